What follows belongs to an exercise in optimizing a design on an open flow for small area; a production flow would make more cautious choices.
The RTL was checked by simulation tests, not by an equivalence proof against the original design.
Runs are listed by start time; runs that overlapped did not see each other's results, and the first one shown may already differ from the original design.
The series may have gaps, and a smaller design here may also do less where the tests do not look.

==> design/flow/design.v <==
module num_to_svnseg(
    input [3:0] in,
    output [6:0] out);
    reg [6:0] hex_encoding;
    always @(*) begin
        case (in)
            4'h0: hex_encoding <= 7'h7E;
            4'h1: hex_encoding <= 7'h30;
            4'h2: hex_encoding <= 7'h6D;
            4'h3: hex_encoding <= 7'h79;
            4'h4: hex_encoding <= 7'h33;
            4'h5: hex_encoding <= 7'h5B;
            4'h6: hex_encoding <= 7'h5F;
            4'h7: hex_encoding <= 7'h70;
            4'h8: hex_encoding <= 7'h7F;
            4'h9: hex_encoding <= 7'h7B;
            4'hA: hex_encoding <= 7'h77;
            4'hB: hex_encoding <= 7'h1F;
            4'hC: hex_encoding <= 7'h4E;
            4'hD: hex_encoding <= 7'h3D;
            4'hE: hex_encoding <= 7'h4F;
            default: hex_encoding <= 7'h47;
        endcase
    end
    assign out = ~hex_encoding;
endmodule
module svnseg_controller(
    input clk,
    input rst,
    input [3:0] num3,
    input [3:0] num2,
    input [3:0] num1,
    input [3:0] num0,
    output dig1,
    output dig2,
    output dig3,
    output dig4,
    output seg0,
    output seg1,
    output seg2,
    output seg3,
    output seg4,
    output seg5,
    output seg6,
    output seg7);
    reg [11:0] counter;
    reg edited_clk;
    wire tick = (counter == 0) && !edited_clk;
    always @(posedge clk) begin
        if (rst) begin
            edited_clk <= 1'b0;
            counter <= 0;
        end else begin
            if (counter == 0)
                edited_clk <= !edited_clk;
            counter <= counter + 1;
        end
    end
    reg [1:0] state;
    reg [3:0] digit_select;
    reg [6:0] curr_output;
    wire [6:0] svn3, svn2, svn1, svn0;
    num_to_svnseg decode3(
        .in(num3),
        .out(svn3));
    num_to_svnseg decode2(
        .in(num2),
        .out(svn2));
    num_to_svnseg decode1(
        .in(num1),
        .out(svn1));
    num_to_svnseg decode0(
        .in(num0),
        .out(svn0));
    always @(posedge clk) begin
        if (rst) begin
            state <= 2'b00;
            digit_select <= 4'b1111;
            curr_output <= 7'h7F;
        end else if (tick)
        case (state)
            2'b00: begin
                digit_select <= 4'b1110;
                curr_output <= svn0;
                state <= 2'b01;
            end
            2'b01: begin
                digit_select <= 4'b1101;
                curr_output <= svn1;
                state <= 2'b10;
            end
            2'b10: begin
                digit_select <= 4'b1011;
                curr_output <= svn2;
                state <= 2'b11;
            end
            2'b11: begin
                digit_select <= 4'b0111;
                curr_output <= svn3;
                state <= 2'b00;
            end
        endcase
    end
    assign {dig4, dig3, dig2, dig1} = digit_select;
    assign {seg0, seg1, seg2, seg3, seg4, seg5, seg6, seg7} = {curr_output, 1'b1};
endmodule
module uart_rx(
    input clk,
    input rst,
    input uart_rxd,
    output reg data_valid,
    output reg [7:0] data);
    parameter CLKS_PER_BIT = 433;  
    parameter IDLE = 0, START_BIT = 1, SAMPLING = 2, STOP_BIT = 3;
    reg [1:0] state;
    reg [3:0] bit_index;
    reg [9:0] counter;
    always @(posedge clk) begin
        if (rst) begin
            state <= IDLE;
            bit_index <= 0;
            counter <= 0;
            data_valid <= 1'b0;
            data <= 8'h00;
        end else
        case (state)
            IDLE: begin
                data_valid <= 1'b0;
                if (uart_rxd == 1'b0) begin
                    state <= START_BIT;
                end
            end
            START_BIT: begin
                if (counter < CLKS_PER_BIT/2)
                    counter <= counter + 1;
                else begin
                    counter <= 0;
                    if (uart_rxd == 1'b0) begin
                        state <= SAMPLING;
                    end else
                        state <= IDLE;
                end
            end
            SAMPLING: begin
                if (counter < CLKS_PER_BIT-1)
                    counter <= counter + 1;
                else begin
                    data[bit_index] <= uart_rxd;
                    counter <= 0;
                    if (bit_index < 7) begin
                        bit_index <= bit_index + 1;
                    end else begin
                        bit_index <= 0;
                        state <= STOP_BIT;
                    end
                end
            end
            STOP_BIT: begin
                if (counter < CLKS_PER_BIT + CLKS_PER_BIT/2)
                    counter <= counter + 1;
                else begin
                    counter <= 0;
                    data_valid <= 1'b1;
                    state <= IDLE;
                end
            end
            default:
                state <= IDLE;
        endcase
    end
endmodule
module uart_tx(
    input clk,
    input rst,
    input data_valid,
    input [7:0] data,
    output reg uart_txd);
    parameter CLKS_PER_BIT = 433;  
    parameter IDLE = 0, START_BIT = 1, TRANSMIT = 2, STOP_BIT = 3;
    reg [2:0] state;
    reg [3:0] bit_index;
    reg [8:0] counter;
    reg [7:0] data_byte;
    always @(posedge clk) begin
        if (rst) begin
            state <= IDLE;
            bit_index <= 0;
            counter <= 0;
            uart_txd <= 1'b1;
        end else
        case (state)
            IDLE: begin
                uart_txd <= 1'b1;
                if (data_valid) begin
                    state <= START_BIT;
                    data_byte <= data;
                end
            end
            START_BIT: begin
                uart_txd <= 1'b0;
                if (counter < CLKS_PER_BIT-1) begin
                    counter <= counter + 1;
                end else begin
                    counter <= 0;
                    state <= TRANSMIT;
                end
            end
            TRANSMIT: begin
                if (counter < CLKS_PER_BIT-1) begin
                    counter <= counter + 1;
                    uart_txd <= data_byte[bit_index];
                end else begin
                    counter <= 0;
                    if (bit_index < 7) begin
                        bit_index <= bit_index + 1;
                    end else begin
                        bit_index <= 0;
                        state <= STOP_BIT;
                    end
                end
            end
            STOP_BIT: begin
                uart_txd <= 1'b1;
                if (counter < CLKS_PER_BIT-1) begin
                    counter <= counter + 1;
                end else begin
                    counter <= 0;
                    state <= IDLE;
                end
            end
        endcase
    end
endmodule
module tonegen
(
    input clk,
    input rst,
    input [7:0] data,
    input data_valid,
    output signal
);
    parameter C=191_110, CSHARP=180_388, D=170_265, DSHARP=160_705, E=151_685, F=143_172,
    FSHARP=135_138, G=127_551, GSHARP=120_395, A=113_636, ASHARP=107_259, B=101_239, COCTAVE=95_557;
    reg prev_dv;
    reg [18:0] note_period;
    reg [18:0] counter;
    reg waveform;
    reg mute;
    reg [24:0] mute_counter;
    wire start = !prev_dv && data_valid;
    wire expire = (mute_counter == 25'd12_500_000);
    wire mute_n = start ? 1'b0 : (expire ? 1'b1 : mute);
    wire [24:0] mute_counter_n = (start || expire) ? 25'd0 : mute_counter;
    always @(posedge clk) begin
        if (rst) begin
            prev_dv <= 1'b0;
            note_period <= C;
            counter <= 0;
            waveform <= 1'b0;
            mute <= 1'b1;
            mute_counter <= 0;
        end else begin
            if (start) begin
                case (data)
                    8'h61: note_period <= C;
                    8'h77: note_period <= CSHARP;
                    8'h73: note_period <= D;
                    8'h65: note_period <= DSHARP;
                    8'h64: note_period <= E;
                    8'h66: note_period <= F;
                    8'h74: note_period <= FSHARP;
                    8'h67: note_period <= G;
                    8'h79: note_period <= GSHARP;
                    8'h68: note_period <= A;
                    8'h75: note_period <= ASHARP;
                    8'h6A: note_period <= B;
                    8'h6B: note_period <= COCTAVE;
                    default: note_period <= C;
                endcase
            end
            mute <= mute_n;
            if (!mute_n) begin
                mute_counter <= mute_counter_n + 1;
                if (counter == note_period) begin
                    counter <= 0;
                    waveform <= !waveform;
                end
                else
                    counter <= counter + 1;
            end
            else
                mute_counter <= mute_counter_n;
            prev_dv <= data_valid;
        end
    end
    assign signal = !mute && waveform;
endmodule
module synth
(
    input FPGA_CLK,
    input RESET,
    input UART_RXD,
    output UART_TXD,
    output SVNSEG_DIG1,
    output SVNSEG_DIG2,
    output SVNSEG_DIG3,
    output SVNSEG_DIG4,
    output SVNSEG_SEG0,
    output SVNSEG_SEG1,
    output SVNSEG_SEG2,
    output SVNSEG_SEG3,
    output SVNSEG_SEG4,
    output SVNSEG_SEG5,
    output SVNSEG_SEG6,
    output SVNSEG_SEG7,
    output BEEP
);
    wire rx = !UART_RXD;
    wire tx;
    assign UART_TXD = !tx;
    wire valid;
    wire [7:0] data_byte;
    uart_rx uart_rx_inst
    (
        .clk(FPGA_CLK),
        .rst(RESET),
        .uart_rxd(rx),
        .data(data_byte),
        .data_valid(valid)
    );
    uart_tx uart_tx_inst
    (
        .clk(FPGA_CLK),
        .rst(RESET),
        .data(data_byte),
        .data_valid(valid),
        .uart_txd(tx)
    );
    svnseg_controller controller_inst
    (
        .clk(FPGA_CLK),
        .rst(RESET),
        .num3(4'h0),
        .num2(4'h0),
        .num1(data_byte[7:4]),
        .num0(data_byte[3:0]),
        .dig1(SVNSEG_DIG1),
        .dig2(SVNSEG_DIG2),
        .dig3(SVNSEG_DIG3),
        .dig4(SVNSEG_DIG4),
        .seg0(SVNSEG_SEG0),
        .seg1(SVNSEG_SEG1),
        .seg2(SVNSEG_SEG2),
        .seg3(SVNSEG_SEG3),
        .seg4(SVNSEG_SEG4),
        .seg5(SVNSEG_SEG5),
        .seg6(SVNSEG_SEG6),
        .seg7(SVNSEG_SEG7)
    );
    tonegen tonegen_inst
    (
        .clk(FPGA_CLK),
        .rst(RESET),
        .data(data_byte),
        .data_valid(valid),
        .signal(BEEP)
    );
endmodule
==> design/flow/run.sh <==
#!/bin/bash
# synth_recipe.tcl (not shown) runs the flow's synth.tcl, then flattens the netlist and writes it again
# the make line also repeats each setting of config.mk as NAME=value (left out here)
make -C /OpenROAD-flow-scripts/flow DESIGN_CONFIG=/design/flow/config.mk WORK_HOME=/design/flow/orfs CLKGATE_MAP_FILE= SYNTH_SCRIPT=/design/flow/synth_recipe.tcl finish
==> design/flow/config.mk <==
export PLATFORM = sky130hd
export DESIGN_NAME = synth
export DESIGN_NICKNAME = synth
export VERILOG_FILES = /design/flow/design.v
export SDC_FILE = /design/flow/constraint.sdc
export NUM_CORES = 4
export LEC_CHECK = 0
export CAP_MARGIN = 20
export CORE_MARGIN = 2
export CORE_UTILIZATION = 40
export SLEW_MARGIN = 20
==> design/flow/constraint.sdc <==
create_clock -name core_clock -period 10.0 [get_ports {FPGA_CLK}]
set_input_delay 2.0000 -clock core_clock [delete_from_list [all_inputs] [get_ports {FPGA_CLK}]]
set_output_delay 2.0000 -clock core_clock [all_outputs]
set_load 0.01 [all_outputs]
==> results of run 1 <==
[kinds of logic after synthesis]
kind of cell / after synthesis / synth area share [%]
AO/OA/AOI/OAI: 203 / 16.2
XOR/XNOR: 74 / 8.10
adder cells (fa/ha/maj): 39 / 6.10
buffers and inverters: 77 / 3.82
flip-flops: 154 / 39.5
multiplexers: 17 / 2.49
other: 1 / 0.0469
AND/OR/NAND/NOR: 389 / 23.7
[cell usage after synthesis (all sizes together), types with 5 or more instances]
library cell | instances | area, sq um
dfxtp | 146 | 2920
nor2 | 146 | 548
a21oi | 73 | 365
nand2 | 67 | 254
nand3 | 40 | 205
o21ai | 40 | 204
xor2 | 40 | 350
ha | 39 | 488
clkbuf | 38 | 143
xnor2 | 34 | 298
inv | 33 | 124
nand4 | 21 | 138
nor2b | 18 | 113
and3 | 17 | 106
nor3 | 16 | 80.1
a211o | 15 | 131
nand2b | 15 | 93.8
or3 | 15 | 93.8
mux2i | 12 | 120
a211oi | 11 | 87.6
a22oi | 11 | 82.6
o22ai | 9 | 56.3
edfxtp | 8 | 240
nor4 | 7 | 58.8
and2 | 6 | 37.5
buf | 6 | 38.8
a21o | 5 | 37.5
a2bb2oi | 5 | 43.8
a31oi | 5 | 31.3
or2 | 5 | 31.3
[registers in the layout, indices dropped and copies added (netlist names), 2 cells and up, named ones only]
register	cells
controller_inst.curr_output	7
uart_tx_inst.state	2
uart_rx_inst.bit_index	4
uart_tx_inst.data_byte	8
tonegen_inst.counter	19
uart_rx_inst.counter	10
uart_tx_inst.counter	9
controller_inst.state	2
controller_inst.decode0.hex_encoding	7
uart_tx_inst.bit_index	4
tonegen_inst.mute_counter	25
controller_inst.digit_select	4
tonegen_inst.note_period	18
controller_inst.decode1.hex_encoding	7
uart_rx_inst.data	8
controller_inst.counter	12
[through the flow]
stage / instance area [sq um] / hold WS [ns]
6_report: 8910 / 0.454
5_1_grt: 8910 / 0.479
4_1_cts: 8910 / 0.454
3_5_place_dp: 8320 / 0.445
3_3_place_gp: 8320 / 0.437
2_1_floorplan: 8000 / 0.406
[how the worst max path moves through the flow]
stage	start	end	slack, ns
after floorplan	RESET	controller_inst.decode0.hex_encoding[3]	6.32
after global placement	UART_RXD	controller_inst.decode1.hex_encoding[5]	5.82
after detailed placement	UART_RXD	controller_inst.decode1.hex_encoding[5]	5.79
after CTS	UART_RXD	controller_inst.decode1.hex_encoding[5]	6.24
after global routing	UART_RXD	controller_inst.decode1.hex_encoding[5]	6.01
final	UART_RXD	controller_inst.decode1.hex_encoding[5]	6.21
[worst max-delay path, stage by stage]
cell             delay, ns
clkdlybuf4s50_1       0.46
inv_1                 0.13
and4_1                0.22
a22oi_1               0.08
or2_2                 0.36
ha_1                  0.35
mux2i_1               0.14
a22oi_1               0.08
or2_2                 0.29
[cells in the final DEF, fill, tap and decap left out, types with 16 or more instances in the layout]
master / count
and3_1: 17
clkbuf_16: 17
a21oi_1: 73
nor2_1: 146
nand3_1: 39
dfxtp_1: 146
xor2_1: 40
o21ai_0: 35
ha_1: 39
nor2b_1: 18
inv_1: 32
nand4_1: 20
nand2_1: 66
xnor2_1: 34
nor3_1: 16
[routing by layer]
| layer | up-vias | global-route usage, % | part of all wire (%) |
|---|---|---|---|
| li1 | 3321 | - | - |
| met1 | 2969 | 21.5 | 49 |
| met2 | 103 | 25.9 | 46 |
| met3 | 13 | 3.95 | 3.2 |
| met4 | 0 | 4.17 | 0.98 |
| met5 | - | 0 | 0 |
[area by class of cell]
type / count / area, sq um / share of cell area [%]
repair buffers: 18 / 170 / 1.91
flip-flops and latches: 154 / 3160 / 35.5
well taps: 265 / 332 / 3.72
inverters: 33 / 124 / 1.39
multi-input cells: 723 / 4530 / 50.9
clock buffers: 18 / 429 / 4.82
clock inverters: 13 / 159 / 1.78
==> impl_metrics.toml, run 1 <==
[routing]
via_per_inst = 5.23
wl_per_cell_microns = 13.6
drc = 0
routed_wl_microns = 16600
firstDrtPassIters = 5
drt_iter0_drc = 341
vias = 6406
drtAntennaViolNets = 0

[min_path]
min_from = "controller_inst.edited_clk"
whs_endpoint = "controller_inst.edited_clk"
min_path_cells = 2
hp-class = "reg -> reg"

[critical_path]
rr_endpoint = "controller_inst.decode1.hex_encoding[5]"
worst-setup-path-type = "in -> reg"
r2r_cells = 11
required_ns = 10.31
r2r_setup_slack_ns = 6.51
worstPathArrival_ns = 4.10
crit_fanout = 7
crit_path_end_kind = "flip-flop"
start_kind = "primary input"
r2r_start = "uart_rx_inst.bit_index[0]"

[sta]
period_share_pct = 37.9
slew_headroom_pct = 30.0
worstMarginPinSlew_ns = 1.05
drv_slew = 0
setup_viol = 0
setup_ws_ns = 6.21
hold_viol = 0
rsz0062_at_grt = "no"
fmax_mhz = 264
period_needed_ns = 3.79
finClkSkew_ns = 0.00877
fin_tns_setup_ns = 0

[global_routing]
grt_pass1_wl_microns = 28600
antenna_found_initial = 0
grt_max_degree = 54
grt_pass1_vias = 5918
grt_use_total_pct = 16.0
overflow = 0

[die]
boundaryPins = 17
die_x_microns = 145
core_area_sq_mm = 0.0195
fp.dieH_microns = 145
start_util_pct = 41.0
rows = 51
die_area_sq_mm = 0.0211

[clock_tree]
clock_path_buffers = 2
htree_levels = 4
hold_buffers = 0
cts_tree = "built"
clock_latency_ns = 0.43
cts_made_buffers = 17
clock_sink_count = 154
post-cts-setup-buffers = 0
root_buffer = "clkbuf_16"
post_cts_resized = 0
path_clk_slew_ns = 0.07

[placement]
dp_hpwl_microns = 11100
gp_congestion = 0.858
port_buffers = 15
dp_slack_ns = 5.79
dp_cells = 1193

[layout]
final_nets = 989
diodes = 0
stdcell_count = 1224
final_util_pct = 45.6
n_fill_cell = 1931
syn2layout_area_growth_pct = 11.4
drive_gt1_share_pct = 5.63

[synth]
yosys_most_used_dff = "dfxtp_1"
async_flop_share_pct = 0
synthDistinctLibCells = 73
syn_area_sq_mm = 0.00800
synth_nets = 996
yosysSeqAreaShare_pct = 39.5
syn_inst = 954
synth_warnings = 5
yosys_register_bits = 154
synth.avg_cell_area_sq_um = 8.38
synth_edf_count = 8

[outcome]
outcome = "timing/DRC/antenna clean"

[flow_run]
drv_cap = 0
Power of run 1 is not shown: the default activity estimate is doubtful for this run.
==> run 2, diff against run 1 <==
==> design/flow/design.v (replaced) <==
module num_to_svnseg(
    input [3:0] in,
    output [6:0] out);
    localparam [15:0] SEG6 = 16'b1101_0111_1110_1101;   
    localparam [15:0] SEG5 = 16'b0010_0111_1001_1111;   
    localparam [15:0] SEG4 = 16'b0010_1111_1111_1011;   
    localparam [15:0] SEG3 = 16'b0111_1011_0110_1101;   
    localparam [15:0] SEG2 = 16'b1111_1101_0100_0101;   
    localparam [15:0] SEG1 = 16'b1101_1111_0111_0001;   
    localparam [15:0] SEG0 = 16'b1110_1111_0111_1100;   
    assign out = ~{SEG6[in], SEG5[in], SEG4[in], SEG3[in], SEG2[in], SEG1[in], SEG0[in]};
endmodule
module svnseg_controller(
    input clk,
    input rst,
    input [7:0] num,
    output dig1,
    output dig2,
    output dig3,
    output dig4,
    output seg0,
    output seg1,
    output seg2,
    output seg3,
    output seg4,
    output seg5,
    output seg6,
    output seg7);
    localparam [12:0] POL = 13'b1010101010101;
    reg [12:0] q;
    wire [12:0] s = q ^ POL;
    wire tick = (s == 13'd0);
    always @(posedge clk)
        if (rst)
            q <= POL;
        else
            q <= {s[11:0], s[12] ^ s[3] ^ s[2] ^ s[0] ^ (s[11:0] == 0)} ^ POL;
    reg [1:0] shown;
    reg blank;
    reg [3:0] nib;
    wire [1:0] shown_n = shown + 2'd1;
    always @(posedge clk) begin
        if (rst) begin
            shown <= 2'd3;
            blank <= 1'b1;
            nib <= 4'h0;
        end else if (tick) begin
            shown <= shown_n;
            blank <= 1'b0;
            nib <= (shown_n == 2'd0) ? num[3:0] : (shown_n == 2'd1) ? num[7:4] : 4'h0;
        end
    end
    wire [6:0] svn;
    num_to_svnseg decode(
        .in(nib),
        .out(svn));
    assign dig1 = blank || shown != 2'd0;
    assign dig2 = blank || shown != 2'd1;
    assign dig3 = blank || shown != 2'd2;
    assign dig4 = blank || shown != 2'd3;
    assign {seg0, seg1, seg2, seg3, seg4, seg5, seg6} = blank ? 7'h7F : svn;
    assign seg7 = 1'b1;
endmodule
module uart_rx(
    input clk,
    input rst,
    input uart_rxd,
    output data_valid,
    output reg [7:0] data);
    localparam [8:0] POL = 9'b101010101;
    localparam [8:0] S0 = 9'b000000001;
    localparam [8:0] S216 = 9'b001101011;
    localparam [8:0] T = 9'b011101101;
    localparam [3:0] IDLE = 4'd0, DV = 4'd1, START = 4'd2, STOP1 = 4'd3, STOP2 = 4'd4;
    reg [3:0] state;
    reg [8:0] q;
    wire [8:0] s = q ^ POL;
    wire [8:0] s_step = {s[7:0], s[8] ^ s[4]};
    wire term = (s == T);
    reg [3:0] state_n;
    reg [8:0] s_n;
    always @(*) begin
        state_n = state;
        s_n = s_step;
        if (state[3]) begin
            if (term) begin
                s_n = S0;
                state_n = (state[2:0] == 3'd7) ? STOP1 : state + 4'd1;
            end
        end else
        case (state)
            START: if (term) begin
                s_n = S0;
                state_n = uart_rxd ? IDLE : 4'b1000;
            end
            STOP1: if (term) begin
                s_n = S216;
                state_n = STOP2;
            end
            STOP2: if (term)
                state_n = DV;
            default: begin
                s_n = S216;
                state_n = uart_rxd ? IDLE : START;
            end
        endcase
    end
    always @(posedge clk) begin
        q <= s_n ^ POL;
        if (rst)
            state <= IDLE;
        else
            state <= state_n;
        if (rst)
            data <= 8'h00;
        else if (state[3] && term)
            data[state[2:0]] <= uart_rxd;
    end
    assign data_valid = (state == DV);
endmodule
module uart_tx(
    input clk,
    input rst,
    input data_valid,
    input [7:0] data,
    output reg uart_txd_n);
    localparam [8:0] POL = 9'b101010101;
    localparam [8:0] S0 = 9'b000000001;
    localparam [8:0] T = 9'b011101101;
    localparam [3:0] IDLE = 4'd0, START = 4'd1, STOP = 4'd2;
    reg [3:0] state;
    reg [8:0] q;
    wire [8:0] s = q ^ POL;
    wire [8:0] s_step = {s[7:0], s[8] ^ s[4]};
    wire term = (s == T);
    wire first = (s == S0);
    reg [3:0] state_n;
    reg [8:0] s_n;
    reg tx_n;
    always @(*) begin
        state_n = state;
        s_n = s_step;
        tx_n = 1'b1;
        if (state[3]) begin
            tx_n = first ? data[state[2:0]] : !uart_txd_n;
            if (term) begin
                s_n = S0;
                state_n = (state[2:0] == 3'd7) ? STOP : state + 4'd1;
            end
        end else
        case (state)
            START: begin
                tx_n = 1'b0;
                if (term) begin
                    s_n = S0;
                    state_n = 4'b1000;
                end
            end
            STOP: if (term)
                state_n = IDLE;
            default: begin
                s_n = S0;
                state_n = data_valid ? START : IDLE;
            end
        endcase
    end
    always @(posedge clk) begin
        q <= s_n ^ POL;
        if (rst) begin
            state <= IDLE;
            uart_txd_n <= 1'b0;
        end else begin
            state <= state_n;
            uart_txd_n <= !tx_n;
        end
    end
endmodule
module tonegen
(
    input clk,
    input rst,
    input [7:0] data,
    input data_valid,
    output signal
);
    localparam [18:0] TPOL = 19'b1010101010101010101;
    localparam [18:0] T0 = 19'b0000000000000000000;
    localparam [23:0] MPOL = 24'b010101010101010101010101;
    localparam [23:0] M1 = 24'b000000000000000000000001;
    localparam [23:0] MT = 24'b101011001111010011100010;
    reg [3:0] idx;
    reg [18:0] tq;
    reg waveform;
    reg mute;
    reg [23:0] mq;
    wire [18:0] ts = tq ^ TPOL;
    wire [23:0] ms = mq ^ MPOL;
    reg [3:0] idx_n;
    always @(*)
        case (data)
            8'h77: idx_n = 4'd1;
            8'h73: idx_n = 4'd2;
            8'h65: idx_n = 4'd3;
            8'h64: idx_n = 4'd4;
            8'h66: idx_n = 4'd5;
            8'h74: idx_n = 4'd6;
            8'h67: idx_n = 4'd7;
            8'h79: idx_n = 4'd8;
            8'h68: idx_n = 4'd9;
            8'h75: idx_n = 4'd10;
            8'h6A: idx_n = 4'd11;
            8'h6B: idx_n = 4'd12;
            default: idx_n = 4'd0;
        endcase
    localparam [303:0] TT = 304'h0daef5d10e7002a41bb409940c9c1e7ae43f04c0f0751346f24be5a104bc16a4ed05f9f3eeed;
    wire [18:0] target;
    genvar gi;
    generate for (gi = 0; gi < 19; gi = gi + 1) begin : tgt
        assign target[gi] = TT[gi * 16 + idx];
    end endgenerate
    wire start = data_valid;
    wire expire = (ms == MT);
    wire mute_n = !start && (mute || expire);
    wire match = (ts == target);
    always @(posedge clk) begin
        if (start || mute)
            mq <= M1 ^ MPOL;
        else
            mq <= {ms[22:0], ms[23] ^ ms[22] ^ ms[21] ^ ms[16]} ^ MPOL;
        if (rst) begin
            idx <= 4'd0;
            tq <= T0 ^ TPOL;
            waveform <= 1'b0;
            mute <= 1'b1;
        end else begin
            if (start)
                idx <= idx_n;
            mute <= mute_n;
            if (!mute_n) begin
                if (match) begin
                    tq <= T0 ^ TPOL;
                    waveform <= !waveform;
                end else
                    tq <= {ts[17:0], ts[18] ^ ts[5] ^ ts[1] ^ ts[0] ^ (ts[17:0] == 0)} ^ TPOL;
            end
        end
    end
    assign signal = !mute && waveform;
endmodule
module synth
(
    input FPGA_CLK,
    input RESET,
    input UART_RXD,
    output UART_TXD,
    output SVNSEG_DIG1,
    output SVNSEG_DIG2,
    output SVNSEG_DIG3,
    output SVNSEG_DIG4,
    output SVNSEG_SEG0,
    output SVNSEG_SEG1,
    output SVNSEG_SEG2,
    output SVNSEG_SEG3,
    output SVNSEG_SEG4,
    output SVNSEG_SEG5,
    output SVNSEG_SEG6,
    output SVNSEG_SEG7,
    output BEEP
);
    wire rx = !UART_RXD;
    wire valid;
    wire [7:0] data_byte;
    uart_rx uart_rx_inst
    (
        .clk(FPGA_CLK),
        .rst(RESET),
        .uart_rxd(rx),
        .data(data_byte),
        .data_valid(valid)
    );
    uart_tx uart_tx_inst
    (
        .clk(FPGA_CLK),
        .rst(RESET),
        .data(data_byte),
        .data_valid(valid),
        .uart_txd_n(UART_TXD)
    );
    svnseg_controller controller_inst
    (
        .clk(FPGA_CLK),
        .rst(RESET),
        .num(data_byte),
        .dig1(SVNSEG_DIG1),
        .dig2(SVNSEG_DIG2),
        .dig3(SVNSEG_DIG3),
        .dig4(SVNSEG_DIG4),
        .seg0(SVNSEG_SEG0),
        .seg1(SVNSEG_SEG1),
        .seg2(SVNSEG_SEG2),
        .seg3(SVNSEG_SEG3),
        .seg4(SVNSEG_SEG4),
        .seg5(SVNSEG_SEG5),
        .seg6(SVNSEG_SEG6),
        .seg7(SVNSEG_SEG7)
    );
    tonegen tonegen_inst
    (
        .clk(FPGA_CLK),
        .rst(RESET),
        .data(data_byte),
        .data_valid(valid),
        .signal(BEEP)
    );
endmodule
==> run 2 against run 1 <==
  * Final cell count decreased by 36%
  * Via count decreased by 35%
  * Global-route usage is 0.46 points higher
  * Clock skew fell by 0.0025 ns
  * Highest routed layer unchanged
  * Die area decreased by 34%
  * First-iteration DRC count down 37%
  * Still clean on timing, DRC and antenna
  * Synthesized area down 34%
  * Non-clock buffer count is the same
==> impl_metrics.toml, run 2 <==
[synth]
synth_edf_count = 0
yosys_register_bits = 104
yosysMostFrequentCell = "dfxtp_1"
synth_compound_area_share_pct = 18.1
syn_inst = 620
synth.mux.area_fraction_pct = 2.98
synthXorXnorAreaFrac_pct = 4.51
synthTopCellsByCount = "dfxtp_1 (104), nor2_1 (82), nand2_1 (79)"
synth_simple_gate_area_share_pct = 23.1
synth.avg_cell_area_sq_um = 8.45
syn_area_sq_mm = 0.00524
synth_top_family_by_area = "simple AND/OR/NAND/NOR gates"
yosys.area_share.adder_pct = 6.45
yosys_most_used_dff = "dfxtp_1"
yosysSeqAreaShare_pct = 39.7
synthDistinctLibCells = 67
yosysTopAreaCell = "dfxtp_1"
synth_top_area_share_pct = 39.7
async_flop_share_pct = 0
synth_warnings = 4
yosys-top-cells-area = "dfxtp_1 (40%), ha_1 (6.4%), nor2_1 (5.9%), nand2_1 (5.7%), a21oi_1 (3.3%)"
synth_nets = 650

[routing]
drtAntennaViolNets = 0
drt_iter0_drc = 214
routed_wl_microns = 11100
vias = 4195
wl_per_cell_microns = 14.0
via_per_inst = 5.32
firstDrtPassIters = 4
drc = 0

[clock_tree]
clock_sink_count = 104
post_cts_resized = 0
cts_tree = "built"
post-cts-setup-buffers = 0
htree_levels = 3
root_buffer = "clkbuf_16"
clock_latency_ns = 0.34
hold_buffers = 0
clock_path_buffers = 2
cts_made_buffers = 9
path_clk_slew_ns = 0.07

[critical_path]
cp_slowest_cell = "clkdlybuf4s50_1"
start_kind = "flip-flop"
crit_fanout = 5
max_stage_delay_ns = 0.61
r2r_start = "tonegen_inst.idx[0]"
r2r_setup_slack_ns = 6.68
path_cells = "inv_1 > ha_1 > nor2b_1 > o311ai_0 > clkdlybuf4s50_1"
worstPathArrival_ns = 2.32
crit_path_end_kind = "output pin"
rr_endpoint = "tonegen_inst.tq[11]"
worst-setup-path-type = "reg -> out"
r2r_cells = 9
required_ns = 8.00

[sta]
period_needed_ns = 4.32
whs_ns = 0.379
rsz0062_at_grt = "no"
fin_tns_setup_ns = 0
fmax_mhz = 231
drv_slew = 0
hold_viol = 0
setup_viol = 0
period_share_pct = 43.2
slew_headroom_pct = 35.9
worstMarginPinSlew_ns = 0.960
finClkSkew_ns = 0.00624

[min_path]
whs_endpoint = "controller_inst.q[10]"
min_path_cells = 1
min_from = "controller_inst.q[9]"
hp-class = "reg -> reg"

[die]
start_util_pct = 41.2
rows = 41
die_area_sq_mm = 0.0140
core_area_sq_mm = 0.0127
boundaryPins = 17
die_x_microns = 118
fp.dieH_microns = 118

[layout]
drive_gt1_share_pct = 5.84
n_fill_cell = 1290
top_register = "tonegen_inst.mq"
final_nets = 641
fin_area_sq_mm = 0.00575
top_regs = "tonegen_inst.mq (24), tonegen_inst.tq (19), controller_inst.q (13)"
diodes = 0
layout_common_cells = "dfxtp_1 (104), nor2_1 (82), nand2_1 (79)"
syn2layout_area_growth_pct = 9.67
largest_reg_flops = 24
final_common_cell = "dfxtp_1"

[outcome]
outcome = "timing/DRC/antenna clean"

[placement]
port_buffers = 15
gp_congestion = 0.818
dp_hpwl_microns = 8030
placed_area_sq_mm = 0.00546

[global_routing]
grt_pass1_wl_microns = 19100
grt_pass1_vias = 3942
grt_use_total_pct = 16.5
grt_max_degree = 31
overflow = 0
antenna_found_initial = 0

[flow_run]
drv_cap = 0
-- run 2: kinds of logic (layout without fill, tap and decap cells) --
group / after synthesis / after routing
and+or+nand+nor: 248 / 248
AOI/OAI and AO/OA: 138 / 138
DFF: 104 / 104
buffers and inverters: 62 / 58
adders and majority gates: 27 / 27
xor gates and xnor gates: 27 / 27
muxes: 13 / 13
other: 1 / 1
-- run 2: cell type report --
type | count | area [sq um] | area share [%]
clock buffer | 9 | 225 | 3.92
sequential | 104 | 2080 | 36.2
clock inverter | 7 | 67.6 | 1.18
tap | 172 | 215 | 3.74
multi-input combinational | 454 | 2900 | 50.4
inverter | 24 | 90.1 | 1.57
timing repair buffer | 18 | 168 | 2.92
-- run 2: how the worst max path moves through the flow --
stage | startpoint | endpoint | slack (ns) | cells past startpoint
global route | controller_inst.nib[0] | SVNSEG_SEG3 | 5.53 | 5
global placement | RESET | tonegen_inst.tq[8] | 5.58 | 4
detailed placement | RESET | tonegen_inst.tq[16] | 5.53 | 4
CTS | controller_inst.nib[0] | SVNSEG_SEG3 | 5.67 | 5
floorplan | controller_inst.nib[0] | SVNSEG_SEG3 | 6.59 | 4
finish | controller_inst.nib[0] | SVNSEG_SEG3 | 5.68 | 5
-- run 2: routing by layer --
layer,share of wire [%],wire length [microns],up-vias,GRT usage (%)
met5,0,0,-,0
met4,1.7,189,0,6.18
met2,48,5330,53,27.6
met3,2.7,299,15,2.17
met1,47,5240,1973,21.6
li1,-,-,2154,-
-- run 2: worst max-delay path, delay by kind of cell, from the launching register on --
family                   cells  cell delay [ns]
buffers and inverters        2             0.74
adder cells (fa/ha/maj)      1             0.30
AO/OA/AOI/OAI                1             0.41
flip-flops                   1             0.40
AND/OR/NAND/NOR              1             0.13
-- run 2: through the flow --
stage          utilization (%)  std cells  worst slack [ns]
3_5_place_dp              42.9        772              5.53
5_1_grt                   45.2        788              5.53
2_1_floorplan                -        620              6.59
4_1_cts                   45.2        788              5.67
3_3_place_gp              42.9        772              5.58
6_report                  45.2        788              5.68
Power of run 2 is not shown: the default activity estimate is doubtful for this run.
==> run 3, diff against run 2 <==
--- a/design/flow/design.v
+++ b/design/flow/design.v
@@ -185,5 +185,5 @@
 );
     localparam [18:0] TPOL = 19'b1010101010101010101;
-    localparam [18:0] T0 = 19'b0000000000000000000;
+    localparam [18:0] T0 = 19'b1000100100011000011;
     localparam [23:0] MPOL = 24'b010101010101010101010101;
     localparam [23:0] M1 = 24'b000000000000000000000001;
@@ -196,27 +196,26 @@
     wire [18:0] ts = tq ^ TPOL;
     wire [23:0] ms = mq ^ MPOL;
-    reg [3:0] idx_n;
-    always @(*)
-        case (data)
-            8'h77: idx_n = 4'd1;
-            8'h73: idx_n = 4'd2;
-            8'h65: idx_n = 4'd3;
-            8'h64: idx_n = 4'd4;
-            8'h66: idx_n = 4'd5;
-            8'h74: idx_n = 4'd6;
-            8'h67: idx_n = 4'd7;
-            8'h79: idx_n = 4'd8;
-            8'h68: idx_n = 4'd9;
-            8'h75: idx_n = 4'd10;
-            8'h6A: idx_n = 4'd11;
-            8'h6B: idx_n = 4'd12;
-            default: idx_n = 4'd0;
-        endcase
-    localparam [303:0] TT = 304'h0daef5d10e7002a41bb409940c9c1e7ae43f04c0f0751346f24be5a104bc16a4ed05f9f3eeed;
+    wire key = (data[7:5] == 3'b011) && ((!data[1] && data[2] && !data[3]) || (data[0] && !data[1] && !data[3] && !data[4]) || (data[0] && data[1] && !data[3] && data[4]) || (data[0] && !data[1] && !data[2] && data[3] && data[4]) || (data[2] && !data[3] && !data[4]) || (data[1] && !data[2] && data[3] && !data[4]) || (!data[0] && !data[2] && data[3] && !data[4]));
+    wire [3:0] idx_n = key ? {data[4], data[2:0]} : 4'b0001;
     wire [18:0] target;
-    genvar gi;
-    generate for (gi = 0; gi < 19; gi = gi + 1) begin : tgt
-        assign target[gi] = TT[gi * 16 + idx];
-    end endgenerate
+    assign target[0] = !((!idx[1] && !idx[3]) || (idx[2]));
+    assign target[1] = (!idx[2]) || (idx[0] && !idx[3]) || (idx[1] && !idx[3]);
+    assign target[2] = (!idx[2]) || (!idx[0] && !idx[1]);
+    assign target[3] = (!idx[3]) || (idx[1]) || (!idx[0]);
+    assign target[4] = (idx[0] && !idx[1]) || (!idx[1] && !idx[3]) || (!idx[2] && !idx[3]);
+    assign target[5] = !((idx[1] && !idx[2]) || (idx[0] && idx[2] && idx[3]) || (!idx[0] && !idx[3]));
+    assign target[6] = (!idx[0] && !idx[1] && !idx[2]) || (!idx[0] && idx[3]) || (idx[0] && idx[2] && !idx[3]);
+    assign target[7] = (!idx[2]) || (!idx[0]) || (idx[1] && idx[3]);
+    assign target[8] = !((idx[3]) || (idx[1] && idx[2]));
+    assign target[9] = (!idx[1] && !idx[2] && !idx[3]) || (!idx[0] && idx[1]);
+    assign target[10] = (!idx[0] && idx[2]) || (idx[0] && !idx[1] && !idx[2]);
+    assign target[11] = (idx[3]) || (idx[0]);
+    assign target[12] = !((!idx[1] && !idx[3]) || (!idx[0] && !idx[2]));
+    assign target[13] = !((!idx[1] && idx[3]) || (!idx[0] && !idx[1] && !idx[2]) || (idx[0] && idx[1] && idx[2] && !idx[3]));
+    assign target[14] = (!idx[0] && idx[3]) || (idx[0] && idx[1] && idx[2]) || (!idx[1] && !idx[2]);
+    assign target[15] = (idx[0] && idx[1] && idx[2] && !idx[3]) || (idx[0] && !idx[1] && idx[2] && idx[3]) || (!idx[1] && !idx[2] && !idx[3]);
+    assign target[16] = (idx[0] && !idx[1] && !idx[2]) || (idx[3]);
+    assign target[17] = 1'b1;
+    assign target[18] = !((!idx[0]) || (!idx[1] && idx[2]));
     wire start = data_valid;
     wire expire = (ms == MT);
@@ -229,5 +228,5 @@
             mq <= {ms[22:0], ms[23] ^ ms[22] ^ ms[21] ^ ms[16]} ^ MPOL;
         if (rst) begin
-            idx <= 4'd0;
+            idx <= 4'b0001;
             tq <= T0 ^ TPOL;
             waveform <= 1'b0;
@@ -242,5 +241,5 @@
                     waveform <= !waveform;
                 end else
-                    tq <= {ts[17:0], ts[18] ^ ts[5] ^ ts[1] ^ ts[0] ^ (ts[17:0] == 0)} ^ TPOL;
+                    tq <= {ts[17:0], ts[18] ^ ts[10] ^ ts[5] ^ ts[1] ^ (ts[17:0] == 0)} ^ TPOL;
             end
         end
==> run 3 against run 2 <==
  * Synthesized cell count is 3.7% lower
  * First-iteration DRC count is 24% higher
  * Sequential share of layout area is 0.92 points higher
  * Hold slack better by 0.00060 ns
  * Count of clock-buffer cells in the layout is 1 higher
  * Fmax is 6.0% higher
  * Register-to-register slack better by 0.15 ns
==> impl_metrics.toml, run 3 <==
[critical_path]
crit_path_end_kind = "output pin"
rr_endpoint = "tonegen_inst.tq[14]"
required_ns = 8.00
r2r_start = "uart_rx_inst.state[0]"
crit_fanout = 5
start_kind = "flip-flop"
worst-setup-path-type = "reg -> out"
worstPathArrival_ns = 2.07
path_cells = "inv_1 > ha_1 > nor2b_1 > o311ai_0 > clkdlybuf4s50_1"
r2r_setup_slack_ns = 6.83
r2r_cells = 8
max_stage_delay_ns = 0.60
cp_slowest_cell = "clkdlybuf4s50_1"

[synth]
synth_edf_count = 0
synth_top_area_share_pct = 41.3
yosys_most_used_dff = "dfxtp_1"
yosys-top-cells-area = "dfxtp_1 (41%), nor2_1 (7.0%), ha_1 (5.2%), nand2_1 (4.8%), a21oi_1 (3.1%)"
async_flop_share_pct = 0
yosysMostFrequentCell = "dfxtp_1"
syn_area_sq_mm = 0.00504
synthTopCellsByCount = "dfxtp_1 (104), nor2_1 (94), nand2_1 (65)"
synthDistinctLibCells = 70
yosysSeqAreaShare_pct = 41.3
synth_nets = 621
yosys_register_bits = 104
syn_inst = 597
synth_warnings = 4
synth.avg_cell_area_sq_um = 8.45
yosysTopAreaCell = "dfxtp_1"

[clock_tree]
clock_path_buffers = 2
post-cts-setup-buffers = 0
post_cts_resized = 0
path_clk_slew_ns = 0.07
hold_buffers = 0
cts_made_buffers = 9
root_buffer = "clkbuf_16"
clock_sink_count = 104
htree_levels = 3
cts_tree = "built"
clock_latency_ns = 0.34

[global_routing]
grt_pass1_wl_microns = 17900
grt_use_total_pct = 16.3
grt_max_degree = 41
antenna_found_initial = 0
overflow = 0
grt_pass1_vias = 3747

[routing]
drc = 0
drtAntennaViolNets = 0
firstDrtPassIters = 4
drt_iter0_drc = 266
routed_wl_microns = 10500
vias = 4098
via_per_inst = 5.36
wl_per_cell_microns = 13.8

[placement]
dp_cells = 749
gp_congestion = 0.838
dp_slack_ns = 6.02
port_buffers = 15
placed_area_sq_mm = 0.00524
dp_hpwl_microns = 7190

[die]
core_area_sq_mm = 0.0125
fp.dieH_microns = 116
die_x_microns = 116
die_area_sq_mm = 0.0135
boundaryPins = 17
rows = 41
start_util_pct = 40.4

[layout]
final_nets = 612
diodes = 0
multi_input_area_sq_mm = 0.00269
n_fill_cell = 1228
stdcell_count = 765
final_common_cell = "dfxtp_1"
fin_area_sq_mm = 0.00560
drive_gt1_share_pct = 5.73
largest_reg_flops = 24
top_register = "tonegen_inst.mq"
top_regs = "tonegen_inst.mq (24), tonegen_inst.tq (19), controller_inst.q (13)"
ff_latch_area_sq_mm = 0.00208
syn2layout_area_growth_pct = 11.1
layout_common_cells = "dfxtp_1 (104), nor2_1 (94), nand2_1 (65)"

[sta]
period_needed_ns = 4.07
drv_slew = 0
fin_tns_setup_ns = 0
worstMarginPinSlew_ns = 0.994
slew_headroom_pct = 32.0
fmax_mhz = 245
setup_ws_ns = 5.93
setup_viol = 0
rsz0062_at_grt = "no"
period_share_pct = 40.7
finClkSkew_ns = 0.00716
hold_viol = 0

[min_path]
min_path_cells = 1
min_from = "controller_inst.q[1]"
hp-class = "reg -> reg"
whs_endpoint = "controller_inst.q[2]"

[outcome]
outcome = "timing/DRC/antenna clean"

[flow_run]
drv_cap = 0
==> run 3: changes by cell type after synthesis, sizes merged, moves of 5 or more <==
cell    previous run  this run
a211o              1        10
a211oi            19         8
ha                27        21
mux2i             10         1
nand2             79        65
nand4b             2         9
nor2              82        95
nor4               0         5
nor4bb             7         1
o21ai             20        33
xor2              13         2
==> run 3: final cells by class <==
cell class	count	area share, %
repair buffers	17	2.95
flip-flops and latches	104	37.2
well taps	172	3.84
clock inverters	6	2.32
clock buffers	10	4.26
inverters	22	1.47
multi-input cells	434	48.0
==> run 3: how the worst max path moves through the flow <==
stage,cells after the start,endpoint,startpoint
floorplan,4,SVNSEG_SEG4,controller_inst.nib[0]
finish,5,SVNSEG_SEG4,controller_inst.nib[0]
global placement,5,tonegen_inst.tq[7],RESET
global route,5,SVNSEG_SEG4,controller_inst.nib[1]
CTS,5,SVNSEG_SEG4,controller_inst.nib[1]
detailed placement,5,tonegen_inst.tq[2],RESET
==> run 3: layer usage <==
metal | track usage (%) | share of wire (%) | up-vias
met3 | 3.06 | 2.7 | 13
met5 | 0 | 0 | -
met1 | 22.0 | 49 | 1943
li1 | - | - | 2074
met4 | 5.95 | 1.2 | 0
met2 | 26.2 | 48 | 68
==> run 3: cells by family after synthesis <==
group / count (synthesis) / share of synthesized area (%)
AND/OR/NAND/NOR: 245 / 24.0
AO/OA/AOI/OAI: 145 / 19.5
flip-flops: 104 / 41.3
buffers and inverters: 59 / 5.36
adder cells (fa/ha/maj): 21 / 5.21
XOR/XNOR: 17 / 2.95
multiplexers: 5 / 1.54
other: 1 / 0.0744
==> run 3: stage by stage <==
| step | hold WS (ns) | util, % |
|---|---|---|
| floorplan | 0.353 | - |
| global placement | 0.359 | 42.0 |
| detailed placement | 0.368 | 42.0 |
| CTS | 0.383 | 45.0 |
| global route | 0.393 | 45.0 |
| finish | 0.379 | 45.0 |
==> run 3: worst max-delay path: cells and delay by family (launching register included) <==
kind | cells | cell delay, ns
adders and majority gates | 1 | 0.22
buffers and inverters | 2 | 0.72
AOI/OAI and AO/OA | 1 | 0.28
DFF | 1 | 0.40
and+or+nand+nor | 1 | 0.12
Power of run 3 is not shown: the default activity estimate is doubtful for this run.
==> run 4, diff against run 3 <==
--- a/design/flow/config.mk
+++ b/design/flow/config.mk
@@ -9,3 +9,4 @@
 export CORE_MARGIN = 2
 export CORE_UTILIZATION = 40
+export CTS_BUF_LIST = sky130_fd_sc_hd__clkbuf_8
 export SLEW_MARGIN = 20
==> run 4 against run 3 <==
  * Still clean
  * Non-clock buffer count unchanged
  * Critical path depth stayed put
  * Sequential cell count did not move
  * Design area decreased by 1.8%
  * Fmax decreased by 0.96%
  * Wire length decreased by 0.27%
  * Utilization fell by 0.81 points
  * Largest cell class unchanged
==> impl_metrics.toml, run 4 <==
[critical_path]
max_stage_delay_ns = 0.60
cp_num_buf_inv = 2
cp_slowest_cell = "clkdlybuf4s50_1"
crit_fanout = 5
worstPathArrival_ns = 2.11
rr_endpoint = "tonegen_inst.tq[14]"
r2r_setup_slack_ns = 6.82
worst-setup-path-type = "reg -> out"
start_kind = "flip-flop"
cpLargestDelayFamily = "buffers and inverters"
path_cells = "inv_1 > ha_1 > nor2b_1 > o311ai_0 > clkdlybuf4s50_1"
required_ns = 8.00
crit_path_end_kind = "output pin"
r2r_start = "uart_rx_inst.state[0]"
r2r_cells = 8

[clock_tree]
post_cts_resized = 0
clock_latency_ns = 0.36
cts_tree = "built"
hold_buffers = 0
path_clk_slew_ns = 0.09
cts_made_buffers = 9
clock_path_buffers = 2
clock_sink_count = 104
post-cts-setup-buffers = 0
root_buffer = "clkbuf_8"
htree_levels = 3

[die]
die_x_microns = 116
rows = 41
core_area_sq_mm = 0.0125
boundaryPins = 17
die_area_sq_mm = 0.0135
start_util_pct = 40.4
fp.dieH_microns = 116

[synth]
yosysMostFrequentCell = "dfxtp_1"
yosys_register_bits = 104
yosysTopAreaCell = "dfxtp_1"
synth_edf_count = 0
synth.avg_cell_area_sq_um = 8.45
yosys-top-cells-area = "dfxtp_1 (41%), nor2_1 (7.0%), ha_1 (5.2%), nand2_1 (4.8%), a21oi_1 (3.1%)"
async_flop_share_pct = 0
synthTopCellsByCount = "dfxtp_1 (104), nor2_1 (94), nand2_1 (65)"
synthDistinctLibCells = 70
synth_warnings = 4
yosys_most_used_dff = "dfxtp_1"
yosysSeqAreaShare_pct = 41.3
syn_area_sq_mm = 0.00504
synth_nets = 621
syn_inst = 597
synth_top_area_share_pct = 41.3

[min_path]
whs_endpoint = "controller_inst.q[2]"
min_from = "controller_inst.q[1]"
hp-class = "reg -> reg"
min_path_cells = 1

[global_routing]
antenna_found_initial = 0
grt_max_degree = 41
grt_pass1_vias = 3726
overflow = 0
grt_use_total_pct = 16.2
grt_pass1_wl_microns = 17800

[layout]
top_regs = "tonegen_inst.mq (24), tonegen_inst.tq (19), controller_inst.q (13)"
final_common_cell = "dfxtp_1"
n_fill_cell = 1234
largest_reg_flops = 24
final_nets = 612
syn2layout_area_growth_pct = 9.13
top_register = "tonegen_inst.mq"
diodes = 0
drive_gt1_share_pct = 5.73
layout_common_cells = "dfxtp_1 (104), nor2_1 (94), nand2_1 (65)"

[routing]
drtAntennaViolNets = 0
wl_per_cell_microns = 13.7
firstDrtPassIters = 4
drt_iter0_drc = 237
routed_wl_microns = 10500
vias = 4085
drc = 0
via_per_inst = 5.34

[sta]
worstMarginPinSlew_ns = 0.985
rsz0062_at_grt = "no"
drv_slew = 0
finClkSkew_ns = 0.00973
slew_headroom_pct = 32.7
fmax_mhz = 243
hold_viol = 0
period_needed_ns = 4.11
fin_tns_setup_ns = 0
period_share_pct = 41.1
setup_viol = 0

[outcome]
outcome = "timing/DRC/antenna clean"

[placement]
gp_congestion = 0.838
port_buffers = 15
dp_hpwl_microns = 7190

[flow_run]
drv_cap = 0
[run 4: layout make-up]
cell class / count / area (sq um) / area share (%)
Clock buffer: 10 / 138 / 2.50
Clock inverter: 6 / 130 / 2.36
Inverter: 22 / 82.6 / 1.50
Multi-Input combinational cell: 434 / 2690 / 48.9
Sequential cell: 104 / 2080 / 37.8
Tap cell: 172 / 215 / 3.91
Timing Repair Buffer: 17 / 165 / 3.00
[run 4: worst register-to-register path, stage by stage, from the launching register on]
cell	delay, ns
dfxtp_1	0.55
ha_1	0.24
nor3b_4	0.32
nor2_1	0.10
a32o_1	0.27
buf_4	0.25
nand4b_4	0.24
o41ai_4	0.94
nor2_1	0.12
[run 4: metrics by stage]
| stage | setup WS [ns] | utilization [%] | std cells | cell area (sq um) | hold WS, ns |
|---|---|---|---|---|---|
| 4_1_cts | 5.86 | 44.1 | 765 | 5500 | 0.389 |
| 3_5_place_dp | 6.02 | 42.0 | 749 | 5240 | 0.368 |
| 3_3_place_gp | 6.07 | 42.0 | 749 | 5240 | 0.359 |
| 5_1_grt | 5.71 | 44.1 | 765 | 5500 | 0.401 |
| 6_report | 5.89 | 44.1 | 765 | 5500 | 0.387 |
| 2_1_floorplan | 6.72 | - | 597 | 5040 | 0.353 |
[run 4: layer usage]
| layer | vias up | share of wire [%] | wire (microns) | track usage (%) |
|---|---|---|---|---|
| li1 | 2074 | - | - | - |
| met1 | 1944 | 49 | 5180 | 22.0 |
| met2 | 53 | 46 | 4880 | 26.0 |
| met3 | 14 | 2.8 | 295 | 3.22 |
| met4 | 0 | 1.3 | 137 | 5.56 |
| met5 | - | 0 | 0 | 0 |
[run 4: kinds of logic after synthesis]
group	synth area share [%]
AOI/OAI and AO/OA	19.5
DFF	41.3
and+or+nand+nor	24.0
other	0.0744
adders and majority gates	5.21
buffers and inverters	5.36
xor gates and xnor gates	2.95
muxes	1.54
[run 4: how the worst max path moves through the flow]
| stage | start | to | cells past startpoint |
|---|---|---|---|
| finish | controller_inst.nib[0] | SVNSEG_SEG4 | 5 |
| global route | controller_inst.nib[1] | SVNSEG_SEG4 | 5 |
| CTS | controller_inst.nib[1] | SVNSEG_SEG4 | 5 |
| detailed placement | RESET | tonegen_inst.tq[2] | 5 |
| global placement | RESET | tonegen_inst.tq[7] | 5 |
| floorplan | controller_inst.nib[0] | SVNSEG_SEG4 | 4 |
Power of run 4 is not shown: the default activity estimate is doubtful for this run.
==> run 5, diff against run 4 <==
==> design/flow/flow/run.sh (new file) <==
#!/bin/bash
# Own layout flow: the standard synthesis, then its combinational logic mapped
# again for area (registers untouched), then the standard layout steps with
# small port buffers and power recovery (downsizing of non-critical cells).
# Each tool's full output goes to a log file of its own in this folder.
set -euo pipefail
W=$(pwd)
F=$W/flow
R=$W/orfs/results/sky130hd/synth/base
LIB=$FLOW_HOME/platforms/sky130hd/lib/sky130_fd_sc_hd__tt_025C_1v80.lib

bash standard.sh synth > $W/log_1_standard_synth.log 2>&1
cp $R/1_2_yosys.v $W/standard_1_2_yosys.v

python3 $F/mkcells.py $LIB $W/comb_cells.v > $W/log_2_mkcells.log 2>&1
LIB=$LIB IN=$W/standard_1_2_yosys.v OUT=$W/remapped.v CELLS=$W/comb_cells.v ABCSCRIPT=$F/area.abc \
  yosys -c $F/remap.tcl > $W/log_3_remap.log 2>&1
cp $W/remapped.v $R/1_2_yosys.v
rm -f $R/1_synth.odb $R/1_synth.sdc

bash standard.sh finish \
  "BUFFER_PORTS_ARGS=-buffer_cell sky130_fd_sc_hd__buf_1" \
  RECOVER_POWER=100 \
  "CTS_ARGS=-sink_clustering_enable -repair_clock_nets -dont_use_dummy_load -buf_list sky130_fd_sc_hd__clkbuf_8" \
  > $W/log_4_standard_finish.log 2>&1
==> design/flow/flow/area.abc (new file) <==
strash; &get -n; &fraig -x; &put; scorr; dc2; strash; balance -l; resub -K 6 -l; rewrite -l; resub -K 6 -N 2 -l; refactor -l; resub -K 8 -l; balance -l; resub -K 8 -N 2 -l; rewrite -l; resub -K 10 -l; rewrite -z -l; resub -K 10 -N 2 -l; balance -l; resub -K 12 -l; refactor -z -l; resub -K 12 -N 2 -l; rewrite -z -l; balance -l; &get -n; &dch -f; &nf -R 1000; &put
==> design/flow/flow/mkcells.py (new file) <==
# Writes comb_cells.v: a Verilog model of every combinational sky130hd cell
# (from the liberty function attributes), for techmapping a mapped netlist back
# to plain logic. Tristate, power and sequential cells are left out.
import re, sys
lib = open(sys.argv[1]).read()
out = []
pos = 0
cells = [(m.start(), m.group(1)) for m in re.finditer(r'\n\s*cell\s*\(\s*"?(sky130_fd_sc_hd__\w+)"?\s*\)', lib)]
cells.append((len(lib), None))
for (s, name), (e, _) in zip(cells, cells[1:]):
    body = lib[s:e]
    if re.search(r'\b(ff|latch|statetable)\s*\(', body): continue
    if 'three_state' in body: continue
    pins = re.findall(r'\n\s*pin\s*\(\s*"?(\w+)"?\s*\)\s*\{(.*?)(?=\n\s*pin\s*\(|\Z)', body, re.S)
    ins, outs = [], []
    for pn, pb in pins:
        d = re.search(r'direction\s*:\s*"?(\w+)"?', pb)
        if not d: continue
        if d.group(1) == 'input': ins.append(pn)
        elif d.group(1) == 'output':
            f = re.search(r'function\s*:\s*"([^"]*)"', pb)
            if not f: break
            outs.append((pn, f.group(1)))
    else:
        if not outs: continue
        if any('VPWR' in f or 'VGND' in f for _, f in outs): continue
        ports = ins + [o for o, _ in outs]
        lines = ['module %s(%s);' % (name, ', '.join(ports))]
        lines += ['  input %s;' % p for p in ins] + ['  output %s;' % o for o, _ in outs]
        for o, f in outs:
            v = f.replace('!', '~').replace('*', '&').replace('+', '|')
            lines.append('  assign %s = %s;' % (o, v))
        lines.append('endmodule')
        out.append('\n'.join(lines))
open(sys.argv[2], 'w').write('\n'.join(out) + '\n')
print(len(out), 'cells')
==> design/flow/flow/remap.tcl (new file) <==
# Re-maps the combinational logic of the standard synthesis netlist for area.
# The registers stay exactly as the standard synthesis made them (same
# instances, names and cells): only combinational cells are turned back into
# logic (comb_cells.v, from the liberty functions) and mapped again by ABC.
# env: LIB, IN, OUT, CELLS, ABCSCRIPT
yosys -import
set lib $::env(LIB)
read_liberty -lib $lib
read_verilog -defer $::env(IN)
hierarchy -top synth
techmap -map $::env(CELLS)
techmap
opt -fast
opt_clean
tee -o $::env(OUT).before.stat stat -liberty $lib
abc -liberty $lib -dont_use *lpflow* -dont_use *probe* -script $::env(ABCSCRIPT)
opt_clean -purge
hilomap -singleton -hicell sky130_fd_sc_hd__conb_1 HI -locell sky130_fd_sc_hd__conb_1 LO
insbuf -buf sky130_fd_sc_hd__buf_4 A X
check -assert -mapped
tee -o $::env(OUT).stat stat -liberty $lib
write_verilog -noattr -nohex -nodec $::env(OUT)
==> design/flow/standard.sh (new file) <==
#!/bin/bash
# synth_recipe.tcl (not shown) runs the flow's synth.tcl, then flattens the netlist and writes it again
# the make line also repeats each setting of config.mk as NAME=value (left out here)
make -C /OpenROAD-flow-scripts/flow DESIGN_CONFIG=/design/flow/config.mk WORK_HOME=/design/flow/orfs CLKGATE_MAP_FILE= SYNTH_SCRIPT=/design/flow/synth_recipe.tcl "${@:-finish}"
removed: design/flow/run.sh
==> run 5 against run 4 <==
  * Now fails the layout checks on max-capacitance violations, max-slew violations
  * Final cell count decreased by 12%
  * Sequential cell count unchanged
  * Critical path depth down 2
  * Die area fell by 13%
  * Global-route usage is 0.83 points higher
  * Sequential share of layout area grew 6.3 points
  * Synthesized cell count decreased by 14%
  * Wire length down 8.1%
  * Via count fell by 6.5%
  * Count of clock-buffer cells in the layout is 1 lower
  * Clock skew up 0.033 ns
  * Highest routed layer unchanged
  * Register-to-register slack lost 0.13 ns
==> impl_metrics.toml, run 5 <==
[global_routing]
grt_pass1_vias = 3377
antenna_found_initial = 0
grt_use_total_pct = 17.1
grt_max_degree = 47
overflow = 0
grt_pass1_wl_microns = 16100

[placement]
gp_congestion = 0.897
port_buffers = 15
dp_hpwl_microns = 6640

[layout]
final_nets = 541
n_fill_cell = 1092
diodes = 0
top_regs = "tonegen_inst.mq (24), tonegen_inst.tq (19), controller_inst.q (13)"
layout_common_cells = "dfxtp_1 (104), nor2_1 (86), nand2_1 (57)"
syn2layout_area_growth_pct = 8.33
top_register = "tonegen_inst.mq"
drive_gt1_share_pct = 2.24
final_common_cell = "dfxtp_1"
largest_reg_flops = 24

[die]
die_x_microns = 108
core_area_sq_mm = 0.0107
boundaryPins = 17
rows = 38
fp.dieH_microns = 108
die_area_sq_mm = 0.0117
start_util_pct = 40.5

[clock_tree]
post-cts-setup-buffers = 0
root_buffer = "clkbuf_8"
hold_buffers = 0
clock_sink_count = 104
post_cts_resized = 0
cts_tree = "built"
htree_levels = 3
cts_made_buffers = 9
clock_path_buffers = 2
clock_latency_ns = 0.37
path_clk_slew_ns = 0.09

[routing]
drc = 0
vias = 3821
drt_iter0_drc = 291
via_per_inst = 5.65
drtAntennaViolNets = 0
wl_per_cell_microns = 14.3
firstDrtPassIters = 5
routed_wl_microns = 9640

[min_path]
hp-class = "reg -> reg"
min_path_cells = 1

[sta]
period_share_pct = 38.4
period_needed_ns = 3.84
drv_slew = 47
setup_viol = 0
hold_viol = 0
worstMarginPinSlew_ns = 1.83
fmax_mhz = 261
finClkSkew_ns = 0.0425
fin_tns_setup_ns = 0
slew_headroom_pct = -21.7
rsz0062_at_grt = "no"
whs_ns = 0.385

[synth]
syn_inst = 511
syn_area_sq_mm = 0.00436
synth.avg_cell_area_sq_um = 8.53
synth_nets = 514
synth_warnings = 4

[critical_path]
start_kind = "primary input"
worst-setup-path-type = "in -> reg"
crit_fanout = 46
required_ns = 10.25
r2r_cells = 10
worstPathArrival_ns = 4.09
crit_path_end_kind = "flip-flop"

[outcome]
outcome = "failed layout checks"
violations = "max-capacitance violations, max-slew violations"

[flow_run]
drv_cap = 1
[run 5: through the flow]
step	cell area, sq um	worst slack (ns)	utilization [%]	instances
2_1_floorplan	4360	6.91	-	511
3_3_place_gp	4600	6.54	42.8	667
3_5_place_dp	4600	6.51	42.8	667
4_1_cts	4720	6.36	43.9	676
5_1_grt	4720	5.93	43.9	676
6_report	4720	6.16	43.9	676
[run 5: cell type report]
class	count	area (sq um)	share of cell area [%]
Multi-Input combinational cell	396	2230	47.2
Sequential cell	104	2080	44.1
Tap cell	140	175	3.71
Clock buffer	9	124	2.62
Timing Repair Buffer	17	71.3	1.51
Inverter	10	37.5	0.795
[run 5: routing by layer]
layer  GRT usage, %  wire (microns)  up-vias
li1               -               -     1926
met1           24.2            4740     1795
met2           25.7            4350       86
met3           5.00             451       14
met4           3.85             102        0
met5              0               0        -
[run 5: final timing paths]
check / from / endpoint / slack, ns
worst min register to register: uart_rx_inst.q[1] / uart_rx_inst.q[2] / 0.39
worst min-delay path: uart_rx_inst.q[1] / uart_rx_inst.q[2] / 0.39
worst max-delay path: RESET / tonegen_inst.tq[0] / 6.16
worst max register to register: tonegen_inst.idx[3] / tonegen_inst.tq[0] / 6.69
[run 5: critical path: stages]
cell and delay (ns):
clkbuf_1 1.28, nor2_1 0.51, o211a_1 0.29
Power of run 5 is not shown: the default activity estimate is doubtful for this run.
==> run 6, diff against run 5 <==
--- a/design/flow/design.v
+++ b/design/flow/design.v
@@ -184,5 +184,5 @@
     output signal
 );
-    localparam [18:0] TPOL = 19'b1010101010101010101;
+    localparam [18:0] TPOL = 19'b0000000000000000000;
     localparam [18:0] T0 = 19'b1000100100011000011;
     localparam [23:0] MPOL = 24'b010101010101010101010101;
--- a/design/flow/flow/run.sh
+++ b/design/flow/flow/run.sh
@@ -1,6 +1,6 @@
 #!/bin/bash
 # Own layout flow: the standard synthesis, then its combinational logic mapped
-# again for area (registers untouched), then the standard layout steps with
-# small port buffers and power recovery (downsizing of non-critical cells).
+# again for area (registers untouched), then the standard layout steps
+# with buf_1 port buffers and a clkbuf_8 clock tree without dummy loads.
 # Each tool's full output goes to a log file of its own in this folder.
 set -euo pipefail
@@ -21,5 +21,4 @@
 bash standard.sh finish \
   "BUFFER_PORTS_ARGS=-buffer_cell sky130_fd_sc_hd__buf_1" \
-  RECOVER_POWER=100 \
   "CTS_ARGS=-sink_clustering_enable -repair_clock_nets -dont_use_dummy_load -buf_list sky130_fd_sc_hd__clkbuf_8" \
   > $W/log_4_standard_finish.log 2>&1
==> design/flow/flow/area.abc (replaced) <==
strash; &get -n; &fraig -x; &put; scorr; dc2; strash; &get -n; &deepsyn -T 60; &put; &get -n; &dch -f; &nf -R 1000; &put
==> run 6 against run 5 <==
  * The run now finishes clean
  * Critical path depth rose by 3
  * Final cell count decreased by 5.0%
  * Die area is 3.5% lower
  * Non-clock buffer count down 1
  * Clock skew fell by 0.025 ns
  * Global-route usage fell by 0.76 points
  * Sequential share of layout area rose by 1.7 points
  * Sequential cell count unchanged
  * Critical path type is now reg -> out
  * Critical endpoint is now SVNSEG_SEG1
==> impl_metrics.toml, run 6 <==
[sta]
finClkSkew_ns = 0.0172
slew_headroom_pct = 34.8
fmax_mhz = 262
rsz0062_at_grt = "no"
worstMarginPinSlew_ns = 0.971
setup_viol = 0
hold_viol = 0
period_needed_ns = 3.82
period_share_pct = 38.2
fin_tns_setup_ns = 0
drv_slew = 0

[die]
start_util_pct = 40.8
boundaryPins = 17
rows = 37
fp.dieH_microns = 106
die_x_microns = 106
die_area_sq_mm = 0.0113
core_area_sq_mm = 0.0103

[critical_path]
r2r_setup_slack_ns = 7.31
start_kind = "flip-flop"
max_stage_delay_ns = 0.43
cp_slowest_cell = "dfxtp_1"
required_ns = 8.00
r2r_cells = 9
worstPathArrival_ns = 1.82
cp_num_buf_inv = 1
crit_fanout = 7
cp-startpoint = "controller_inst.nib[0]"
worst-path-stages = 6
path_cells = "or2_0 > nand4_1 > o21ai_0 > nor2_1 > or3_1 > buf_1"
worst-setup-path-type = "reg -> out"
cpLargestDelayFamily = "simple AND/OR/NAND/NOR gates"
crit_path_end_kind = "output pin"
r2r_start = "tonegen_inst.idx[0]"

[outcome]
outcome = "timing/DRC/antenna clean"

[layout]
layout_common_cells = "dfxtp_1 (104), nor2_1 (70), nand2_1 (64)"
diodes = 0
final_nets = 511
final_common_cell = "dfxtp_1"
drive_gt1_share_pct = 2.17
top_register = "tonegen_inst.mq"
syn2layout_area_growth_pct = 8.35
top_regs = "tonegen_inst.mq (24), tonegen_inst.tq (19), controller_inst.q (13)"
largest_reg_flops = 24

[clock_tree]
root_buffer = "clkbuf_8"
cts_made_buffers = 9
clock_latency_ns = 0.35
cts_tree = "built"
post-cts-setup-buffers = 0
clock_sink_count = 104
path_clk_slew_ns = 0.09
post_cts_resized = 0
clock_path_buffers = 2
hold_buffers = 0
htree_levels = 3

[routing]
drtAntennaViolNets = 0
routed_wl_microns = 8650
wl_per_cell_microns = 13.5
vias = 3520
firstDrtPassIters = 5
via_per_inst = 5.48
drc = 0
drt_iter0_drc = 288

[synth]
synth_warnings = 4
synth.avg_cell_area_sq_um = 8.71
syn_area_sq_mm = 0.00420
synth_nets = 485
syn_inst = 482

[global_routing]
grt_max_degree = 39
grt_use_total_pct = 16.3
antenna_found_initial = 0
grt_pass1_wl_microns = 15100
overflow = 0
grt_pass1_vias = 3323

[placement]
gp_congestion = 0.911
dp_hpwl_microns = 6200
port_buffers = 15

[min_path]
min_path_cells = 1
hp-class = "reg -> reg"
min_from = "uart_rx_inst.q[7]"

[flow_run]
drv_cap = 0
-- run 6: cell type report --
type	instances	area, sq um
Inverter	10	37.5
Fill cell	1051	5730
Timing Repair Buffer	16	63.8
Tap cell	136	170
Clock buffer	9	124
Multi-Input combinational cell	367	2070
Sequential cell	104	2080
-- run 6: per-stage QoR --
step,std cells,utilization (%),instance area [sq um],setup WS [ns],hold slack [ns]
after floorplan,482,-,4200,6.76,0.353
after global placement,633,43.0,4420,6.37,0.361
after detailed placement,633,43.0,4420,6.36,0.372
after CTS,642,44.2,4550,6.17,0.366
after global routing,642,44.2,4550,6.04,0.397
final,642,44.2,4550,6.18,0.368
-- run 6: worst paths after layout --
check,to
min reg2reg,uart_rx_inst.q[8]
max,SVNSEG_SEG1
max reg2reg,tonegen_inst.tq[9]
min,uart_rx_inst.q[8]
-- run 6: worst reg2reg max path, stage by stage, from the launching register on --
cell and delay, ns:
dfxtp_1 0.53, clkinv_1 0.30, nor2_1 0.20, nand2_1 0.08, o221a_1 0.24, o21ai_0 0.27, nand4_1 0.20, nor2_1 0.29
nor2_1 0.26, a22o_1 0.24
-- run 6: metal layers --
layer / part of all wire (%) / GRT usage (%) / vias up / wire length (microns)
li1: - / - / 1797 / -
met1: 46 / 21.1 / 1615 / 3990
met2: 47 / 25.5 / 85 / 4070
met3: 4.2 / 4.60 / 23 / 364
met4: 2.7 / 7.05 / 0 / 232
met5: 0 / 0 / - / 0
Power of run 6 is not shown: the default activity estimate is doubtful for this run.
==> run 7, diff against run 6 <==
--- a/design/flow/design.v
+++ b/design/flow/design.v
@@ -44,11 +44,12 @@
             shown <= 2'd3;
             blank <= 1'b1;
-            nib <= 4'h0;
         end else if (tick) begin
             shown <= shown_n;
             blank <= 1'b0;
-            nib <= (shown_n == 2'd0) ? num[3:0] : (shown_n == 2'd1) ? num[7:4] : 4'h0;
         end
     end
+    always @(posedge clk)
+        if (tick)
+            nib <= (shown_n == 2'd0) ? num[3:0] : (shown_n == 2'd1) ? num[7:4] : 4'h0;
     wire [6:0] svn;
     num_to_svnseg decode(
@@ -69,13 +70,14 @@
     output reg [7:0] data);
     localparam [8:0] POL = 9'b101010101;
-    localparam [8:0] S0 = 9'b000000001;
-    localparam [8:0] S216 = 9'b001101011;
-    localparam [8:0] T = 9'b011101101;
+    localparam [8:0] S0 = 9'b110101101;
+    localparam [8:0] S216 = 9'b010011100;
+    localparam [8:0] T = 9'b000101011;
+    localparam [8:0] TM = 9'b101111110;
     localparam [3:0] IDLE = 4'd0, DV = 4'd1, START = 4'd2, STOP1 = 4'd3, STOP2 = 4'd4;
     reg [3:0] state;
     reg [8:0] q;
     wire [8:0] s = q ^ POL;
-    wire [8:0] s_step = {s[7:0], s[8] ^ s[4]};
-    wire term = (s == T);
+    wire [8:0] s_step = {s[7:0], s[8] ^ s[3]};
+    wire term = ((s & TM) == (T & TM));
     reg [3:0] state_n;
     reg [8:0] s_n;
@@ -126,13 +128,15 @@
     output reg uart_txd_n);
     localparam [8:0] POL = 9'b101010101;
-    localparam [8:0] S0 = 9'b000000001;
-    localparam [8:0] T = 9'b011101101;
+    localparam [8:0] S0 = 9'b110101101;
+    localparam [8:0] T = 9'b000101011;
+    localparam [8:0] TM = 9'b101111110;
+    localparam [8:0] FM = 9'b101110100;
     localparam [3:0] IDLE = 4'd0, START = 4'd1, STOP = 4'd2;
     reg [3:0] state;
     reg [8:0] q;
     wire [8:0] s = q ^ POL;
-    wire [8:0] s_step = {s[7:0], s[8] ^ s[4]};
-    wire term = (s == T);
-    wire first = (s == S0);
+    wire [8:0] s_step = {s[7:0], s[8] ^ s[3]};
+    wire term = ((s & TM) == (T & TM));
+    wire first = ((s & FM) == (S0 & FM));
     reg [3:0] state_n;
     reg [8:0] s_n;
@@ -185,5 +189,5 @@
 );
     localparam [18:0] TPOL = 19'b0000000000000000000;
-    localparam [18:0] T0 = 19'b1000100100011000011;
+    localparam [18:0] T0 = 19'b1100010010001100001;
     localparam [23:0] MPOL = 24'b010101010101010101010101;
     localparam [23:0] M1 = 24'b000000000000000000000001;
@@ -199,23 +203,23 @@
     wire [3:0] idx_n = key ? {data[4], data[2:0]} : 4'b0001;
     wire [18:0] target;
-    assign target[0] = !((!idx[1] && !idx[3]) || (idx[2]));
-    assign target[1] = (!idx[2]) || (idx[0] && !idx[3]) || (idx[1] && !idx[3]);
-    assign target[2] = (!idx[2]) || (!idx[0] && !idx[1]);
-    assign target[3] = (!idx[3]) || (idx[1]) || (!idx[0]);
-    assign target[4] = (idx[0] && !idx[1]) || (!idx[1] && !idx[3]) || (!idx[2] && !idx[3]);
-    assign target[5] = !((idx[1] && !idx[2]) || (idx[0] && idx[2] && idx[3]) || (!idx[0] && !idx[3]));
-    assign target[6] = (!idx[0] && !idx[1] && !idx[2]) || (!idx[0] && idx[3]) || (idx[0] && idx[2] && !idx[3]);
-    assign target[7] = (!idx[2]) || (!idx[0]) || (idx[1] && idx[3]);
-    assign target[8] = !((idx[3]) || (idx[1] && idx[2]));
-    assign target[9] = (!idx[1] && !idx[2] && !idx[3]) || (!idx[0] && idx[1]);
-    assign target[10] = (!idx[0] && idx[2]) || (idx[0] && !idx[1] && !idx[2]);
-    assign target[11] = (idx[3]) || (idx[0]);
-    assign target[12] = !((!idx[1] && !idx[3]) || (!idx[0] && !idx[2]));
-    assign target[13] = !((!idx[1] && idx[3]) || (!idx[0] && !idx[1] && !idx[2]) || (idx[0] && idx[1] && idx[2] && !idx[3]));
-    assign target[14] = (!idx[0] && idx[3]) || (idx[0] && idx[1] && idx[2]) || (!idx[1] && !idx[2]);
-    assign target[15] = (idx[0] && idx[1] && idx[2] && !idx[3]) || (idx[0] && !idx[1] && idx[2] && idx[3]) || (!idx[1] && !idx[2] && !idx[3]);
-    assign target[16] = (idx[0] && !idx[1] && !idx[2]) || (idx[3]);
-    assign target[17] = 1'b1;
-    assign target[18] = !((!idx[0]) || (!idx[1] && idx[2]));
+    assign target[0] = (!idx[2]) || (idx[0] && !idx[3]) || (idx[1] && !idx[3]);
+    assign target[1] = (!idx[2]) || (!idx[0] && !idx[1]);
+    assign target[2] = (!idx[3]) || (idx[1]) || (!idx[0]);
+    assign target[3] = (idx[0] && !idx[1]) || (!idx[1] && !idx[3]) || (!idx[2] && !idx[3]);
+    assign target[4] = !((idx[1] && !idx[2]) || (idx[0] && idx[2] && idx[3]) || (!idx[0] && !idx[3]));
+    assign target[5] = (!idx[0] && !idx[1] && !idx[2]) || (!idx[0] && idx[3]) || (idx[0] && idx[2] && !idx[3]);
+    assign target[6] = (!idx[2]) || (!idx[0]) || (idx[1] && idx[3]);
+    assign target[7] = !((idx[3]) || (idx[1] && idx[2]));
+    assign target[8] = (!idx[1] && !idx[2] && !idx[3]) || (!idx[0] && idx[1]);
+    assign target[9] = (!idx[0] && idx[2]) || (idx[0] && !idx[1] && !idx[2]);
+    assign target[10] = (idx[3]) || (idx[0]);
+    assign target[11] = !((!idx[1] && !idx[3]) || (!idx[0] && !idx[2]));
+    assign target[12] = !((!idx[1] && idx[3]) || (!idx[0] && !idx[1] && !idx[2]) || (idx[0] && idx[1] && idx[2] && !idx[3]));
+    assign target[13] = (!idx[0] && idx[3]) || (idx[0] && idx[1] && idx[2]) || (!idx[1] && !idx[2]);
+    assign target[14] = (idx[0] && idx[1] && idx[2] && !idx[3]) || (idx[0] && !idx[1] && idx[2] && idx[3]) || (!idx[1] && !idx[2] && !idx[3]);
+    assign target[15] = (idx[0] && !idx[1] && !idx[2]) || (idx[3]);
+    assign target[16] = 1'b1;
+    assign target[17] = !((!idx[0]) || (!idx[1] && idx[2]));
+    assign target[18] = (!idx[0] && !idx[1] && idx[2]) || (idx[3]) || (idx[0] && idx[1] && !idx[2]);
     wire start = data_valid;
     wire expire = (ms == MT);
@@ -227,12 +231,11 @@
         else
             mq <= {ms[22:0], ms[23] ^ ms[22] ^ ms[21] ^ ms[16]} ^ MPOL;
+        if (start)
+            idx <= idx_n;
         if (rst) begin
-            idx <= 4'b0001;
             tq <= T0 ^ TPOL;
             waveform <= 1'b0;
             mute <= 1'b1;
         end else begin
-            if (start)
-                idx <= idx_n;
             mute <= mute_n;
             if (!mute_n) begin
==> run 7 against run 6 <==
  * Global-route usage increased by 0.58 points
  * Design area down 1.6%
  * Sequential cell count unchanged
  * Critical path type unchanged
==> impl_metrics.toml, run 7 <==
[critical_path]
r2r_cells = 9
path_cells = "or2_0 > a31oi_1 > a21boi_0 > o22ai_1 > buf_1"
crit_path_end = "SVNSEG_SEG6"
required_ns = 8.00
cp-startpoint = "controller_inst.nib[2]"
worstPathArrival_ns = 1.94
r2r_setup_slack_ns = 7.31
crit_fanout = 7
worst-setup-path-type = "reg -> out"
rr_endpoint = "tonegen_inst.tq[14]"
r2r_start = "tonegen_inst.idx[1]"
start_kind = "flip-flop"
crit_path_end_kind = "output pin"
max_stage_delay_ns = 0.49
cp_slowest_cell = "edfxtp_1"

[routing]
via_per_inst = 5.44
drt_iter0_drc = 192
wl_met3_microns = 373
vias = 3408
drc = 0
met2_length_microns = 3980
wl_met1_microns = 4480
firstDrtPassIters = 5
wl_per_cell_microns = 14.3
drtAntennaViolNets = 0
highest_layer = "met4"
routed_wl_microns = 8970

[clock_tree]
post-cts-setup-buffers = 0
cts_made_buffers = 9
clock_path_buffers = 2
path_clk_slew_ns = 0.09
clock_sink_count = 104
post_cts_resized = 0
root_buffer = "clkbuf_8"
htree_levels = 3
clock_latency_ns = 0.36
cts_tree = "built"
hold_buffers = 0

[synth]
syn_inst = 466
synth_warnings = 4
synth_nets = 469
synth.avg_cell_area_sq_um = 8.84
syn_area_sq_mm = 0.00412

[sta]
finClkSkew_ns = 0.0257
worstMarginPinSlew_ns = 0.980
setup_ws_ns = 6.06
period_share_pct = 39.4
rsz0062_at_grt = "no"
setup_viol = 0
fmax_mhz = 254
fin_tns_setup_ns = 0
slew_headroom_pct = 34.1
drv_slew = 0
hold_viol = 0
period_needed_ns = 3.94
whs_ns = 0.377

[die]
die_x_microns = 105
fp.dieH_microns = 105
core_area_sq_mm = 0.0101
die_area_sq_mm = 0.0111
boundaryPins = 17
start_util_pct = 40.6
rows = 37

[placement]
port_buffers = 15
dp_hpwl_microns = 6450
gp_congestion = 0.921
dp_slack_ns = 5.88

[global_routing]
grt_use_total_pct = 16.9
antenna_found_initial = 0
grt_pass1_wl_microns = 15300
grt_max_degree = 21
overflow = 0
grt_pass1_vias = 3204

[layout]
layout_common_cells = "dfxtp_1 (96), nor2_1 (68), nand2_1 (61)"
final_nets = 495
syn2layout_area_growth_pct = 8.56
largest_reg_flops = 24
drive_gt1_share_pct = 2.45
diodes = 0
n_fill_cell = 1023
top_register = "tonegen_inst.mq"
top_regs = "tonegen_inst.mq (24), tonegen_inst.tq (19), controller_inst.q (13)"
final_common_cell = "dfxtp_1"

[min_path]
min_path_cells = 1
hp-class = "reg -> reg"

[flow_run]
drv_cap = 0

[outcome]
outcome = "timing/DRC/antenna clean"
[run 7: metrics by stage]
step | utilization (%) | instance area, sq um | std cells
finish | 44.1 | 4470 | 626
global route | 44.1 | 4470 | 626
CTS | 44.1 | 4470 | 626
detailed placement | 42.9 | 4350 | 617
global placement | 42.9 | 4350 | 617
floorplan | - | 4120 | 466
[run 7: worst min path at each step]
| stage | slack (ns) | startpoint | end |
|---|---|---|---|
| floorplan | 0.35 | uart_rx_inst.q[6] | uart_rx_inst.q[7] |
| global placement | 0.36 | tonegen_inst.mq[5] | tonegen_inst.mq[6] |
| detailed placement | 0.36 | tonegen_inst.mq[5] | tonegen_inst.mq[6] |
| CTS | 0.38 | uart_tx_inst.q[6] | uart_tx_inst.q[7] |
| global route | 0.39 | controller_inst.q[7] | controller_inst.q[8] |
| finish | 0.38 | uart_tx_inst.q[6] | uart_tx_inst.q[7] |
[run 7: metal layers]
layer	vias up	global-route usage [%]
met2	70	25.9
met4	0	6.95
met5	-	0
met1	1614	23.9
met3	11	2.35
li1	1713	-
[run 7: cell type report]
| cell class | count | area (sq um) | share of cell area, % |
|---|---|---|---|
| Clock buffer | 9 | 124 | 2.77 |
| Inverter | 16 | 60.1 | 1.34 |
| Multi-Input combinational cell | 345 | 1890 | 42.3 |
| Sequential cell | 104 | 2160 | 48.3 |
| Tap cell | 136 | 170 | 3.80 |
| Timing Repair Buffer | 16 | 63.8 | 1.43 |
[run 7: critical path: cells and delay by family (launching register included)]
family,cells,cell delay (ns)
AND/OR/NAND/NOR,1,0.29
flip-flops,1,0.49
buffers and inverters,1,0.14
AO/OA/AOI/OAI,3,0.67
Power of run 7 is not shown: the default activity estimate is doubtful for this run.
==> run 8, diff against run 7 <==
--- a/design/flow/flow/run.sh
+++ b/design/flow/flow/run.sh
@@ -14,6 +14,17 @@
 
 python3 $F/mkcells.py $LIB $W/comb_cells.v > $W/log_2_mkcells.log 2>&1
-LIB=$LIB IN=$W/standard_1_2_yosys.v OUT=$W/remapped.v CELLS=$W/comb_cells.v ABCSCRIPT=$F/area.abc \
-  yosys -c $F/remap.tcl > $W/log_3_remap.log 2>&1
+# four ABC runs with different deepsyn seeds; keep the smallest netlist
+for k in 1 2 3 4; do
+  sed "s/&deepsyn -T 60/\&deepsyn -T 60 -S $k/" $F/area.abc > $W/area_$k.abc
+  LIB=$LIB IN=$W/standard_1_2_yosys.v OUT=$W/remapped_$k.v CELLS=$W/comb_cells.v ABCSCRIPT=$W/area_$k.abc \
+    yosys -c $F/remap.tcl > $W/log_3_remap_$k.log 2>&1 &
+done
+wait
+best=$(for k in 1 2 3 4; do
+  a=$(grep "Chip area" $W/remapped_$k.v.stat | awk '{print $NF}')
+  [ -n "$a" ] && echo "$a $k"
+done | sort -g | head -1 | awk '{print $2}')
+echo "chosen remap $best" > $W/log_3_remap_choice.log
+cp $W/remapped_$best.v $W/remapped.v
 cp $W/remapped.v $R/1_2_yosys.v
 rm -f $R/1_synth.odb $R/1_synth.sdc
==> run 8 against run 7 <==
  * Count of clock-buffer cells in the layout stayed put
  * Die area down 0.76%
  * Wire length decreased by 3.7%
  * Synthesized area is 0.79% lower
  * Synthesized cell count shrank 3.0%
  * Critical path type unchanged
  * Highest routed layer unchanged
==> impl_metrics.toml, run 8 <==
[layout]
final_nets = 482
final_common_cell = "dfxtp_1"
largest_reg_flops = 24
drive_gt1_share_pct = 2.73
diodes = 0
syn2layout_area_growth_pct = 8.78
top_register = "tonegen_inst.mq"
top_regs = "tonegen_inst.mq (24), tonegen_inst.tq (19), controller_inst.q (13)"
layout_common_cells = "dfxtp_1 (96), nor2_1 (60), nand2_1 (52)"

[placement]
dp_hpwl_microns = 6120
port_buffers = 15
gp_congestion = 0.947

[clock_tree]
htree_levels = 3
post_cts_resized = 0
clock_sink_count = 104
clock_path_buffers = 2
cts_made_buffers = 9
path_clk_slew_ns = 0.07
clock_latency_ns = 0.36
post-cts-setup-buffers = 0
cts_tree = "built"
root_buffer = "clkbuf_8"
hold_buffers = 0

[sta]
rsz0062_at_grt = "no"
finClkSkew_ns = 0.0312
fmax_mhz = 276
hold_viol = 0
period_needed_ns = 3.63
drv_slew = 0
slew_headroom_pct = 35.2
setup_viol = 0
worstMarginPinSlew_ns = 0.962
period_share_pct = 36.3
fin_tns_setup_ns = 0

[critical_path]
cp_num_buf_inv = 1
max_stage_delay_ns = 0.46
cpLargestDelayFamily = "compound AO/OA/AOI/OAI gates"
required_ns = 8.00
r2r_setup_slack_ns = 6.54
start_kind = "flip-flop"
worstPathArrival_ns = 1.63
crit_fanout = 6
path_cells = "nand2_1 > a21boi_0 > o221ai_1 > buf_1"
cp_slowest_cell = "edfxtp_1"
worst-setup-path-type = "reg -> out"
crit_path_end_kind = "output pin"

[global_routing]
grt_max_degree = 31
overflow = 0
grt_pass1_wl_microns = 15000
grt_pass1_vias = 3208
grt_use_total_pct = 16.5
antenna_found_initial = 0

[die]
rows = 36
die_x_microns = 105
start_util_pct = 41.4
boundaryPins = 17
fp.dieH_microns = 105
core_area_sq_mm = 0.00986
die_area_sq_mm = 0.0110

[routing]
drtAntennaViolNets = 0
drt_iter0_drc = 154
via_per_inst = 5.52
routed_wl_microns = 8630
vias = 3367
wl_per_cell_microns = 14.2
drc = 0
firstDrtPassIters = 4

[min_path]
hp-class = "reg -> reg"

[synth]
syn_inst = 452
synth_nets = 455
syn_area_sq_mm = 0.00409
synth_warnings = 4
synth.avg_cell_area_sq_um = 9.04

[outcome]
outcome = "timing/DRC/antenna clean"

[flow_run]
drv_cap = 0
-- run 8: cell type report --
type,instances,area [sq um]
Fill cell,936,5420
Sequential cell,104,2160
Multi-Input combinational cell,329,1860
Tap cell,133,166
Clock buffer,9,124
Timing Repair Buffer,17,71.3
Inverter,18,67.6
-- run 8: path summary, 6_finish.rpt --
kind,startpoint,cells after the start,end
setup / recovery,controller_inst.nib[3],4,SVNSEG_SEG1
hold / removal,controller_inst.q[5],1,controller_inst.q[6]
hold reg to reg,controller_inst.q[5],1,controller_inst.q[6]
setup reg to reg,tonegen_inst.idx[1],10,tonegen_inst.tq[7]
-- run 8: worst reg2reg max path, stage by stage, from the launching register on --
cell	delay (ns)
edfxtp_1	0.53
clkinv_1	0.18
nor2_1	0.22
a21oi_1	0.10
a2111oi_0	0.37
a221o_1	0.17
o21ai_0	0.08
nand4b_1	0.19
nor4_1	0.74
nor2_1	0.45
a22o_1	0.35
-- run 8: metrics by stage --
stage               util (%)  cell area [sq um]  worst slack [ns]  std cells  hold WS, ns
finish                  45.1               4450              6.37        610        0.371
global route            45.1               4450              6.12        610        0.384
global placement        43.8               4320              6.26        601        0.362
detailed placement      43.8               4320              6.22        601        0.366
floorplan                  -               4090              6.85        452        0.354
CTS                     45.0               4440              6.37        610        0.376
-- run 8: routing by layer --
layer	track usage [%]	part of all wire, %
met5	0	0
met3	4.87	5.9
met4	5.43	1.3
met1	22.8	47
met2	24.7	45
Power of run 8 is not shown: the default activity estimate is doubtful for this run.
==> run 9, diff against run 8 <==
--- a/design/flow/flow/run.sh
+++ b/design/flow/flow/run.sh
@@ -14,6 +14,6 @@
 
 python3 $F/mkcells.py $LIB $W/comb_cells.v > $W/log_2_mkcells.log 2>&1
-# four ABC runs with different deepsyn seeds; keep the smallest netlist
-for k in 1 2 3 4; do
+# eight ABC runs with different deepsyn seeds; keep the smallest netlist
+for k in 1 2 3 4 5 6 7 8; do
   sed "s/&deepsyn -T 60/\&deepsyn -T 60 -S $k/" $F/area.abc > $W/area_$k.abc
   LIB=$LIB IN=$W/standard_1_2_yosys.v OUT=$W/remapped_$k.v CELLS=$W/comb_cells.v ABCSCRIPT=$W/area_$k.abc \
@@ -21,5 +21,5 @@
 done
 wait
-best=$(for k in 1 2 3 4; do
+best=$(for k in 1 2 3 4 5 6 7 8; do
   a=$(grep "Chip area" $W/remapped_$k.v.stat | awk '{print $NF}')
   [ -n "$a" ] && echo "$a $k"
==> run 9 against run 8 <==
  * Final cell count rose by 0.98%
  * Synthesized area grew 0.24%
  * First-iteration DRC count increased by 19%
  * Worst setup slack lost 0.28 ns
  * Hold slack got worse by 0.0076 ns
  * Synthesized cell count is 1.1% higher
  * Non-clock buffer count up 1
  * Largest cell class unchanged
==> impl_metrics.toml, run 9 <==
[clock_tree]
post_cts_resized = 0
post-cts-setup-buffers = 0
htree_levels = 3
clock_latency_ns = 0.36
cts_made_buffers = 9
root_buffer = "clkbuf_8"
clock_sink_count = 104
clock_path_buffers = 2
cts_tree = "built"
path_clk_slew_ns = 0.11
hold_buffers = 0

[routing]
firstDrtPassIters = 5
drtAntennaViolNets = 0
vias = 3412
via_per_inst = 5.54
routed_wl_microns = 8690
drc = 0
drt_iter0_drc = 183
wl_per_cell_microns = 14.1

[die]
core_area_sq_mm = 0.00986
boundaryPins = 17
fp.dieH_microns = 105
start_util_pct = 41.5
rows = 36
die_area_sq_mm = 0.0111
die_x_microns = 105

[sta]
worstMarginPinSlew_ns = 0.868
rsz0062_at_grt = "no"
drv_slew = 0
hold_viol = 0
fmax_mhz = 256
setup_viol = 0
period_share_pct = 39.1
finClkSkew_ns = 0.0387
slew_headroom_pct = 41.9
period_needed_ns = 3.91
fin_tns_setup_ns = 0

[min_path]
hp-class = "reg -> reg"

[global_routing]
grt_pass1_wl_microns = 14800
antenna_found_initial = 0
grt_pass1_vias = 3206
grt_max_degree = 28
overflow = 0
grt_use_total_pct = 16.2

[layout]
final_nets = 488
drive_gt1_share_pct = 2.48
top_register = "tonegen_inst.mq"
top_regs = "tonegen_inst.mq (24), tonegen_inst.tq (19), controller_inst.q (13)"
syn2layout_area_growth_pct = 8.82
diodes = 0
multi_input_area_sq_mm = 0.00187
layout_common_cells = "dfxtp_1 (96), nand2_1 (64), nor2_1 (60)"
n_fill_cell = 950
fin_area_sq_mm = 0.00446
ff_latch_area_sq_mm = 0.00216
largest_reg_flops = 24
final_common_cell = "dfxtp_1"

[placement]
gp_congestion = 0.887
dp_hpwl_microns = 6090
placed_area_sq_mm = 0.00434
port_buffers = 15

[synth]
syn_inst = 457
syn_area_sq_mm = 0.00410
synth.avg_cell_area_sq_um = 8.97
synth_warnings = 4
synth_nets = 460

[flow_run]
drv_cap = 0

[critical_path]
crit_fanout = 6
worst-setup-path-type = "reg -> out"
worstPathArrival_ns = 1.91
required_ns = 8.00
crit_path_end_kind = "output pin"
start_kind = "flip-flop"

[outcome]
outcome = "timing/DRC/antenna clean"
-- run 9: area by class of cell --
class / instances / share of cell area (%)
multi-input cells: 336 / 41.9
flip-flops and latches: 104 / 48.5
repair buffers: 18 / 1.77
clock buffers: 9 / 2.78
well taps: 133 / 3.73
inverters: 16 / 1.35
-- run 9: path summary, 6_finish.rpt --
path                          startpoint               endpoint  slack [ns]  depth (start not counted)
setup reg to reg     tonegen_inst.idx[0]    tonegen_inst.tq[16]        7.00                          8
hold reg to reg     controller_inst.q[9]  controller_inst.q[10]        0.36                          1
hold / removal      controller_inst.q[9]  controller_inst.q[10]        0.36                          1
setup / recovery  controller_inst.nib[0]            SVNSEG_SEG1        6.09                          5
-- run 9: routing by layer --
| layer | part of all wire (%) | track usage (%) |
|---|---|---|
| met5 | 0 | 0 |
| met4 | 1.7 | 6.29 |
| met3 | 3.3 | 3.90 |
| met2 | 46 | 25.6 |
| met1 | 49 | 21.3 |
-- run 9: worst max-delay path: stages (launching register included) --
cell and delay, ns:
edfxtp_1 0.46, or2_0 0.30, o21ai_0 0.24, nor2_1 0.09
or3_1 0.36, buf_1 0.14
-- run 9: metrics by stage --
| stage | hold slack (ns) | util (%) | std cells | worst slack [ns] |
|---|---|---|---|---|
| after CTS | 0.363 | 45.2 | 616 | 6.08 |
| after floorplan | 0.358 | - | 457 | 6.58 |
| final | 0.363 | 45.2 | 616 | 6.09 |
| after detailed placement | 0.368 | 43.9 | 607 | 5.85 |
| after global placement | 0.364 | 43.9 | 607 | 5.90 |
| after global routing | 0.372 | 45.2 | 616 | 5.94 |
Power of run 9 is not shown: the default activity estimate is doubtful for this run.
==> run 10, diff against run 9 <==
--- a/design/flow/design.v
+++ b/design/flow/design.v
@@ -44,12 +44,11 @@
             shown <= 2'd3;
             blank <= 1'b1;
+            nib <= 4'h0;
         end else if (tick) begin
             shown <= shown_n;
             blank <= 1'b0;
+            nib <= (shown_n == 2'd0) ? num[3:0] : (shown_n == 2'd1) ? num[7:4] : 4'h0;
         end
     end
-    always @(posedge clk)
-        if (tick)
-            nib <= (shown_n == 2'd0) ? num[3:0] : (shown_n == 2'd1) ? num[7:4] : 4'h0;
     wire [6:0] svn;
     num_to_svnseg decode(
@@ -231,11 +230,12 @@
         else
             mq <= {ms[22:0], ms[23] ^ ms[22] ^ ms[21] ^ ms[16]} ^ MPOL;
-        if (start)
-            idx <= idx_n;
         if (rst) begin
+            idx <= 4'b0001;
             tq <= T0 ^ TPOL;
             waveform <= 1'b0;
             mute <= 1'b1;
         end else begin
+            if (start)
+                idx <= idx_n;
             mute <= mute_n;
             if (!mute_n) begin
==> run 10 against run 9 <==
  * Still clean on timing, DRC and antenna
  * Utilization down 0.24 points
  * Synthesized cell count up 3.5%
  * First-iteration DRC count up 11%
  * Fmax up 9.1%
  * Design area down 0.98%
  * Register-to-register slack worse by 0.32 ns
  * Hold slack better by 0.0093 ns
==> impl_metrics.toml, run 10 <==
[outcome]
outcome = "timing/DRC/antenna clean"

[die]
die_x_microns = 105
fp.dieH_microns = 105
rows = 36
start_util_pct = 41.4
die_area_sq_mm = 0.0110
boundaryPins = 17
core_area_sq_mm = 0.00982

[layout]
syn2layout_area_growth_pct = 8.65
top_register = "tonegen_inst.mq"
top_regs = "tonegen_inst.mq (24), tonegen_inst.tq (19), controller_inst.q (13)"
fin_area_sq_mm = 0.00442
drive_gt1_share_pct = 2.21
multi_input_area_sq_mm = 0.00192
final_common_cell = "dfxtp_1"
layout_common_cells = "dfxtp_1 (104), nor2_1 (69), nand2_1 (66)"
final_nets = 502
n_fill_cell = 999
diodes = 0
ff_latch_area_sq_mm = 0.00208
largest_reg_flops = 24

[routing]
vias = 3432
drc = 0
drtAntennaViolNets = 0
firstDrtPassIters = 5
drt_iter0_drc = 204
via_per_inst = 5.45
routed_wl_microns = 8400
wl_per_cell_microns = 13.3

[synth]
syn_area_sq_mm = 0.00406
synth_nets = 476
syn_inst = 473
synth_warnings = 4
synth.avg_cell_area_sq_um = 8.59

[sta]
period_needed_ns = 3.58
finClkSkew_ns = 0.0208
worstMarginPinSlew_ns = 0.936
rsz0062_at_grt = "no"
fin_tns_setup_ns = 0
hold_viol = 0
drv_slew = 0
fmax_mhz = 279
setup_viol = 0
slew_headroom_pct = 37.4
period_share_pct = 35.8

[global_routing]
grt_pass1_wl_microns = 14600
grt_use_total_pct = 16.2
grt_max_degree = 28
grt_util_met3_pct = 4.12
antenna_found_initial = 0
overflow = 0
met1_usage_pct = 20.9
use_met2_pct = 25.8
grt_pass1_vias = 3173
top_usage_layer = "met2"

[clock_tree]
cts_made_buffers = 9
post-cts-setup-buffers = 0
post_cts_resized = 0
htree_levels = 3
clock_latency_ns = 0.36
clock_sink_count = 104
cts_tree = "built"
path_clk_slew_ns = 0.09
clock_path_buffers = 2
root_buffer = "clkbuf_8"
hold_buffers = 0

[critical_path]
rr_endpoint = "tonegen_inst.tq[1]"
crit_fanout = 9
r2r_start = "tonegen_inst.idx[1]"
r2r_setup_slack_ns = 6.68
r2r_cells = 9
cp_slowest_cell = "dfxtp_1"
max_stage_delay_ns = 0.49
start_kind = "flip-flop"
path_cells = "nor2b_1 > a21oi_1 > o31a_1 > nand3_1 > buf_1"
worst-setup-path-type = "reg -> out"
required_ns = 8.00
crit_path_end_kind = "output pin"
worstPathArrival_ns = 1.58

[placement]
port_buffers = 15
dp_hpwl_microns = 5930
placed_area_sq_mm = 0.00429
gp_congestion = 0.886

[min_path]
min_from = "tonegen_inst.mq[11]"
min_path_cells = 1
hp-class = "reg -> reg"
whs_endpoint = "tonegen_inst.mq[12]"

[flow_run]
drv_cap = 0
[run 10: worst max path at each step]
stage / from / endpoint / slack, ns / cells past startpoint
6_report: controller_inst.nib[1] / SVNSEG_SEG0 / 6.42 / 5
5_1_grt: controller_inst.nib[1] / SVNSEG_SEG0 / 6.26 / 5
4_1_cts: controller_inst.nib[0] / SVNSEG_SEG0 / 6.39 / 5
3_5_place_dp: RESET / tonegen_inst.tq[18] / 6.30 / 5
3_3_place_gp: RESET / tonegen_inst.tq[18] / 6.38 / 5
2_1_floorplan: RESET / tonegen_inst.tq[18] / 6.90 / 3
[run 10: worst max-delay path: cells and delay by family, from the launching register on]
| kind | cells | cell delay, ns |
|---|---|---|
| buffers and inverters | 1 | 0.13 |
| AO/OA/AOI/OAI | 2 | 0.38 |
| flip-flops | 1 | 0.49 |
| AND/OR/NAND/NOR | 2 | 0.22 |
[run 10: layout make-up]
type	instances	area share, %
flip-flops and latches	104	47.2
multi-input cells	353	43.6
well taps	133	3.77
clock buffers	9	2.81
repair buffers	16	1.45
inverters	15	1.28
[run 10: through the flow]
stage          cells  hold WS [ns]  setup WS, ns  utilization [%]
2_1_floorplan    473         0.353          6.90                -
3_3_place_gp     621         0.362          6.38             43.7
3_5_place_dp     621         0.365          6.30             43.7
4_1_cts          630         0.375          6.39             44.9
5_1_grt          630         0.383          6.26             45.0
6_report         630         0.373          6.42             45.0
[run 10: layer usage]
metal  up-vias  share of wire, %
li1       1741                 -
met5         -                 0
met2        88                46
met1      1589                47
met4         0               1.8
met3        14               5.1
Power of run 10 is not shown: the default activity estimate is doubtful for this run.
==> run 11, diff against run 10 <==
--- a/design/flow/flow/run.sh
+++ b/design/flow/flow/run.sh
@@ -14,6 +14,6 @@
 
 python3 $F/mkcells.py $LIB $W/comb_cells.v > $W/log_2_mkcells.log 2>&1
-# eight ABC runs with different deepsyn seeds; keep the smallest netlist
-for k in 1 2 3 4 5 6 7 8; do
+# four ABC runs (one per core) with different deepsyn seeds; keep the smallest netlist
+for k in 1 2 3 4; do
   sed "s/&deepsyn -T 60/\&deepsyn -T 60 -S $k/" $F/area.abc > $W/area_$k.abc
   LIB=$LIB IN=$W/standard_1_2_yosys.v OUT=$W/remapped_$k.v CELLS=$W/comb_cells.v ABCSCRIPT=$W/area_$k.abc \
@@ -21,5 +21,5 @@
 done
 wait
-best=$(for k in 1 2 3 4 5 6 7 8; do
+best=$(for k in 1 2 3 4; do
   a=$(grep "Chip area" $W/remapped_$k.v.stat | awk '{print $NF}')
   [ -n "$a" ] && echo "$a $k"
==> run 11 against run 10 <==
  * Global-route usage unchanged
  * Largest cell class unchanged
  * Utilization unchanged
  * Register-to-register slack hardly changed
  * Sequential share of layout area is the same
  * Via count stayed put
  * First-iteration DRC count unchanged
  * Hold slack unchanged
  * Wire length did not move
==> impl_metrics.toml, run 11 <==
[layout]
syn2layout_area_growth_pct = 8.65
layout_common_cells = "dfxtp_1 (104), nor2_1 (69), nand2_1 (66)"
drive_gt1_share_pct = 2.21
largest_reg_flops = 24
final_nets = 502
top_register = "tonegen_inst.mq"
top_regs = "tonegen_inst.mq (24), tonegen_inst.tq (19), controller_inst.q (13)"
final_common_cell = "dfxtp_1"
diodes = 0

[critical_path]
cp_slowest_cell = "dfxtp_1"
r2r_cells = 9
crit_fanout = 9
r2r_setup_slack_ns = 6.68
start_kind = "flip-flop"
crit_path_end_kind = "output pin"
path_cells = "nor2b_1 > a21oi_1 > o31a_1 > nand3_1 > buf_1"
max_stage_delay_ns = 0.49
worst-setup-path-type = "reg -> out"
rr_endpoint = "tonegen_inst.tq[1]"
worstPathArrival_ns = 1.58
r2r_start = "tonegen_inst.idx[1]"
required_ns = 8.00

[routing]
drc = 0
routed_wl_microns = 8400
firstDrtPassIters = 5
via_per_inst = 5.45
drtAntennaViolNets = 0
vias = 3432
wl_per_cell_microns = 13.3
drt_iter0_drc = 204

[clock_tree]
clock_path_buffers = 2
post_cts_resized = 0
cts_tree = "built"
hold_buffers = 0
root_buffer = "clkbuf_8"
htree_levels = 3
cts_made_buffers = 9
path_clk_slew_ns = 0.09
post-cts-setup-buffers = 0
clock_latency_ns = 0.36
clock_sink_count = 104

[min_path]
min_path_cells = 1
hp-class = "reg -> reg"
whs_endpoint = "tonegen_inst.mq[12]"
min_from = "tonegen_inst.mq[11]"

[sta]
worstMarginPinSlew_ns = 0.936
hold_viol = 0
finClkSkew_ns = 0.0208
setup_viol = 0
fmax_mhz = 279
slew_headroom_pct = 37.4
drv_slew = 0
period_share_pct = 35.8
period_needed_ns = 3.58
fin_tns_setup_ns = 0
rsz0062_at_grt = "no"

[flow_run]
drv_cap = 0

[outcome]
outcome = "timing/DRC/antenna clean"

[placement]
port_buffers = 15
gp_congestion = 0.886
dp_hpwl_microns = 5930

[die]
boundaryPins = 17
fp.dieH_microns = 105
start_util_pct = 41.4
rows = 36
die_area_sq_mm = 0.0110
die_x_microns = 105
core_area_sq_mm = 0.00982

[synth]
synth_nets = 476
synth_warnings = 4
syn_area_sq_mm = 0.00406
syn_inst = 473
synth.avg_cell_area_sq_um = 8.59

[global_routing]
grt_use_total_pct = 16.2
antenna_found_initial = 0
overflow = 0
grt_max_degree = 28
grt_pass1_wl_microns = 14600
grt_pass1_vias = 3173
run 11: area by class of cell:
type	instances	area (sq um)
fillers	999	5400
flip-flops and latches	104	2080
inverters	15	56.3
multi-input cells	353	1920
well taps	133	166
repair buffers	16	63.8
clock buffers	9	124
run 11: worst max-delay path: cells and delay by family, from the launching register on:
| kind | cells | cell delay [ns] |
|---|---|---|
| and+or+nand+nor | 2 | 0.22 |
| DFF | 1 | 0.49 |
| AOI/OAI and AO/OA | 2 | 0.38 |
| buffers and inverters | 1 | 0.13 |
run 11: routing by layer:
| metal | GRT usage (%) | up-vias | wire length, microns |
|---|---|---|---|
| met5 | 0 | - | 0 |
| met4 | 6.38 | 0 | 153 |
| met3 | 4.12 | 14 | 430 |
| met2 | 25.8 | 88 | 3850 |
| met1 | 20.9 | 1589 | 3960 |
| li1 | - | 1741 | - |
run 11: worst max-delay path by stage:
stage                          end  cells after the start  slack (ns)                    from
3_5_place_dp   tonegen_inst.tq[18]                      5        6.30                   RESET
5_1_grt                SVNSEG_SEG0                      5        6.26  controller_inst.nib[1]
3_3_place_gp   tonegen_inst.tq[18]                      5        6.38                   RESET
4_1_cts                SVNSEG_SEG0                      5        6.39  controller_inst.nib[0]
6_report               SVNSEG_SEG0                      5        6.42  controller_inst.nib[1]
2_1_floorplan  tonegen_inst.tq[18]                      3        6.90                   RESET
run 11: metrics by stage:
step	setup WS (ns)	util (%)	hold WS, ns	cells	cell area [sq um]
CTS	6.39	44.9	0.375	630	4410
detailed placement	6.30	43.7	0.365	621	4290
global placement	6.38	43.7	0.362	621	4290
floorplan	6.90	-	0.353	473	4060
global route	6.26	45.0	0.383	630	4420
finish	6.42	45.0	0.373	630	4420
Power of run 11 is not shown: the default activity estimate is doubtful for this run.

[port drivers added, routing unchanged]
Ports are ideal in the flow. The routed layouts listed here were re-timed in OpenROAD. Step 1, drivers: a clkbuf_16 drives FPGA_CLK and a buf_2 each remaining input, both assumed. Step 2, shift: input delay + t, output delay - t, t = (earliest + latest rising clock arrival at the registers) / 2. This alone moves slack from input paths to output paths. Slacks: ideal ports / drivers / drivers and shift; pairs: ideal ports / drivers.
| run | shift t [ns] | setup slack, ns | worst setup path at the end |
|---|---|---|---|
| run 1 | 0.469 | 6.207 / 6.233 / 5.764 | input to register |
| run 2 | 0.378 | 5.680 / 5.642 / 6.020 | register to output |
| run 3 | 0.371 | 5.926 / 5.888 / 6.071 | input to register |
| run 4 | 0.392 | 5.886 / 5.852 / 6.081 | input to register |
| run 5 | 0.379 | 6.163 / 6.153 / 5.774 | input to register |
| run 6 | 0.371 | 6.184 / 6.153 / 6.369 | input to register |
| run 7 | 0.380 | 6.059 / 6.025 / 6.229 | input to register |
| run 8 | 0.380 | 6.372 / 6.341 / 6.215 | input to register |
| run 9 | 0.378 | 6.089 / 6.055 / 5.851 | input to register |
| run 10 | 0.380 | 6.416 / 6.385 / 6.271 | input to register |
| run 11 | 0.380 | 6.416 / 6.385 / 6.271 | input to register |
The setup slack of run 1, which loses most, moves by +0.026 ns with the drivers and by -0.443 ns with both steps.
